What follows belongs to an exercise in optimizing a design on an open flow for small area; a production flow would make more cautious choices.
Only simulation tests tie the RTL to the original design; equivalence was not proved.
Order is by start time. A run may have started before the one above it ended, and the first run may already hold edits.
Not every run is shown, and edits may drop behaviour that the tests do not exercise.
Power and IR drop assume default switching activity.

File: flow/design.v
module io_architecture(
    input CLK, RESET,  
    input [7:0] DATA_IN,  
    input [7:0] IO_ADDR,  
    input [7:0] MEM_ADDR,  
    input [7:0] DMA_DATA,  
    input PIO_READ, PIO_WRITE,  
    input DMA_REQUEST, DMA_ACK,  
    output reg [7:0] DATA_OUT,  
    output reg [7:0] MEM_OUT,  
    output reg PIO_STATUS,  
    output reg DMA_STATUS  
);
reg [7:0] io_device [15:0];  
always @(posedge CLK or posedge RESET) begin
    if (RESET) begin
        PIO_STATUS <= 0;
        DATA_OUT <= 8'b00000000;
    end else begin
        if (PIO_WRITE) begin
            if (IO_ADDR < 8'd16) io_device[IO_ADDR[3:0]] <= DATA_IN;  
            PIO_STATUS <= 1;  
        end else if (PIO_READ) begin
            DATA_OUT <= (IO_ADDR < 8'd16) ? io_device[IO_ADDR[3:0]] : 8'h00;  
            PIO_STATUS <= 1;  
        end else begin
            PIO_STATUS <= 0;  
        end
    end
end
reg [7:0] memory [31:0];  
reg [7:0] dma_buffer;  
always @(posedge CLK or posedge RESET) begin
    if (RESET) begin
        DMA_STATUS <= 0;
        MEM_OUT <= 8'b00000000;
        dma_buffer <= 8'b00000000;
    end else begin
        if (DMA_REQUEST && !DMA_ACK) begin
            dma_buffer <= DMA_DATA;  
            if (MEM_ADDR < 8'd32) memory[MEM_ADDR[4:0]] <= dma_buffer;  
            DMA_STATUS <= 1;  
        end else if (DMA_ACK) begin
            MEM_OUT <= (MEM_ADDR < 8'd32) ? memory[MEM_ADDR[4:0]] : 8'h00;  
            DMA_STATUS <= 0;  
        end else begin
            DMA_STATUS <= 0;  
        end
    end
end
endmodule
File: flow/run.sh
#!/bin/bash
# synth_recipe.tcl (not shown) runs the flow's synth.tcl, then flattens the netlist and writes it again
# the make line also repeats each setting of config.mk as NAME=value (left out here)
make -C /OpenROAD-flow-scripts/flow DESIGN_CONFIG=/design/flow/config.mk WORK_HOME=/design/flow/orfs CLKGATE_MAP_FILE= SYNTH_SCRIPT=/design/flow/synth_recipe.tcl finish
File: flow/config.mk
export PLATFORM = sky130hd
export DESIGN_NAME = io_architecture
export DESIGN_NICKNAME = io_architecture
export VERILOG_FILES = /design/flow/design.v
export SDC_FILE = /design/flow/constraint.sdc
export NUM_CORES = 4
export LEC_CHECK = 0
export CAP_MARGIN = 20
export CORE_MARGIN = 2
export CORE_UTILIZATION = 40
export SLEW_MARGIN = 20
File: flow/constraint.sdc
create_clock -name core_clock -period 5.0 [get_ports {CLK}]
set_input_delay 1.0000 -clock core_clock [delete_from_list [all_inputs] [get_ports {CLK}]]
set_output_delay 1.0000 -clock core_clock [all_outputs]
set_load 0.01 [all_outputs]
==> impl_metrics.json, run 1 <==
{
  "status": "complete, no violations",
  "htreeDepth": 2,
  "syn_area_sq_mm": 0.0169,
  "synthesis.nets": 1155,
  "setup.worst_path.start": "IO_ADDR[3]",
  "pin_count": 56,
  "drc": 0,
  "port_buffers": 55,
  "synth_common_cells": "edfxtp_1, nand2_1, nand3_1, nor3_1, mux2i_1",
  "start_util_pct": 40.4,
  "power_density_mw_per_mm2": 388,
  "synth_most_common_cell": "edfxtp_1",
  "async_reset_ff_share_pct": 6.34,
  "leakage_nw": 6.46,
  "post-route-period-util_pct": 67.1,
  "critical_path.max_fanout": 20,
  "antenna_found_initial": 0,
  "grt_usage_pct": 24.2,
  "diodes": 0,
  "drive_above_1_share_pct": 15.8,
  "firstDrtPassIters": 5,
  "slew_violations": 0,
  "worstPathCellList": "clkdlybuf4s50_1, nor2_1, nand2_1, nor2b_1",
  "clk_latency_ns": 0.57,
  "end_kind": "flop",
  "rsz0062_at_grt": "no",
  "maxSlewHeadroom_pct": 33.1,
  "die_x_microns": 210,
  "cts_setup_buffers": 0,
  "rows": 75,
  "yosysUniqueCellTypes": 76,
  "yosys_warnings": 3,
  "irDropWorstVdd_mv": 0.259,
  "fin_worst_skew_ns": 0.0183,
  "r2r_cells": 5,
  "yosys.area.top_type_share_pct": 68.1,
  "grt_pass1_wl_microns": 76100,
  "period_needed_ns": 3.36,
  "worst_ep_arrival_time_ns": 3.56,
  "seq_area_frac_synth_pct": 72.0,
  "syn_to_final_growth_pct": 16.1,
  "fin_setup_tns_ns": 0,
  "required_ns": 5.20,
  "die_h_microns": 210,
  "core_area_sq_mm": 0.0419,
  "grt_pass1_vias": 10600,
  "first_iter_violations": 1583,
  "post_drt_wl_per_cell_microns": 29.6,
  "place_hpwl_microns": 35300,
  "vias_per_cell": 6.22,
  "cts_buffer_depth": 3,
  "cts_tree": "built",
  "cts_buffers": 44,
  "synthTopCellsByArea": "edfxtp_1, dfrtp_1, mux2i_1",
  "timing_hold_violations_final": 0,
  "synth_top_cell_by_area": "edfxtp_1",
  "gr-total-overflow": 0,
  "syn-instance-count": 1117,
  "grt_max_degree": 39,
  "postCtsHoldBufs": 0,
  "cts_resized": 0,
  "wirelength_microns": 52800,
  "fill_cells": 3633,
  "cts_root_buf": "clkbuf_16",
  "cts_num_sinks": 410,
  "critPathKind": "in2reg",
  "regToRegEndpoint": "MEM_OUT[4]",
  "fin_worst_hold_slack_ns": 0.509,
  "die_area_sq_mm": 0.0440,
  "max_cap_violations": 0,
  "setup_viol": 0,
  "synth_seq_cells": 410,
  "max_slew.worst_pin.slew_ns": 1.00,
  "max_freq_ghz": 0.298,
  "routabilityCongestion": 0.964,
  "critical_path.max_stage_delay_ns": 0.83,
  "fin_nets": 1252,
  "reg2reg_slack_ns": 3.03,
  "path_clk_slew_ns": 0.06,
  "synth_flop_cell": "edfxtp_1",
  "cp_slowest_cell": "clkdlybuf4s50_1",
  "worstSetupStartpointType": "primary input",
  "vias": 11100,
  "reg2reg_from": "memory[31][4]",
  "worst_hold_path_type": "reg2reg",
  "ant_nets": 0,
  "placed_cell_area_sq_mm": 0.0182,
  "avgSynthCellArea_sq_um": 15.1,
  "final_area_sq_mm": 0.0196,
  "synth_edf_count": 384,
  "cp-endpoint": "io_device[0][6]"
}
final cells by class:
cell class | instances | area, sq um | share of cell area, %
inverter | 12 | 45.0 | 0.229
clock buffer | 62 | 1230 | 6.26
tap | 539 | 674 | 3.43
multi-input combinational | 617 | 4250 | 21.6
clock inverter | 16 | 180 | 0.917
timing repair buffer | 129 | 1090 | 5.53
sequential | 410 | 12200 | 62.0
through the flow:
stage / util (%) / setup WS (ns) / cells / power, mW
finish: 46.9 / 1.64 / 1785 / 7.62
global route: 46.9 / 1.56 / 1785 / 7.82
CTS: 46.9 / 1.77 / 1784 / 7.65
detailed placement: 43.5 / 1.17 / 1706 / 4.46
global placement: 43.5 / 1.16 / 1706 / 4.46
floorplan: - / 1.79 / 1117 / 4.20
cells in the final DEF, fill, tap and decap left out, drive strengths merged, types with 29 or more instances in the layout:
cell / instances
edfxtp: 384
buf: 79
nand2: 63
clkbuf: 63
nand3: 54
nor3: 50
clkdlybuf4s50: 49
mux2i: 47
o21ai: 41
a22oi: 35
nor2: 32
mux2: 29
registers in the layout, indices dropped and copies added, names as in the netlist:
signal,cells
MEM_OUT,8
io_device,128
DATA_OUT,8
memory,256
DMA_STATUS,1
PIO_STATUS,1
dma_buffer,8
power breakdown:
part / switching [mW] / internal [mW] / total, mW / leakage (nW)
registers: 0.0195 / 3.84 / 3.86 / 3.79
logic: 0.393 / 0.154 / 0.547 / 1.98
clock network: 1.30 / 1.91 / 3.21 / 0.689
total: 1.71 / 5.91 / 7.62 / 6.46
cell families after synthesis:
logic type | after synthesis | synth area share [%]
buf+inv | 90 | 2.96
flops | 410 | 72.0
simple gates | 310 | 9.92
mux | 79 | 5.11
compound gates | 228 | 10.0
how the worst min path moves through the flow:
stage                     from       endpoint  slack [ns]  cells past startpoint
2_1_floorplan  io_device[0][0]    DATA_OUT[0]        0.51                      2
3_3_place_gp     dma_buffer[7]  dma_buffer[7]        0.49                      1
3_5_place_dp       DATA_OUT[0]    DATA_OUT[0]        0.50                      2
4_1_cts          dma_buffer[3]  dma_buffer[3]        0.51                      1
5_1_grt          dma_buffer[7]  dma_buffer[7]        0.52                      1
6_report         dma_buffer[1]  dma_buffer[1]        0.51                      1
routing by layer:
metal / GRT usage [%] / part of all wire, % / vias up
li1: - / - / 4646
met1: 35.2 / 42 / 5644
met2: 34.7 / 43 / 739
met3: 7.78 / 12 / 81
met4: 6.73 / 2.2 / 0
met5: 0 / 0 / -
worst max-delay path, delay by kind of cell:
family | cells | cell delay (ns)
simple gates | 3 | 1.72
buf+inv | 1 | 0.83
==> run 2: changes to the inputs <==
==> flow/design.v (replaced) <==
module io_word8 (
    input            clk,
    input            we,
    input            wen,
    input      [7:0] d,
    output reg [7:0] q
);
always @(posedge clk)
    q <= (d & {8{we}}) | (q & {8{wen}});
endmodule
module io_word8r (
    input            clk,
    input            rst,
    input            we,
    input            wen,
    input      [7:0] d,
    output reg [7:0] q
);
always @(posedge clk or posedge rst)
    if (rst) q <= 8'h00;
    else     q <= (d & {8{we}}) | (q & {8{wen}});
endmodule
module io_reg8r (
    input            clk,
    input            rst,
    input      [7:0] d,
    output reg [7:0] q
);
always @(posedge clk or posedge rst)
    if (rst) q <= 8'h00;
    else     q <= d;
endmodule
module io_sel3 (
    input  [2:0] s,
    input  [7:0] a0,
    input  [7:0] a1,
    input  [7:0] a2,
    output [7:0] yn
);
assign yn = ~((a0 & {8{s[0]}}) | (a1 & {8{s[1]}}) | (a2 & {8{s[2]}}));
endmodule
module io_sel2 (
    input  [1:0] s,
    input  [7:0] a0,
    input  [7:0] a1,
    output [7:0] yn
);
assign yn = ~((a0 & {8{s[0]}}) | (a1 & {8{s[1]}}));
endmodule
module io_architecture(
    input CLK, RESET,  
    input [7:0] DATA_IN,  
    input [7:0] IO_ADDR,  
    input [7:0] MEM_ADDR,  
    input [7:0] DMA_DATA,  
    input PIO_READ, PIO_WRITE,  
    input DMA_REQUEST, DMA_ACK,  
    output [7:0] DATA_OUT,  
    output [7:0] MEM_OUT,  
    output reg PIO_STATUS,  
    output reg DMA_STATUS  
);
wire pio_in  = (IO_ADDR[7:4] == 4'd0);           
wire pio_wr  = PIO_WRITE & pio_in & ~RESET;               
wire pio_rd  = ~PIO_WRITE & PIO_READ;             
wire pio_rds = pio_rd & pio_in;                   
wire [15:0] pio_we, pio_wen, pio_rs;
wire [7:0]  io_q [15:0];
genvar i;
generate for (i = 0; i < 16; i = i + 1) begin : pio
    assign pio_we[i]  = pio_wr  & (IO_ADDR[3:0] == i);
    assign pio_wen[i] = ~pio_we[i];
    assign pio_rs[i]  = pio_rds & (IO_ADDR[3:0] == i);
    io_word8 dev (.clk(CLK), .we(pio_we[i]), .wen(pio_wen[i]), .d(DATA_IN), .q(io_q[i]));
end endgenerate
wire [7:0] pio_n0, pio_n1, pio_n2, pio_n3, pio_n4, pio_n5;
io_sel3 prd0 (.s(pio_rs[2:0]),   .a0(io_q[0]),  .a1(io_q[1]),  .a2(io_q[2]),  .yn(pio_n0));
io_sel3 prd1 (.s(pio_rs[5:3]),   .a0(io_q[3]),  .a1(io_q[4]),  .a2(io_q[5]),  .yn(pio_n1));
io_sel3 prd2 (.s(pio_rs[8:6]),   .a0(io_q[6]),  .a1(io_q[7]),  .a2(io_q[8]),  .yn(pio_n2));
io_sel3 prd3 (.s(pio_rs[11:9]),  .a0(io_q[9]),  .a1(io_q[10]), .a2(io_q[11]), .yn(pio_n3));
io_sel3 prd4 (.s(pio_rs[14:12]), .a0(io_q[12]), .a1(io_q[13]), .a2(io_q[14]), .yn(pio_n4));
io_sel2 prd5 (.s({~pio_rd, pio_rs[15]}), .a0(io_q[15]), .a1(DATA_OUT), .yn(pio_n5));
wire [7:0] pio_d = ~(pio_n0 & pio_n1 & pio_n2 & pio_n3 & pio_n4 & pio_n5);
io_reg8r dout (.clk(CLK), .rst(RESET), .d(pio_d), .q(DATA_OUT));
always @(posedge CLK or posedge RESET)
    if (RESET) PIO_STATUS <= 1'b0;
    else       PIO_STATUS <= PIO_WRITE | PIO_READ;
wire dma_in  = (MEM_ADDR[7:5] == 3'd0);           
wire dma_req = DMA_REQUEST & ~DMA_ACK;            
wire dma_wr  = dma_req & dma_in & ~RESET;                 
wire dma_rds = DMA_ACK & dma_in;                  
wire [7:0] dma_buffer;
io_word8r dbuf (.clk(CLK), .rst(RESET), .we(dma_req), .wen(~dma_req), .d(DMA_DATA), .q(dma_buffer));
wire [31:0] mem_we, mem_wen, mem_rs;
wire [7:0]  mem_q [31:0];
generate for (i = 0; i < 32; i = i + 1) begin : mem
    assign mem_we[i]  = dma_wr  & (MEM_ADDR[4:0] == i);
    assign mem_wen[i] = ~mem_we[i];
    assign mem_rs[i]  = dma_rds & (MEM_ADDR[4:0] == i);
    io_word8 word (.clk(CLK), .we(mem_we[i]), .wen(mem_wen[i]), .d(dma_buffer), .q(mem_q[i]));
end endgenerate
wire [7:0] dma_n [10:0];
generate for (i = 0; i < 10; i = i + 1) begin : mrd
    io_sel3 s (.s(mem_rs[3*i+2:3*i]), .a0(mem_q[3*i]), .a1(mem_q[3*i+1]), .a2(mem_q[3*i+2]), .yn(dma_n[i]));
end endgenerate
io_sel3 mrd10 (.s({~DMA_ACK, mem_rs[31:30]}), .a0(mem_q[30]), .a1(mem_q[31]), .a2(MEM_OUT), .yn(dma_n[10]));
wire [7:0] mem_d = ~(dma_n[0] & dma_n[1] & dma_n[2] & dma_n[3] & dma_n[4] & dma_n[5] &
                     dma_n[6] & dma_n[7] & dma_n[8] & dma_n[9] & dma_n[10]);
io_reg8r mout (.clk(CLK), .rst(RESET), .d(mem_d), .q(MEM_OUT));
always @(posedge CLK or posedge RESET)
    if (RESET) DMA_STATUS <= 1'b0;
    else       DMA_STATUS <= dma_req;
endmodule
--- a/flow/config.mk
+++ b/flow/config.mk
@@ -9,3 +9,5 @@
 export CORE_MARGIN = 2
 export CORE_UTILIZATION = 40
 export SLEW_MARGIN = 20
+export SYNTH_HIERARCHICAL = 1
+export SYNTH_MINIMUM_KEEP_SIZE = 0
==> run 2 against run 1 <==
Final area fell by 12%. Sequential power is 13% lower. Register-to-register slack improved by 0.14 ns. Setup slack lost 0.28 ns. Non-clock buffer count fell by 54. Critical path type unchanged. Critical endpoint is now mout.q[7].
==> impl_metrics.json, run 2 <==
{
  "rows": 72,
  "min_from": "pio[14].dev.q[3]",
  "synthesis.nets": 1378,
  "timing_hold_violations_final": 0,
  "fin_nets": 1330,
  "instances_no_fill": 1843,
  "clock_power_share_pct": 46.1,
  "diodes": 0,
  "max_slew.worst_pin.slew_ns": 1.05,
  "rsz0062_at_grt": "no",
  "multi_input_area_sq_mm": 0.00622,
  "post_drt_wl_per_cell_microns": 25.3,
  "syn_area_sq_mm": 0.0158,
  "seq_area_frac_synth_pct": 52.9,
  "p_sw_mw": 1.57,
  "cts_setup_buffers": 0,
  "vias_per_cell": 6.64,
  "reg2reg_from": "mem[0].word.q[7]",
  "status": "complete, no violations",
  "drive_above_1_share_pct": 7.62,
  "worstSetupStartpointType": "primary input",
  "place_hpwl_microns": 30300,
  "async_reset_ff_share_pct": 6.34,
  "vias": 12200,
  "worstPathCellList": "clkdlybuf4s50_1, or4b_1, buf_4, nor3_1, a222oi_1, nand4_1, or3_1",
  "leakage_nw": 6.25,
  "max_cap_violations": 0,
  "yosys_warnings": 10,
  "die_area_sq_mm": 0.0410,
  "synth_common_cells": "a22o_1, dfxtp_1, a222oi_1, nor3_1, buf_6",
  "grt_pass1_vias": 11700,
  "slew_violations": 0,
  "p_seq_share_pct": 49.0,
  "setup_viol": 0,
  "fin_worst_hold_slack_ns": 0.469,
  "firstDrtPassIters": 9,
  "grt_pass1_wl_microns": 71100,
  "drc": 0,
  "grt-busiest-layer": "met2",
  "fill_cells": 3607,
  "synth_flop_cell": "dfxtp_1",
  "fin_setup_tns_ns": 0,
  "p_int_mw": 5.31,
  "grt_usage_pct": 22.1,
  "combPwrFrac_pct": 4.8,
  "critical_path.max_fanout": 20,
  "synth_seq_cells": 410,
  "core_area_sq_mm": 0.0387,
  "wirelength_microns": 46600,
  "use_met3_pct": 3.71,
  "worst_ep_arrival_time_ns": 4.07,
  "layout_common_cells": "a22o_1, dfxtp_1, a222oi_1, nor3_1",
  "cp_top_family": "simple AND/OR/NAND/NOR gates",
  "cts_buffer_depth": 3,
  "critPathBufInv": 2,
  "mostFrequentLayoutCell": "a22o_1",
  "use_met2_pct": 35.9,
  "grt.met1_usage_pct": 28.8,
  "largest_register_ffs": 256,
  "synth_most_common_cell": "a22o_1",
  "cts_resized": 0,
  "path_clk_slew_ns": 0.06,
  "cts_num_sinks": 410,
  "dp_slack_ns": 0.929,
  "postCtsHoldBufs": 0,
  "worst_hold_path_type": "reg2reg",
  "clk_latency_ns": 0.55,
  "fin_worst_skew_ns": 0.00778,
  "syn-instance-count": 1340,
  "layout_setup_ws_ns": 1.36,
  "numPlacedInstances": 1766,
  "die_x_microns": 202,
  "post-route-period-util_pct": 72.8,
  "first_iter_violations": 1569,
  "maxSlewHeadroom_pct": 29.4,
  "end_kind": "flop",
  "finalPower_mw": 6.88,
  "avgSynthCellArea_sq_um": 11.8,
  "ant_nets": 0,
  "cp_slowest_cell": "a222oi_1",
  "grt_max_degree": 49,
  "seqCellArea_sq_mm": 0.00834,
  "antenna_found_initial": 0,
  "start_util_pct": 40.7,
  "sw_frac_of_total_pct": 22.8,
  "cts_tree": "built",
  "yosysUniqueCellTypes": 29,
  "period_needed_ns": 3.64,
  "cts_buffers": 42,
  "die_h_microns": 202,
  "synth_edf_count": 0,
  "gr-total-overflow": 0,
  "cts_root_buf": "clkbuf_16",
  "routabilityCongestion": 0.942,
  "setup.worst_path.start": "DMA_ACK",
  "port_buffers": 55,
  "required_ns": 5.43,
  "synthTopCellsByArea": "dfxtp_1, a22o_1, a222oi_1",
  "htreeDepth": 2,
  "yosys.area.top_type_share_pct": 48.8,
  "critical_path.max_stage_delay_ns": 0.64,
  "syn_to_final_growth_pct": 10.1,
  "synth_top_cell_by_area": "dfxtp_1",
  "max_freq_ghz": 0.275,
  "irDropWorstVdd_mv": 0.239,
  "power_density_mw_per_mm2": 397,
  "pin_count": 56,
  "critPathKind": "in2reg"
}
==> run 2: metrics by stage <==
| stage | instance area, sq um | util (%) |
|---|---|---|
| global route | 17300 | 44.8 |
| CTS | 17300 | 44.8 |
| floorplan | 15800 | - |
| global placement | 15900 | 41.1 |
| finish | 17300 | 44.8 |
| detailed placement | 15900 | 41.1 |
==> run 2: per-module statistics from Yosys (local to each module, per instance) <==
module | cells inside | times used
io_sel3 | 10 | 16
io_reg8r | 9 | 2
io_word8 | 18 | 48
io_architecture | 269 | 1
io_word8r | 19 | 1
io_sel2 | 10 | 1
==> run 2: final cells by class <==
| class | count | area share (%) |
|---|---|---|
| repair buffers | 75 | 4.04 |
| well taps | 518 | 3.74 |
| multi-input cells | 756 | 35.9 |
| inverters | 7 | 0.151 |
| flip-flops and latches | 410 | 48.1 |
| clock buffers | 64 | 7.43 |
| clock inverters | 13 | 0.685 |
==> run 2: final timing paths <==
path / depth (start not counted) / end / slack [ns]
max: 7 / mout.q[7] / 1.36
min: 1 / pio[14].dev.q[3] / 0.47
max reg2reg: 3 / mout.q[7] / 3.17
min reg2reg: 1 / pio[14].dev.q[3] / 0.47
max in group asynchronous: 2 / mout.q[6] / 3.59
min in group asynchronous: 2 / PIO_STATUS / 1.02
==> run 2: routing by layer <==
metal	part of all wire [%]	up-vias
met2	45	611
met3	7.1	173
met1	43	6017
met4	4.7	0
li1	-	5433
met5	0	-
==> run 2: logic make-up after synthesis <==
logic type	after synthesis	share of synthesized area, %
buf+inv	174	7.59
compound gates	528	30.6
simple gates	228	8.94
flops	410	52.9
==> run 2: power by group through the flow <==
stage,Combinational [mW],Sequential [mW],Clock [mW]
floorplan,0.104,3.48,0
global placement,0.321,3.44,0
CTS,0.326,3.37,3.24
global route,0.347,3.38,3.36
finish,0.333,3.37,3.18
detailed placement,0.325,3.44,0
==> run 3: changes to the inputs <==
--- a/flow/config.mk
+++ b/flow/config.mk
@@ -7,7 +7,8 @@
 export LEC_CHECK = 0
 export CAP_MARGIN = 20
 export CORE_MARGIN = 2
-export CORE_UTILIZATION = 40
+export CORE_UTILIZATION = 60
+export CTS_BUF_LIST = sky130_fd_sc_hd__clkbuf_4
 export SLEW_MARGIN = 20
 export SYNTH_HIERARCHICAL = 1
 export SYNTH_MINIMUM_KEEP_SIZE = 0
==> run 3 against run 2 <==
Still clean on timing, DRC and antenna. Maximum frequency is 3.1% higher. Combinational power decreased by 5%. Sequential power hardly changed. Final area is 2.2% lower. Clock skew grew 0.048 ns. Clock power fell by 16%. Die area decreased by 33%. Setup slack improved by 0.11 ns. Synthesized cell count stayed put. Power fell by 7.6%.
==> impl_metrics.json, run 3 <==
{
  "syn_to_final_growth_pct": 7.66,
  "wirelength_microns": 45800,
  "final_area_sq_mm": 0.0170,
  "irDropWorstVdd_mv": 0.232,
  "layout_common_cells": "a22o_1, dfxtp_1, clkbuf_4, a222oi_1, nor3_1",
  "first_iter_violations": 1826,
  "htreeDepth": 3,
  "end_kind": "flop",
  "p_int_mw": 4.78,
  "yosysUniqueCellTypes": 29,
  "setup_viol": 0,
  "mostFrequentLayoutCell": "a22o_1",
  "dp_slack_ns": 0.713,
  "grt_usage_pct": 32.1,
  "min_from": "pio[5].dev.q[1]",
  "cts_root_buf": "clkbuf_4",
  "synth_most_common_cell": "a22o_1",
  "worstSetupStartpointType": "primary input",
  "r2r_cells": 3,
  "port_buffers": 55,
  "max_slew.worst_pin.slew_ns": 1.08,
  "postCtsHoldBufs": 0,
  "required_ns": 5.62,
  "status": "complete, no violations",
  "rows": 59,
  "worst_ep_arrival_time_ns": 4.15,
  "cts_num_sinks": 410,
  "ant_nets": 0,
  "critPathKind": "in2reg",
  "clock_power_share_pct": 41.9,
  "synth_common_cells": "a22o_1, dfxtp_1, a222oi_1, nor3_1, buf_6",
  "async_reset_ff_share_pct": 6.34,
  "die_area_sq_mm": 0.0276,
  "firstDrtPassIters": 12,
  "clk_latency_ns": 0.74,
  "max_freq_ghz": 0.283,
  "cts_buffer_depth": 3,
  "p_seq_share_pct": 53.2,
  "cts_resized": 0,
  "timing_hold_violations_final": 0,
  "worst_hold_path_type": "reg2reg",
  "post-route-period-util_pct": 70.6,
  "yosys_warnings": 10,
  "reg2reg_slack_ns": 3.17,
  "vias_per_cell": 7.11,
  "hold_depth": 1,
  "holdPathEnd": "pio[5].dev.q[1]",
  "routabilityCongestion": 0.936,
  "cts_buffers": 101,
  "post_drt_wl_per_cell_microns": 26.0,
  "grt_pass1_vias": 11900,
  "path_clk_slew_ns": 0.06,
  "syn_area_sq_mm": 0.0158,
  "power_density_mw_per_mm2": 375,
  "synth_top_cell_by_area": "dfxtp_1",
  "fin_worst_skew_ns": 0.0559,
  "placed_cell_area_sq_mm": 0.0157,
  "cts_setup_buffers": 0,
  "rsz0062_at_grt": "no",
  "grt_max_degree": 65,
  "combPwrFrac_pct": 5.0,
  "drive_above_1_share_pct": 13.5,
  "syn-instance-count": 1340,
  "largest_register_ffs": 256,
  "layout_setup_ws_ns": 1.47,
  "fin_nets": 1391,
  "die_h_microns": 166,
  "slew_violations": 0,
  "grt_pass1_wl_microns": 69900,
  "die_x_microns": 166,
  "period_needed_ns": 3.53,
  "drc": 0,
  "antenna_found_initial": 1,
  "p_sw_mw": 1.57,
  "max_cap_violations": 0,
  "maxSlewHeadroom_pct": 27.5,
  "synth_seq_cells": 410,
  "synthTopCellsByArea": "dfxtp_1, a22o_1, a222oi_1",
  "start_util_pct": 60.8,
  "fin_setup_tns_ns": 0,
  "regToRegEndpoint": "mout.q[7]",
  "synthesis.nets": 1378,
  "cts_tree": "built",
  "avgSynthCellArea_sq_um": 11.8,
  "critical_path.max_fanout": 20,
  "leakage_nw": 6.30,
  "sw_frac_of_total_pct": 24.7,
  "finalPower_mw": 6.35,
  "vias": 12500,
  "final_util_pct": 65.5,
  "synth_flop_cell": "dfxtp_1",
  "synth_edf_count": 0,
  "gr-total-overflow": 0,
  "place_hpwl_microns": 29800,
  "seq_area_frac_synth_pct": 52.9,
  "yosys.area.top_type_share_pct": 48.8,
  "pin_count": 56,
  "reg2reg_from": "mem[6].word.q[7]",
  "core_area_sq_mm": 0.0259
}
run 3: cell count changes in the layout (fill, tap and decap cells not counted), sizes merged:
cell | before | now
clkbuf | 64 | 142
clkinv | 11 | 26
inv | 7 | 10
buf | 20 | 22
diode | 0 | 2
bufinv | 2 | 1
run 3: worst max path at each step:
stage | start | to | slack (ns) | cells after the start
after floorplan | IO_ADDR[5] | dout.q[0] | 2.07 | 6
after global placement | DMA_ACK | mout.q[6] | 0.80 | 7
after detailed placement | DMA_ACK | mout.q[6] | 0.71 | 7
after CTS | DMA_ACK | mout.q[6] | 1.45 | 7
after global routing | DMA_ACK | mout.q[7] | 1.40 | 7
final | DMA_ACK | mout.q[7] | 1.47 | 7
run 3: layout make-up:
class	count	area, sq um
diodes	2	5.00
clock inverters	30	156
flip-flops and latches	410	8340
clock buffers	142	1070
multi-input cells	756	6240
well taps	335	419
repair buffers	77	716
inverters	7	26.3
fillers	2128	8950
run 3: cells by family after synthesis:
group | after synthesis | share of synthesized area, %
buffers and inverters | 174 | 7.59
and+or+nand+nor | 228 | 8.94
AOI/OAI and AO/OA | 528 | 30.6
DFF | 410 | 52.9
run 3: worst max-delay path: stages:
cell and delay, ns:
clkdlybuf4s50_1 0.53, or4b_1 0.75, buf_4 0.35, nor3_1 0.72
a222oi_1 0.31, nand4_1 0.30, or3_1 0.16
run 3: through the flow:
step | std cells | hold slack (ns)
after floorplan | 1340 | 0.439
after global placement | 1585 | 0.451
after detailed placement | 1585 | 0.453
after CTS | 1757 | 0.473
after global routing | 1759 | 0.481
final | 1759 | 0.468
run 3: per-layer routing:
layer  track usage (%)  part of all wire [%]
met1              43.1                    42
met2              48.7                    45
met3              6.41                   8.1
met4              17.8                   4.9
met5                 0                     0
run 3: per-module statistics from Yosys (local to each module, per instance):
module | flops+latches | cell area (sq um) | cells inside
io_sel2 | 0 | 123 | 10
io_sel3 | 0 | 90.1 | 10
io_architecture | 2 | 1660 | 269
io_reg8r | 8 | 204 | 9
io_word8 | 8 | 246 | 18
io_word8r | 8 | 297 | 19
run 3: power by group through the flow:
stage | clock network (mW) | registers [mW] | logic [mW]
after floorplan | 0 | 3.48 | 0.104
after global placement | 0 | 3.45 | 0.303
after detailed placement | 0 | 3.45 | 0.306
after CTS | 2.72 | 3.38 | 0.307
after global routing | 2.90 | 3.38 | 0.328
final | 2.66 | 3.38 | 0.315
==> run 4: changes to the inputs <==
--- a/flow/config.mk
+++ b/flow/config.mk
@@ -8,7 +8,8 @@
 export CAP_MARGIN = 20
 export CORE_MARGIN = 2
 export CORE_UTILIZATION = 60
-export CTS_BUF_LIST = sky130_fd_sc_hd__clkbuf_4
+export CTS_BUF_LIST = sky130_fd_sc_hd__clkbuf_8
+export CTS_CLUSTER_SIZE = 30
 export SLEW_MARGIN = 20
 export SYNTH_HIERARCHICAL = 1
 export SYNTH_MINIMUM_KEEP_SIZE = 0
==> run 4 against run 3 <==
Synthesized cell count stayed put. Largest cell class unchanged. Area after synthesis stayed put. Via count is 1.5% lower. First-iteration DRC count is 5.3% higher. Highest routed layer unchanged. Setup slack worse by 0.14 ns. Critical endpoint unchanged. Cell count is 3.4% lower. Worst hold slack hardly changed. Flip-flop and latch count stayed put.
==> impl_metrics.json, run 4 <==
{
  "avgSynthCellArea_sq_um": 11.8,
  "firstDrtPassIters": 10,
  "ant_nets": 0,
  "end_kind": "flop",
  "worst_hold_path_type": "reg2reg",
  "status": "complete, no violations",
  "htreeDepth": 3,
  "hold_depth": 1,
  "min_from": "pio[5].dev.q[1]",
  "routabilityCongestion": 0.936,
  "yosys.area.top_type_share_pct": 48.8,
  "cts_tree": "built",
  "combPwrFrac_pct": 4.8,
  "start_util_pct": 60.8,
  "required_ns": 5.50,
  "vias_per_cell": 7.25,
  "critical_path.max_fanout": 20,
  "critPathKind": "in2reg",
  "post-route-period-util_pct": 73.4,
  "timing_hold_violations_final": 0,
  "slew_violations": 0,
  "synth_seq_cells": 410,
  "reg2reg_from": "mem[6].word.q[7]",
  "max_slew.worst_pin.slew_ns": 1.08,
  "largest_register_ffs": 256,
  "synth_compound_area_share_pct": 30.6,
  "syn_area_sq_mm": 0.0158,
  "cts_num_sinks": 410,
  "layout_setup_ws_ns": 1.33,
  "grt_max_degree": 65,
  "worstSetupStartpointType": "primary input",
  "port_buffers": 55,
  "regToRegEndpoint": "mout.q[7]",
  "seq_area_frac_synth_pct": 52.9,
  "critical_path.max_stage_delay_ns": 0.75,
  "diodes": 0,
  "gr-total-overflow": 0,
  "fin_worst_skew_ns": 0.0151,
  "syn_to_final_growth_pct": 8.31,
  "place_hpwl_microns": 29800,
  "max_cap_violations": 0,
  "yosys_warnings": 10,
  "syn-instance-count": 1340,
  "holdPathEnd": "pio[5].dev.q[1]",
  "maxSlewHeadroom_pct": 27.5,
  "leakage_nw": 6.31,
  "cts_root_buf": "clkbuf_8",
  "synth_common_cells": "a22o_1, dfxtp_1, a222oi_1, nor3_1, buf_6",
  "die_area_sq_mm": 0.0276,
  "rsz0062_at_grt": "no",
  "synthMuxAreaShare_pct": 0,
  "r2r_cells": 3,
  "grt_pass1_wl_microns": 69600,
  "mostFrequentLayoutCell": "a22o_1",
  "synth_edf_count": 0,
  "critPathBufInv": 2,
  "grt_usage_pct": 32.0,
  "synthTopCellsByArea": "dfxtp_1, a22o_1, a222oi_1",
  "yosys.area_share.adder_pct": 0,
  "irDropWorstVdd_mv": 0.394,
  "cp_slowest_cell": "or4b_1",
  "power_density_mw_per_mm2": 385,
  "cp_top_family": "simple AND/OR/NAND/NOR gates",
  "clock_power_share_pct": 43.7,
  "worst_ep_arrival_time_ns": 4.17,
  "antenna_found_initial": 0,
  "p_sw_mw": 1.56,
  "p_int_mw": 5.00,
  "vias": 12300,
  "max_freq_ghz": 0.273,
  "sw_frac_of_total_pct": 23.7,
  "synth_most_common_cell": "a22o_1",
  "yosysUniqueCellTypes": 29,
  "rows": 59,
  "p_seq_share_pct": 51.5,
  "grt_pass1_vias": 11600,
  "synthesis.nets": 1378,
  "drc": 0,
  "postCtsHoldBufs": 0,
  "fin_setup_tns_ns": 0,
  "worstPathCellList": "clkdlybuf4s50_1, or4b_1, buf_4, nor3_1, a222oi_1, nand4_1, or3_1",
  "first_iter_violations": 1922,
  "synthXorXnorAreaFrac_pct": 0,
  "synth_top_family_by_area": "compound AO/OA/AOI/OAI gates",
  "fin_nets": 1358,
  "reg2reg_slack_ns": 3.23,
  "pin_count": 56,
  "path_clk_slew_ns": 0.06,
  "synth_flop_cell": "dfxtp_1",
  "cts_buffer_depth": 3,
  "clk_latency_ns": 0.57,
  "post_drt_wl_per_cell_microns": 26.9,
  "die_x_microns": 166,
  "dp_slack_ns": 0.713,
  "drive_above_1_share_pct": 10.0,
  "wirelength_microns": 45700,
  "async_reset_ff_share_pct": 6.34,
  "synth_top_cell_by_area": "dfxtp_1",
  "die_h_microns": 166,
  "period_needed_ns": 3.67,
  "setup_viol": 0,
  "layout_common_cells": "a22o_1, dfxtp_1, a222oi_1, nor3_1, clkbuf_8",
  "cts_setup_buffers": 0,
  "core_area_sq_mm": 0.0259,
  "synthSimpleGateAreaFrac_pct": 8.94,
  "cts_resized": 0,
  "cts_buffers": 68
}
run 4: cells by family after synthesis:
group                  after synthesis
AOI/OAI and AO/OA                  528
DFF                                410
buffers and inverters              174
and+or+nand+nor                    228
run 4: power groups by stage:
stage	clock, mW	sequential (mW)	combinational [mW]
2_1_floorplan	0	3.48	0.104
3_3_place_gp	0	3.45	0.303
3_5_place_dp	0	3.45	0.306
4_1_cts	2.91	3.38	0.307
5_1_grt	3.07	3.38	0.329
6_report	2.87	3.38	0.316
run 4: metal layers:
layer | up-vias | share of wire [%] | GRT usage [%]
met1 | 5964 | 42 | 43.4
met4 | 0 | 4.7 | 15.7
met5 | - | 0 | 0
li1 | 5490 | - | -
met2 | 725 | 45 | 49.3
met3 | 142 | 8.5 | 6.24
run 4: modules after synthesis (local to each module, per instance):
module / copies in the design / flops+latches / area (sq um)
io_word8r: 1 / 8 / 297
io_architecture: 1 / 2 / 1660
io_reg8r: 2 / 8 / 204
io_sel3: 16 / 0 / 90.1
io_sel2: 1 / 0 / 123
io_word8: 48 / 8 / 246
run 4: per-stage QoR:
step	power [mW]	hold slack, ns	util, %	instance area (sq um)	cells
floorplan	3.58	0.439	-	15800	1340
global placement	3.75	0.451	60.7	15700	1585
detailed placement	3.75	0.453	60.7	15700	1585
CTS	6.59	0.472	65.8	17100	1700
global route	6.78	0.480	65.9	17100	1700
finish	6.56	0.468	65.9	17100	1700
run 4: worst max path at each step:
stage	start	end	slack [ns]	cells past startpoint
4_1_cts	DMA_ACK	mout.q[6]	1.30	7
3_5_place_dp	DMA_ACK	mout.q[6]	0.71	7
3_3_place_gp	DMA_ACK	mout.q[6]	0.80	7
5_1_grt	DMA_ACK	mout.q[7]	1.25	7
2_1_floorplan	IO_ADDR[5]	dout.q[0]	2.07	6
6_report	DMA_ACK	mout.q[7]	1.33	7
run 4: cell type report:
type	count	area (sq um)
Clock buffer	85	1170
Clock inverter	30	159
Fill cell	2049	8840
Inverter	7	26.3
Multi-Input combinational cell	756	6240
Sequential cell	410	8340
Tap cell	335	419
Timing Repair Buffer	77	716
==> run 5: changes to the inputs <==
--- a/flow/design.v
+++ b/flow/design.v
@@ -30,6 +30,20 @@
     if (rst) q <= 8'h00;
     else     q <= d;
 endmodule
+module io_wsel (
+    input  la,     
+    input  la_n,   
+    input  hw,     
+    input  hw_n,   
+    input  hr_n,   
+    output we,
+    output wen,
+    output rs
+);
+assign we  = ~(la_n | hw_n);
+assign wen = ~(la & hw);
+assign rs  = ~(la_n | hr_n);
+endmodule
 module io_sel3 (
     input  [2:0] s,
     input  [7:0] a0,
@@ -39,13 +53,54 @@
 );
 assign yn = ~((a0 & {8{s[0]}}) | (a1 & {8{s[1]}}) | (a2 & {8{s[2]}}));
 endmodule
-module io_sel2 (
+module io_inv #(parameter N = 8) (
+    input  [N-1:0] a,
+    output [N-1:0] y
+);
+assign y = ~a;
+endmodule
+module io_pre2 (
+    input  [1:0] a,
+    input  [1:0] an,
+    output [3:0] y,
+    output [3:0] yn
+);
+assign y  = {~(an[1] | an[0]), ~(an[1] | a[0]), ~(a[1] | an[0]), ~(a[1] | a[0])};
+assign yn = {~(a[1] & a[0]), ~(a[1] & an[0]), ~(an[1] & a[0]), ~(an[1] & an[0])};
+endmodule
+module io_pre2en (
+    input        en,
+    input  [1:0] a,
+    input  [1:0] an,
+    output [3:0] yn
+);
+assign yn = {~(en & a[1] & a[0]), ~(en & a[1] & an[0]), ~(en & an[1] & a[0]), ~(en & an[1] & an[0])};
+endmodule
+module io_pre3en (
+    input        en,
+    input  [2:0] a,
+    input  [2:0] an,
+    output [7:0] yn
+);
+genvar k;
+generate for (k = 0; k < 8; k = k + 1) begin : g
+    assign yn[k] = ~(en & (k[2] ? a[2] : an[2]) & (k[1] ? a[1] : an[1]) & (k[0] ? a[0] : an[0]));
+end endgenerate
+endmodule
+module io_or5s2 (
+    input  [7:0] n0, n1, n2, n3, n4,
     input  [1:0] s,
     input  [7:0] a0,
     input  [7:0] a1,
-    output [7:0] yn
+    output [7:0] y
 );
-assign yn = ~((a0 & {8{s[0]}}) | (a1 & {8{s[1]}}));
+assign y = ~(n0 & n1 & n2 & n3 & n4) | (a0 & {8{s[0]}}) | (a1 & {8{s[1]}});
+endmodule
+module io_or11 (
+    input  [7:0] n0, n1, n2, n3, n4, n5, n6, n7, n8, n9, n10,
+    output [7:0] y
+);
+assign y = ~(n0 & n1 & n2 & n3 & n4 & n5 & n6 & n7 & n8 & n9 & n10);
 endmodule
 module io_architecture(
     input CLK, RESET,  
@@ -64,23 +119,29 @@
 wire pio_wr  = PIO_WRITE & pio_in & ~RESET;               
 wire pio_rd  = ~PIO_WRITE & PIO_READ;             
 wire pio_rds = pio_rd & pio_in;                   
+wire [7:0] pan;
+wire [3:0] pla, pla_n, phw, phw_n, phr_n;
+io_inv #(8) pinv (.a({phw_n, IO_ADDR[3:0]}), .y({phw, pan[3:0]}));
+io_pre2   ppl  (.a(IO_ADDR[1:0]), .an(pan[1:0]), .y(pla), .yn(pla_n));
+io_pre2en pphw (.en(pio_wr),  .a(IO_ADDR[3:2]), .an(pan[3:2]), .yn(phw_n));
+io_pre2en pphr (.en(pio_rds), .a(IO_ADDR[3:2]), .an(pan[3:2]), .yn(phr_n));
+genvar i;
 wire [15:0] pio_we, pio_wen, pio_rs;
 wire [7:0]  io_q [15:0];
-genvar i;
 generate for (i = 0; i < 16; i = i + 1) begin : pio
-    assign pio_we[i]  = pio_wr  & (IO_ADDR[3:0] == i);
-    assign pio_wen[i] = ~pio_we[i];
-    assign pio_rs[i]  = pio_rds & (IO_ADDR[3:0] == i);
+    io_wsel sel (.la(pla[i%4]), .la_n(pla_n[i%4]), .hw(phw[i/4]), .hw_n(phw_n[i/4]), .hr_n(phr_n[i/4]),
+                 .we(pio_we[i]), .wen(pio_wen[i]), .rs(pio_rs[i]));
     io_word8 dev (.clk(CLK), .we(pio_we[i]), .wen(pio_wen[i]), .d(DATA_IN), .q(io_q[i]));
 end endgenerate
-wire [7:0] pio_n0, pio_n1, pio_n2, pio_n3, pio_n4, pio_n5;
+wire [7:0] pio_n0, pio_n1, pio_n2, pio_n3, pio_n4;
 io_sel3 prd0 (.s(pio_rs[2:0]),   .a0(io_q[0]),  .a1(io_q[1]),  .a2(io_q[2]),  .yn(pio_n0));
 io_sel3 prd1 (.s(pio_rs[5:3]),   .a0(io_q[3]),  .a1(io_q[4]),  .a2(io_q[5]),  .yn(pio_n1));
 io_sel3 prd2 (.s(pio_rs[8:6]),   .a0(io_q[6]),  .a1(io_q[7]),  .a2(io_q[8]),  .yn(pio_n2));
 io_sel3 prd3 (.s(pio_rs[11:9]),  .a0(io_q[9]),  .a1(io_q[10]), .a2(io_q[11]), .yn(pio_n3));
 io_sel3 prd4 (.s(pio_rs[14:12]), .a0(io_q[12]), .a1(io_q[13]), .a2(io_q[14]), .yn(pio_n4));
-io_sel2 prd5 (.s({~pio_rd, pio_rs[15]}), .a0(io_q[15]), .a1(DATA_OUT), .yn(pio_n5));
-wire [7:0] pio_d = ~(pio_n0 & pio_n1 & pio_n2 & pio_n3 & pio_n4 & pio_n5);
+wire [7:0] pio_d;
+io_or5s2 prdo (.n0(pio_n0), .n1(pio_n1), .n2(pio_n2), .n3(pio_n3), .n4(pio_n4),
+               .s({~pio_rd, pio_rs[15]}), .a0(io_q[15]), .a1(DATA_OUT), .y(pio_d));
 io_reg8r dout (.clk(CLK), .rst(RESET), .d(pio_d), .q(DATA_OUT));
 always @(posedge CLK or posedge RESET)
     if (RESET) PIO_STATUS <= 1'b0;
@@ -91,12 +152,18 @@
 wire dma_rds = DMA_ACK & dma_in;                  
 wire [7:0] dma_buffer;
 io_word8r dbuf (.clk(CLK), .rst(RESET), .we(dma_req), .wen(~dma_req), .d(DMA_DATA), .q(dma_buffer));
+wire [4:0] man;
+wire [3:0] mla, mla_n;
+wire [7:0] mhw, mhw_n, mhr_n;
+io_inv #(13) minv (.a({mhw_n, MEM_ADDR[4:0]}), .y({mhw, man}));
+io_pre2   mpl   (.a(MEM_ADDR[1:0]), .an(man[1:0]), .y(mla), .yn(mla_n));
+io_pre3en mphw  (.en(dma_wr),  .a(MEM_ADDR[4:2]), .an(man[4:2]), .yn(mhw_n));
+io_pre3en mphr  (.en(dma_rds), .a(MEM_ADDR[4:2]), .an(man[4:2]), .yn(mhr_n));
 wire [31:0] mem_we, mem_wen, mem_rs;
 wire [7:0]  mem_q [31:0];
 generate for (i = 0; i < 32; i = i + 1) begin : mem
-    assign mem_we[i]  = dma_wr  & (MEM_ADDR[4:0] == i);
-    assign mem_wen[i] = ~mem_we[i];
-    assign mem_rs[i]  = dma_rds & (MEM_ADDR[4:0] == i);
+    io_wsel sel (.la(mla[i%4]), .la_n(mla_n[i%4]), .hw(mhw[i/4]), .hw_n(mhw_n[i/4]), .hr_n(mhr_n[i/4]),
+                 .we(mem_we[i]), .wen(mem_wen[i]), .rs(mem_rs[i]));
     io_word8 word (.clk(CLK), .we(mem_we[i]), .wen(mem_wen[i]), .d(dma_buffer), .q(mem_q[i]));
 end endgenerate
 wire [7:0] dma_n [10:0];
@@ -104,8 +171,9 @@
     io_sel3 s (.s(mem_rs[3*i+2:3*i]), .a0(mem_q[3*i]), .a1(mem_q[3*i+1]), .a2(mem_q[3*i+2]), .yn(dma_n[i]));
 end endgenerate
 io_sel3 mrd10 (.s({~DMA_ACK, mem_rs[31:30]}), .a0(mem_q[30]), .a1(mem_q[31]), .a2(MEM_OUT), .yn(dma_n[10]));
-wire [7:0] mem_d = ~(dma_n[0] & dma_n[1] & dma_n[2] & dma_n[3] & dma_n[4] & dma_n[5] &
-                     dma_n[6] & dma_n[7] & dma_n[8] & dma_n[9] & dma_n[10]);
+wire [7:0] mem_d;
+io_or11 mrdo (.n0(dma_n[0]), .n1(dma_n[1]), .n2(dma_n[2]), .n3(dma_n[3]), .n4(dma_n[4]), .n5(dma_n[5]),
+              .n6(dma_n[6]), .n7(dma_n[7]), .n8(dma_n[8]), .n9(dma_n[9]), .n10(dma_n[10]), .y(mem_d));
 io_reg8r mout (.clk(CLK), .rst(RESET), .d(mem_d), .q(MEM_OUT));
 always @(posedge CLK or posedge RESET)
     if (RESET) DMA_STATUS <= 1'b0;
==> flow/flow/run.sh (new file) <==
#!/bin/bash
# The standard layout (standard.sh, unchanged synthesis, floorplan,
# power grid and tap cells), with two settings passed to ORFS:
#  - port buffers use the smallest buffer cell, buf_1;
#  - the clock tree uses clkbuf_4 buffers on small sink clusters and no
#    dummy loads.
set -euo pipefail
export BUFFER_PORTS_ARGS="-buffer_cell sky130_fd_sc_hd__buf_1"
export CTS_ARGS="-sink_clustering_enable -repair_clock_nets -dont_use_dummy_load -buf_list sky130_fd_sc_hd__clkbuf_4 -sink_clustering_size 10 -sink_clustering_max_diameter 40"
bash standard.sh > standard.log 2>&1
==> flow/standard.sh (new file) <==
#!/bin/bash
# synth_recipe.tcl (not shown) runs the flow's synth.tcl, then flattens the netlist and writes it again
# the make line also repeats each setting of config.mk as NAME=value (left out here)
make -C /OpenROAD-flow-scripts/flow DESIGN_CONFIG=/design/flow/config.mk WORK_HOME=/design/flow/orfs CLKGATE_MAP_FILE= SYNTH_SCRIPT=/design/flow/synth_recipe.tcl "${@:-finish}"
--- a/flow/config.mk
+++ b/flow/config.mk
@@ -7,9 +7,7 @@
 export LEC_CHECK = 0
 export CAP_MARGIN = 20
 export CORE_MARGIN = 2
-export CORE_UTILIZATION = 60
-export CTS_BUF_LIST = sky130_fd_sc_hd__clkbuf_8
-export CTS_CLUSTER_SIZE = 30
+export CORE_UTILIZATION = 50
 export SLEW_MARGIN = 20
 export SYNTH_HIERARCHICAL = 1
 export SYNTH_MINIMUM_KEEP_SIZE = 0
removed: flow/run.sh
==> run 5 against run 4 <==
Setup slack improved by 0.66 ns. Worst hold slack worse by 0.11 ns. Area after synthesis decreased by 2.6%. Combinational power fell by 15%. Sequential share of layout area is 4.9 points higher. Synthesized cell count increased by 0.60%. Utilization shrank 15 points. Critical endpoint is now mout.q[3].
==> impl_metrics.json, run 5 <==
{
  "leakage_nw": 5.95,
  "grt_pass1_vias": 11400,
  "postCtsHoldBufs": 0,
  "syn_area_sq_mm": 0.0153,
  "clock_power_share_pct": 29.0,
  "yosysUniqueCellTypes": 19,
  "grt-busiest-layer": "met2",
  "power_density_mw_per_mm2": 332,
  "worst_hold_path_type": "in2async",
  "layout_common_cells": "a22o_1, dfxtp_1, a222oi_1, nor2_1, nand2_1",
  "required_ns": 5.70,
  "critPathKind": "in2reg",
  "start_util_pct": 50.4,
  "die_area_sq_mm": 0.0321,
  "slew_violations": 0,
  "period_needed_ns": 3.01,
  "grt_pass1_wl_microns": 69200,
  "mostFrequentLayoutCell": "a22o_1",
  "pin_count": 56,
  "antenna_found_initial": 1,
  "die_h_microns": 179,
  "worst_ep_arrival_time_ns": 3.71,
  "use_met3_pct": 4.58,
  "cts_setup_buffers": 0,
  "grt_usage_pct": 28.2,
  "maxSlewHeadroom_pct": 21.7,
  "core_area_sq_mm": 0.0304,
  "drive_above_1_share_pct": 5.11,
  "yosys.area.top_type_share_pct": 50.1,
  "seq_area_frac_synth_pct": 54.3,
  "synthesis.nets": 1386,
  "place_hpwl_microns": 30300,
  "status": "complete, no violations",
  "die_x_microns": 179,
  "use_met2_pct": 46.1,
  "drc": 0,
  "irDropWorstVdd_mv": 0.186,
  "p_seq_share_pct": 65.7,
  "critical_path.max_stage_delay_ns": 0.61,
  "grt.met1_usage_pct": 37.1,
  "max_slew.worst_pin.slew_ns": 1.17,
  "cts_resized": 0,
  "syn_to_final_growth_pct": 1.15,
  "synth_edf_count": 0,
  "rows": 64,
  "cts_num_sinks": 410,
  "cts_tree": "built",
  "fin_worst_skew_ns": 0.0754,
  "worstSetupStartpointType": "primary input",
  "p_int_mw": 3.86,
  "vias_per_cell": 6.90,
  "max_freq_ghz": 0.332,
  "grt_max_degree": 34,
  "worstPathCellList": "buf_1, or3_1, nor2_1, nand4_1, nor2_1, a222oi_1, nand4_1, or3_1",
  "wirelength_microns": 45500,
  "firstDrtPassIters": 10,
  "cts_buffers": 51,
  "async_reset_ff_share_pct": 6.34,
  "final_util_pct": 51.0,
  "port_buffers": 55,
  "clk_latency_ns": 0.77,
  "synth_seq_cells": 410,
  "sw_frac_of_total_pct": 25.1,
  "largest_register_ffs": 256,
  "vias": 11900,
  "synth_most_common_cell": "a22o_1",
  "ant_nets": 0,
  "timing_hold_violations_final": 0,
  "p_sw_mw": 1.29,
  "routabilityCongestion": 0.877,
  "cp_slowest_cell": "nor2_1",
  "synth_top_cell_by_area": "dfxtp_1",
  "fin_setup_tns_ns": 0,
  "path_clk_slew_ns": 0.11,
  "post-route-period-util_pct": 60.2,
  "critical_path.max_fanout": 8,
  "max_cap_violations": 0,
  "cts_root_buf": "clkbuf_4",
  "post_drt_wl_per_cell_microns": 26.3,
  "avgSynthCellArea_sq_um": 11.4,
  "combPwrFrac_pct": 5.2,
  "critPathBufInv": 1,
  "setup_viol": 0,
  "synthTopCellsByArea": "dfxtp_1, a22o_1, a222oi_1",
  "fin_nets": 1372,
  "gr-total-overflow": 0,
  "rsz0062_at_grt": "no",
  "synth_common_cells": "a22o_1, dfxtp_1, a222oi_1, nor2_1, nand2_1",
  "first_iter_violations": 1710,
  "end_kind": "flop",
  "cp_top_family": "simple AND/OR/NAND/NOR gates",
  "yosys_warnings": 10,
  "synth_flop_cell": "dfxtp_1",
  "syn-instance-count": 1348,
  "htreeDepth": 2,
  "cts_buffer_depth": 3
}
==> run 5: cell types whose count changed in the layout (fill, tap and decap cells not counted), sizes merged, moves of 39 or more <==
cell / change
buf: +45
clkdlybuf4s50: -55
nand2: +63
nor2: +106
nor3: -91
or3: -39
==> run 5: layer usage <==
layer	wire, microns	part of all wire [%]
met3	3180	7.0
met1	19400	43
met5	0	0
met2	20900	46
met4	1980	4.4
==> run 5: worst register-to-register path, stage by stage (launching register included) <==
cell and delay (ns):
dfxtp_1 0.35, a222oi_1 0.56, nand4_1 0.28, or3_1 0.42
==> run 5: modules after synthesis, one instance, submodules excluded, excerpt <==
module	flops+latches	cell area, sq um	times used
io_architecture	2	123	1
io_or11	0	190	1
io_or5s2	0	213	1
io_pre2en	0	20.0	2
io_sel3	0	90.1	16
io_word8	8	246	48
io_word8r	8	297	1
io_wsel	0	11.3	48
==> run 5: final timing paths <==
check / from / endpoint / slack, ns / cells past startpoint
worst max-delay path: MEM_ADDR[6] / mout.q[3] / 1.99 / 8
worst min-delay path: RESET / mout.q[1] / 0.36 / 3
worst max register to register: mem[12].word.q[4] / mout.q[4] / 3.20 / 3
worst min register to register: mem[15].word.q[1] / mem[15].word.q[1] / 0.48 / 1
max in group asynchronous: RESET / mout.q[4] / 4.33 / 3
min in group core_clock: mem[15].word.q[1] / mem[15].word.q[1] / 0.48 / 1
==> run 5: final cells by class <==
class / instances / area (sq um)
fillers: 2790 / 14900
multi-input cells: 777 / 5900
clock buffers: 51 / 383
diodes: 1 / 2.50
repair buffers: 67 / 297
well taps: 396 / 495
flip-flops and latches: 410 / 8340
inverters: 27 / 101
==> run 5: logic make-up (layout without fill, tap and decap cells) <==
kind of cell / after synthesis / in the layout / share of synthesized area (%)
AOI/OAI and AO/OA: 528 / 528 / 31.2
DFF: 410 / 410 / 54.3
and+or+nand+nor: 249 / 249 / 7.25
buffers and inverters: 161 / 145 / 7.23
other: 0 / 1 / 0
==> run 5: stage by stage <==
step | setup WS [ns] | hold WS, ns | power, mW | cell area [sq um] | std cells
5_1_grt | 1.84 | 0.300 | 5.35 | 15500 | 1729
6_report | 1.99 | 0.360 | 5.16 | 15500 | 1729
4_1_cts | 2.12 | 0.288 | 5.20 | 15500 | 1728
2_1_floorplan | 2.42 | 0.439 | 3.56 | 15300 | 1348
3_3_place_gp | 1.01 | 0.451 | 3.73 | 15100 | 1677
3_5_place_dp | 1.29 | 0.453 | 3.73 | 15100 | 1677
==> run 5: power by group through the flow <==
stage / Sequential, mW / Clock [mW] / Combinational [mW]
after CTS: 3.39 / 1.55 / 0.263
after floorplan: 3.48 / 0 / 0.0838
final: 3.39 / 1.50 / 0.269
after global placement: 3.46 / 0 / 0.263
after detailed placement: 3.46 / 0 / 0.264
after global routing: 3.40 / 1.67 / 0.282
==> run 6: changes to the inputs <==
--- a/flow/design.v
+++ b/flow/design.v
@@ -101,6 +101,36 @@
     output [7:0] y
 );
 assign y = ~(n0 & n1 & n2 & n3 & n4 & n5 & n6 & n7 & n8 & n9 & n10);
+endmodule
+module io_ctl (
+    input  [3:0] io_hi,      
+    input  [2:0] mem_hi,     
+    input        pio_write,
+    input        pio_read,
+    input        dma_request,
+    input        dma_ack,
+    input        reset,
+    output       pio_wr,     
+    output       pio_rds,    
+    output       pio_hold,   
+    output       pio_st,     
+    output       dma_req,    
+    output       dma_reqn,
+    output       dma_wr,     
+    output       dma_rds,    
+    output       dma_hold    
+);
+wire pio_in = ~|io_hi;
+wire dma_in = ~|mem_hi;
+assign pio_wr   = pio_write & pio_in & ~reset;
+assign pio_hold = pio_write | ~pio_read;
+assign pio_rds  = ~pio_hold & pio_in;
+assign pio_st   = pio_write | pio_read;
+assign dma_req  = dma_request & ~dma_ack;
+assign dma_reqn = ~dma_req;
+assign dma_wr   = dma_req & dma_in & ~reset;
+assign dma_rds  = dma_ack & dma_in;
+assign dma_hold = ~dma_ack;
 endmodule
 module io_architecture(
     input CLK, RESET,  
@@ -115,10 +145,11 @@
     output reg PIO_STATUS,  
     output reg DMA_STATUS  
 );
-wire pio_in  = (IO_ADDR[7:4] == 4'd0);           
-wire pio_wr  = PIO_WRITE & pio_in & ~RESET;               
-wire pio_rd  = ~PIO_WRITE & PIO_READ;             
-wire pio_rds = pio_rd & pio_in;                   
+wire pio_wr, pio_rds, pio_hold, pio_st, dma_req, dma_reqn, dma_wr, dma_rds, dma_hold;
+io_ctl ctl (.io_hi(IO_ADDR[7:4]), .mem_hi(MEM_ADDR[7:5]), .pio_write(PIO_WRITE), .pio_read(PIO_READ),
+            .dma_request(DMA_REQUEST), .dma_ack(DMA_ACK), .reset(RESET),
+            .pio_wr(pio_wr), .pio_rds(pio_rds), .pio_hold(pio_hold), .pio_st(pio_st),
+            .dma_req(dma_req), .dma_reqn(dma_reqn), .dma_wr(dma_wr), .dma_rds(dma_rds), .dma_hold(dma_hold));
 wire [7:0] pan;
 wire [3:0] pla, pla_n, phw, phw_n, phr_n;
 io_inv #(8) pinv (.a({phw_n, IO_ADDR[3:0]}), .y({phw, pan[3:0]}));
@@ -141,17 +172,13 @@
 io_sel3 prd4 (.s(pio_rs[14:12]), .a0(io_q[12]), .a1(io_q[13]), .a2(io_q[14]), .yn(pio_n4));
 wire [7:0] pio_d;
 io_or5s2 prdo (.n0(pio_n0), .n1(pio_n1), .n2(pio_n2), .n3(pio_n3), .n4(pio_n4),
-               .s({~pio_rd, pio_rs[15]}), .a0(io_q[15]), .a1(DATA_OUT), .y(pio_d));
+               .s({pio_hold, pio_rs[15]}), .a0(io_q[15]), .a1(DATA_OUT), .y(pio_d));
 io_reg8r dout (.clk(CLK), .rst(RESET), .d(pio_d), .q(DATA_OUT));
 always @(posedge CLK or posedge RESET)
     if (RESET) PIO_STATUS <= 1'b0;
-    else       PIO_STATUS <= PIO_WRITE | PIO_READ;
-wire dma_in  = (MEM_ADDR[7:5] == 3'd0);           
-wire dma_req = DMA_REQUEST & ~DMA_ACK;            
-wire dma_wr  = dma_req & dma_in & ~RESET;                 
-wire dma_rds = DMA_ACK & dma_in;                  
+    else       PIO_STATUS <= pio_st;
 wire [7:0] dma_buffer;
-io_word8r dbuf (.clk(CLK), .rst(RESET), .we(dma_req), .wen(~dma_req), .d(DMA_DATA), .q(dma_buffer));
+io_word8r dbuf (.clk(CLK), .rst(RESET), .we(dma_req), .wen(dma_reqn), .d(DMA_DATA), .q(dma_buffer));
 wire [4:0] man;
 wire [3:0] mla, mla_n;
 wire [7:0] mhw, mhw_n, mhr_n;
@@ -170,7 +197,7 @@
 generate for (i = 0; i < 10; i = i + 1) begin : mrd
     io_sel3 s (.s(mem_rs[3*i+2:3*i]), .a0(mem_q[3*i]), .a1(mem_q[3*i+1]), .a2(mem_q[3*i+2]), .yn(dma_n[i]));
 end endgenerate
-io_sel3 mrd10 (.s({~DMA_ACK, mem_rs[31:30]}), .a0(mem_q[30]), .a1(mem_q[31]), .a2(MEM_OUT), .yn(dma_n[10]));
+io_sel3 mrd10 (.s({dma_hold, mem_rs[31:30]}), .a0(mem_q[30]), .a1(mem_q[31]), .a2(MEM_OUT), .yn(dma_n[10]));
 wire [7:0] mem_d;
 io_or11 mrdo (.n0(dma_n[0]), .n1(dma_n[1]), .n2(dma_n[2]), .n3(dma_n[3]), .n4(dma_n[4]), .n5(dma_n[5]),
               .n6(dma_n[6]), .n7(dma_n[7]), .n8(dma_n[8]), .n9(dma_n[9]), .n10(dma_n[10]), .y(mem_d));
--- a/flow/config.mk
+++ b/flow/config.mk
@@ -5,9 +5,9 @@
 export SDC_FILE = /design/flow/constraint.sdc
 export NUM_CORES = 4
 export LEC_CHECK = 0
-export CAP_MARGIN = 20
+export CAP_MARGIN = 5
 export CORE_MARGIN = 2
-export CORE_UTILIZATION = 50
-export SLEW_MARGIN = 20
+export CORE_UTILIZATION = 60
+export SLEW_MARGIN = 5
 export SYNTH_HIERARCHICAL = 1
 export SYNTH_MINIMUM_KEEP_SIZE = 0
==> run 6 against run 5 <==
Still clean on timing, DRC and antenna. First-iteration DRC count grew 12%. Sequential power is essentially flat. Synthesized cell count is the same. Cell count shrank 3.8%. Global-route usage grew 3.9 points. Sequential share of layout area grew 0.30 points. Clock power is essentially flat. Via count shrank 0.42%. Critical path depth is the same. Utilization grew 10 points. Final area shrank 0.56%. Critical path type unchanged. Highest routed layer unchanged.
==> impl_metrics.json, run 6 <==
{
  "wirelength_microns": 43600,
  "cts_resized": 0,
  "numPlacedInstances": 1610,
  "synthTopCellsByArea": "dfxtp_1, a22o_1, a222oi_1",
  "cts_setup_buffers": 0,
  "die_h_microns": 164,
  "synthSimpleGateAreaFrac_pct": 7.25,
  "path_clk_slew_ns": 0.10,
  "syn_to_final_growth_pct": 0.579,
  "vias_per_cell": 7.14,
  "post-route-period-util_pct": 59.5,
  "synth_most_common_cell": "a22o_1",
  "gr-total-overflow": 0,
  "drc": 0,
  "synth_top_cell_by_area": "dfxtp_1",
  "fin_nets": 1372,
  "fin_setup_tns_ns": 0,
  "port_buffers": 55,
  "postCtsHoldBufs": 0,
  "worst_ep_arrival_time_ns": 3.64,
  "syn-instance-count": 1348,
  "required_ns": 5.67,
  "vias": 11900,
  "routabilityCongestion": 0.955,
  "status": "complete, no violations",
  "firstDrtPassIters": 10,
  "yosysUniqueCellTypes": 19,
  "layout_common_cells": "a22o_1, dfxtp_1, a222oi_1, nor2_1, nand2_1",
  "yosys_warnings": 10,
  "synth_common_cells": "a22o_1, dfxtp_1, a222oi_1, nor2_1, nand2_1",
  "timing_hold_violations_final": 0,
  "irDropWorstVdd_mv": 0.204,
  "syn_area_sq_mm": 0.0153,
  "end_kind": "flop",
  "setup_viol": 0,
  "yosys.area.top_type_share_pct": 50.1,
  "slew_violations": 0,
  "htreeDepth": 2,
  "pin_count": 56,
  "drive_above_1_share_pct": 4.95,
  "cts_buffers": 52,
  "max_slew.worst_pin.slew_ns": 1.10,
  "grt_pass1_vias": 11100,
  "die_x_microns": 164,
  "grt_max_degree": 34,
  "rsz0062_at_grt": "no",
  "synth_flop_cell": "dfxtp_1",
  "ant_nets": 0,
  "max_cap_violations": 0,
  "critPathKind": "in2reg",
  "fill_cells": 2084,
  "cts_tree": "built",
  "setup.worst_path.start": "MEM_ADDR[6]",
  "fin_worst_skew_ns": 0.0561,
  "cts_buffer_depth": 3,
  "synth_compound_area_share_pct": 31.2,
  "layout_setup_ws_ns": 2.02,
  "period_needed_ns": 2.98,
  "multi_input_area_sq_mm": 0.00590,
  "worstSetupStartpointType": "primary input",
  "yosys.area_share.adder_pct": 0,
  "critical_path.max_fanout": 8,
  "synth_edf_count": 0,
  "place_hpwl_microns": 28900,
  "antenna_found_initial": 1,
  "grt_usage_pct": 32.1,
  "instances_no_fill": 1664,
  "reg2reg_slack_ns": 3.34,
  "synthMuxAreaShare_pct": 0,
  "clk_latency_ns": 0.71,
  "rows": 58,
  "async_reset_ff_share_pct": 6.34,
  "synthXorXnorAreaFrac_pct": 0,
  "largest_register_ffs": 256,
  "seqCellArea_sq_mm": 0.00834,
  "seq_area_frac_synth_pct": 54.3,
  "dp_slack_ns": 1.43,
  "avgSynthCellArea_sq_um": 11.4,
  "cts_num_sinks": 410,
  "synth_seq_cells": 410,
  "synth_top_family_by_area": "compound AO/OA/AOI/OAI gates",
  "power_density_mw_per_mm2": 334,
  "first_iter_violations": 1916,
  "synthesis.nets": 1386,
  "max_freq_ghz": 0.336,
  "grt_pass1_wl_microns": 67200,
  "core_area_sq_mm": 0.0252,
  "start_util_pct": 60.9,
  "post_drt_wl_per_cell_microns": 26.2,
  "die_area_sq_mm": 0.0269,
  "mostFrequentLayoutCell": "a22o_1",
  "cts_root_buf": "clkbuf_4",
  "leakage_nw": 5.95,
  "reg2reg_from": "mem[0].word.q[6]",
  "worst_hold_path_type": "in2async",
  "maxSlewHeadroom_pct": 26.3
}
run 6: logic make-up after synthesis:
family	after synthesis
compound gates	528
flops	410
buf+inv	161
simple gates	249
run 6: cell type report:
type	instances	area share, %
multi-input combinational	777	38.2
inverter	27	0.657
timing repair buffer	66	1.87
antenna	2	0.0324
clock buffer	52	2.53
sequential	410	54.0
tap	330	2.68
run 6: critical path: stages:
cell and delay, ns:
buf_1 0.06, or3_1 0.43, nor2_1 0.61, nand4_1 0.33, nor2_1 0.55, a222oi_1 0.29
nand3_1 0.23, or3_1 0.13
run 6: metrics by stage:
step                      power (mW)  hold slack, ns  util, %  cell area, sq um
after floorplan                 3.56           0.439        -             15300
after global placement          3.71           0.452     59.7             15000
after detailed placement        3.71           0.453     59.7             15000
after CTS                       5.18           0.270     61.3             15400
after global routing            5.34           0.298     61.3             15400
final                           5.15           0.327     61.3             15400
run 6: where the power goes:
part | leakage, nW | switching [mW] | internal, mW
registers | 3.44 | 0.0381 | 3.33
clock network | 0.239 | 1.02 | 0.477
logic | 2.27 | 0.216 | 0.0637
total | 5.95 | 1.28 | 3.87
run 6: path summary, 6_finish.rpt:
check	to	cells after the start
worst min register to register	pio[15].dev.q[5]	1
worst min-delay path	DMA_STATUS	3
worst max register to register	mout.q[6]	3
worst max-delay path	mout.q[0]	8
min in group core_clock	pio[15].dev.q[5]	1
max in group asynchronous	mout.q[3]	3
run 6: layer usage:
| metal | routed length, microns | vias up | track usage (%) |
|---|---|---|---|
| met5 | 0 | - | 0 |
| met4 | 2150 | 0 | 14.6 |
| met3 | 3870 | 154 | 5.38 |
| met2 | 19100 | 720 | 49.3 |
| met1 | 18500 | 5676 | 44.6 |
| li1 | - | 5332 | - |
run 6: Yosys stat by module, one instance, submodules excluded, a selection:
module / flip-flops and latches / copies in the design
io_or11: 0 / 1
io_wsel: 0 / 48
io_ctl: 0 / 1
io_architecture: 2 / 1
io_pre3en: 0 / 2
io_pre2en: 0 / 2
==> run 7: changes to the inputs <==
--- a/flow/config.mk
+++ b/flow/config.mk
@@ -7,7 +7,7 @@
 export LEC_CHECK = 0
 export CAP_MARGIN = 5
 export CORE_MARGIN = 2
-export CORE_UTILIZATION = 60
+export CORE_UTILIZATION = 70
 export SLEW_MARGIN = 5
 export SYNTH_HIERARCHICAL = 1
 export SYNTH_MINIMUM_KEEP_SIZE = 0
==> run 7 against run 6 <==
Clock-buffer cell count down 1. Wire length down 0.25%. Combinational power down 12%.
==> impl_metrics.json, run 7 <==
{
  "rows": 54,
  "cts_tree": "built",
  "vias_per_cell": 7.58,
  "wirelength_microns": 43400,
  "core_area_sq_mm": 0.0217,
  "gr-total-overflow": 0,
  "leakage_nw": 5.94,
  "dp_slack_ns": 1.43,
  "antenna_found_initial": 1,
  "die_x_microns": 152,
  "clk_latency_ns": 0.71,
  "irDropWorstVdd_mv": 0.235,
  "cts_setup_buffers": 0,
  "timing_hold_violations_final": 0,
  "synth_common_cells": "a22o_1, dfxtp_1, a222oi_1, nor2_1, nand2_1",
  "htreeDepth": 2,
  "slew_violations": 0,
  "p_int_mw": 3.86,
  "path_clk_slew_ns": 0.10,
  "placed_cell_area_sq_mm": 0.0150,
  "yosysUniqueCellTypes": 19,
  "fin_nets": 1370,
  "vias": 12200,
  "max_cap_violations": 0,
  "synth_flop_cell": "dfxtp_1",
  "finalPower_mw": 5.12,
  "fin_worst_hold_slack_ns": 0.382,
  "synth_edf_count": 0,
  "start_util_pct": 70.8,
  "required_ns": 5.52,
  "worst_ep_arrival_time_ns": 3.60,
  "worst_hold_path_type": "in2async",
  "setup_viol": 0,
  "numPlacedInstances": 1559,
  "place_hpwl_microns": 30000,
  "status": "complete, no violations",
  "pin_count": 56,
  "layout_common_cells": "a22o_1, dfxtp_1, a222oi_1, nor2_1, nand2_1",
  "combPwrFrac_pct": 4.8,
  "cts_num_sinks": 410,
  "period_needed_ns": 3.08,
  "postCtsHoldBufs": 0,
  "synthesis.nets": 1386,
  "instances_no_fill": 1611,
  "critPathKind": "in2reg",
  "grt_pass1_wl_microns": 66800,
  "cts_root_buf": "clkbuf_4",
  "synthTopCellsByArea": "dfxtp_1, a22o_1, a222oi_1",
  "fin_worst_skew_ns": 0.0696,
  "synth_most_common_cell": "a22o_1",
  "largest_register_ffs": 256,
  "synth_top_cell_by_area": "dfxtp_1",
  "fill_cells": 1659,
  "drc": 0,
  "end_kind": "flop",
  "syn_to_final_growth_pct": 0.0572,
  "final_area_sq_mm": 0.0154,
  "grt_pass1_vias": 11400,
  "wl_met1_microns": 17000,
  "syn_area_sq_mm": 0.0153,
  "grt_max_degree": 33,
  "met2_length_microns": 19600,
  "yosys_warnings": 10,
  "layout_setup_ws_ns": 1.92,
  "synth_seq_cells": 410,
  "routed.top_layer": "met4",
  "port_buffers": 55,
  "post_drt_wl_per_cell_microns": 27.0,
  "post-route-period-util_pct": 61.7,
  "drive_above_1_share_pct": 4.81,
  "mostFrequentLayoutCell": "a22o_1",
  "ant_nets": 0,
  "routabilityCongestion": 0.982,
  "multi_input_area_sq_mm": 0.00590,
  "async_reset_ff_share_pct": 6.34,
  "first_iter_violations": 2003,
  "cts_buffer_depth": 3,
  "wl_met3_microns": 4270,
  "yosys.area.top_type_share_pct": 50.1,
  "worstSetupStartpointType": "primary input",
  "max_freq_ghz": 0.324,
  "final_util_pct": 70.8,
  "die_area_sq_mm": 0.0231,
  "grt_usage_pct": 36.2,
  "p_seq_share_pct": 66.4,
  "clock_power_share_pct": 28.8,
  "seqCellArea_sq_mm": 0.00834,
  "seq_area_frac_synth_pct": 54.3,
  "rsz0062_at_grt": "no",
  "critical_path.max_fanout": 16,
  "cts_buffers": 51,
  "avgSynthCellArea_sq_um": 11.4,
  "power_density_mw_per_mm2": 333,
  "syn-instance-count": 1348,
  "maxSlewHeadroom_pct": 23.1,
  "die_h_microns": 152,
  "max_slew.worst_pin.slew_ns": 1.15,
  "fin_setup_tns_ns": 0,
  "sw_frac_of_total_pct": 24.6,
  "cts_resized": 0,
  "p_sw_mw": 1.26,
  "firstDrtPassIters": 10
}
==> run 7: final timing paths <==
check,slack [ns],end,depth (start not counted),from
min in group core_clock,0.48,mem[5].word.q[4],1,mem[5].word.q[4]
min,0.38,DMA_STATUS,2,RESET
min reg2reg,0.48,mem[5].word.q[4],1,mem[5].word.q[4]
max,1.92,mout.q[0],7,MEM_ADDR[1]
max reg2reg,3.02,mout.q[6],3,mout.q[6]
max in group asynchronous,4.19,mout.q[6],2,RESET
==> run 7: cell type report <==
cell class	count	share of cell area [%]
sequential	410	54.3
multi-input combinational	777	38.4
clock buffer	51	2.49
tap	280	2.28
timing repair buffer	65	1.83
inverter	27	0.660
antenna	1	0.0163
==> run 7: power groups by stage <==
stage / sequential, mW / combinational, mW / clock, mW
3_3_place_gp: 3.47 / 0.232 / 0
6_report: 3.40 / 0.245 / 1.47
4_1_cts: 3.40 / 0.237 / 1.50
3_5_place_dp: 3.47 / 0.237 / 0
2_1_floorplan: 3.48 / 0.0838 / 0
5_1_grt: 3.41 / 0.255 / 1.61
==> run 7: cells by family after synthesis <==
| kind of cell | Yosys count | synth area share [%] |
|---|---|---|
| simple gates | 249 | 7.25 |
| flops | 410 | 54.3 |
| buf+inv | 161 | 7.23 |
| compound gates | 528 | 31.2 |
==> run 7: per-layer routing <==
metal,vias to the layer above,global-route usage [%]
met5,-,0
met4,0,18.1
met3,182,6.27
met2,839,57.6
met1,5869,48.1
li1,5328,-
==> run 7: Yosys stat by module, one instance, submodules excluded, excerpt <==
module           area, sq um  cells  flip-flops and latches
io_word8r                297     19                       8
io_word8                 246     18                       8
io_or5s2                 213     34                       0
io_reg8r                 204      9                       8
io_or11                  190     32                       0
io_sel3                 90.1     10                       0
io_ctl                  68.8     11                       0
io_pre3en               61.3      9                       0
io_architecture         53.8      3                       2
io_pre2                 30.0      8                       0
io_pre2en               20.0      4                       0
io_wsel                 11.3      3                       0
==> run 7: critical path, cell delays in order <==
cell and delay (ns):
buf_1 0.15, inv_1 0.10, nand2_1 0.63, nor2_1 0.36, a222oi_1 0.63, nand4_1 0.29, or3_1 0.42

## what the ideal ports hide
Ports are ideal in the flow. The routed layouts listed here were re-timed in OpenROAD.
Step 1 (the two cells are an assumption about what drives the block):
set clk [get_ports {CLK}]
set_driving_cell -lib_cell sky130_fd_sc_hd__clkbuf_16 $clk
set_driving_cell -lib_cell sky130_fd_sc_hd__buf_2 [delete_from_list [all_inputs] $clk]
Step 2, shift: input delay + t, output delay - t, t = (earliest + latest rising clock arrival at the registers) / 2. This alone moves slack from input paths to output paths.
Slacks: no drivers / after step 1 / after step 2; pairs: no drivers / after step 1.
| run | t, ns | setup WS [ns] | latest minus earliest clock arrival (ns) | worst register clock-pin slew, ns | pins driven straight from the clock port |
|---|---|---|---|---|---|
| run 1 | 0.619 | 1.643 / 1.676 / 1.057 | 0.019 / 0.020 | 0.06 / 0.06 | 1 |
| run 2 | 0.599 | 1.361 / 1.393 / 0.795 | 0.011 / 0.011 | 0.07 / 0.07 | 1 |
| run 3 | 0.755 | 1.471 / 1.491 / 0.736 | 0.056 / 0.056 | 0.08 / 0.08 | 1 |
| run 4 | 0.607 | 1.332 / 1.355 / 0.748 | 0.017 / 0.017 | 0.07 / 0.07 | 1 |
| run 5 | 0.777 | 1.991 / 2.020 / 1.243 | 0.083 / 0.082 | 0.11 / 0.11 | 1 |
| run 6 | 0.726 | 2.024 / 2.048 / 1.322 | 0.078 / 0.079 | 0.11 / 0.11 | 1 |
| run 7 | 0.717 | 1.916 / 1.935 / 1.218 | 0.076 / 0.076 | 0.11 / 0.11 | 1 |
After both steps every run listed still meets setup and hold. The setup slack of run 5, which loses most, moves by +0.029 ns with the drivers and by -0.748 ns with both steps.
